From an optimization exercise on the open Yosys and OpenROAD flow, aimed at small area; shortcuts taken in it are not production practice. Function was checked by simulation only, so behaviour that the tests miss may differ from the original. The runs stand in the order in which they began. Some may have run side by side, so a run need not build on the results above it, and the first need not be the original design. Not every run is shown, and edits may drop behaviour that the tests do not exercise. No activity file was given, so power comes from the tool's default toggle rates.

**flow/design.v**
```verilog
module count99(input clk, input rst, input en, input clr, output reg [6:0] Count, output loop);
always @ (posedge clk or negedge rst)
begin
  if (~rst)
	Count <= 0;    
  else if (clr)
	Count <= 0;
  else if (en) begin
	if ( Count == 99 )
	  Count <= 0;
	else
	  Count <= Count + 1;   
  end
end
assign loop = (Count == 99);
endmodule
module count59(input clk, input rst, input en, input clr, input ud, output reg [6:0] Count, output loop);
always @ (posedge clk or negedge rst)
begin
  if (~rst)
	Count <= 0;    
  else if (clr)
	Count <= 0;
  else if (en) begin
	if ( Count == 59 & ud )
	  Count <= 0;
	else if ( Count == 00 & ~ud)
	  Count <= 59;
	else if (ud)
	  Count <= Count + 1;   
	else Count <= Count - 1;
  end
end
assign loop = (Count == 59)&ud | (Count == 00)&~ud;
endmodule
module countc59(input clk, input rst, input en, input clr, input ud, output reg [6:0] Count);
always @ (posedge clk or negedge rst)
begin
  if (~rst)
	Count <= 0;    
  else if (clr)
	Count <= 0;
  else if (en) begin
	if (ud)
	  Count <= 0;
	else
	  Count <= Count + 1;   
  end
end
endmodule
module count23(input clk, input rst, input en, input ud, output reg [6:0] Count);
always @ (posedge clk or negedge rst)
begin
  if (~rst)
	Count <= 0;    
  else if (en) begin
	if ( Count == 23 & ud )
	  Count <= 0;
	else if ( Count == 00 & ~ud)
	  Count <= 23;
	else if (ud)
	  Count <= Count + 1;   
	else Count <= Count - 1;
  end
end
endmodule
module edgedet(input clk, input rst, input sig, output pulse);
reg q;
always @ (posedge clk or negedge rst)
begin
  if (~rst)
	q <= 1'b1;
  else
	q <= sig;
end
assign pulse = sig & ~q;
endmodule
module statemModo(input clk, reset, h, output r, ah, am, c, aj_h, aj_m);
reg [3:0] state;
parameter r0=4'd0, r1=4'd1, ah0=4'd2, ah1=4'd3, am0=4'd4, am1=4'd5, c0=4'd6, c1=4'd7, aj_h0=4'd8, aj_h1=4'd9, aj_m0=4'd10, aj_m1=4'd11;
assign r = (state == r0 | state == r1);
assign c = (state == c0 | state == c1);
assign ah = (state == ah0 | state == ah1);
assign am = (state == am0 | state == am1);
assign aj_h = (state == aj_h0 | state == aj_h1);
assign aj_m = (state == aj_m0 | state == aj_m1);
always @(posedge clk or negedge reset)
 	begin
      	if (reset==0)
           	state <= r0;
      	else
           	case (state)
                	r0:
                     	if ( h == 1'b1 ) state <= r1;
                	r1:
                     	if ( h == 1'b0 ) state <= ah0;
                	ah0:
                     	if ( h == 1'b1 ) state <= ah1;
                	ah1:
                     	if ( h == 1'b0 ) state <= am0;
                	am0:
                     	if ( h == 1'b1 ) state <= am1;
                	am1:
                     	if ( h == 1'b0 ) state <= c0;
                	c0:
                     	if ( h == 1'b1 ) state <= c1;
                	c1:
                     	if ( h == 1'b0 ) state <= aj_h0;
                	aj_h0:
                     	if ( h == 1'b1 ) state <= aj_h1;
                	aj_h1:
                     	if ( h == 1'b0 ) state <= aj_m0;
                	aj_m0:
                     	if ( h == 1'b1 ) state <= aj_m1;
                	aj_m1:
                     	if ( h == 1'b0 ) state <= r0;
                	default: ;
           	endcase
 	end
endmodule
module statemMais(input clk, reset, h, r, c, t, output al, at,  c_start);
reg [3:0] state;
parameter al0=4'd0, al1=4'd1, ad0=4'd2, ad1=4'd3, at0=4'd4, at1=4'd5, c_start0=4'd6, c_start1=4'd7, c_stop0=4'd8, c_stop1=4'd9;
  assign al = (state == al0 | state == al1) ^(state == at0 | state == at1);
  assign at = (state == at0 | state == at1);
assign c_start = (state == c_start0 | state == c_start1);
  always @(posedge clk or negedge reset)
 	begin
   	if (reset==0)
        	state <= ad0;
      	else
           	case (state)
                	ad0:
                  	if ( h == 1'b1 & r == 1'b1 & t == 1'b0 & c == 1'b0) state <= ad1;
                 	else if (c == 1'b1) state <= c_stop0;
                	ad1:
                     	if ( h == 1'b0 & r == 1'b1 & t == 1'b0 & c == 1'b0) state <= al0;
                     	else if (c == 1'b1) state <= c_stop0;
                	al0:
                  	if ( h == 1'b1 & r == 1'b1 & t == 1'b0 &c == 1'b0) state <= al1;
                     	else if(t == 1'b1) state <= at0;
                     	else if (c == 1'b1) state <= c_stop0;
                	al1:
                   	if ( h == 1'b0 & r == 1'b1 & t == 1'b0 & c == 1'b0) state <= ad0;
                     	else if(t == 1'b1) state <= at0;
                     	else if (c == 1'b1) state <= c_stop0;
                	at0:
                     	if ( h == 1'b1 & r == 1'b1 & t == 1'b1 & c == 1'b0) state <= at1;
             	else if(t==1'b0) state <= ad0;
                   	else if (c == 1'b1) state <= c_stop0;
                	at1:
                  	if ( h == 1'b0 & r == 1'b1 & t == 1'b1 & c == 1'b0) state <= ad0;
             	else if(t==1'b0) state <= ad0;
                    	else if(c == 1'b1) state <= c_stop0;
                	c_start0:
                     	if ( h == 1'b1 & c == 1'b1 ) state <= c_start1;
                     	else if(c == 1'b0) state <= ad0;
                	c_start1:
                     	if ( h == 1'b0 & c == 1'b1 ) state <= c_stop0;
                     	else if(c == 1'b0) state <= ad0;
                	c_stop0:
                     	if ( h == 1'b1 & c == 1'b1 ) state <= c_stop1;
                     	else if(c == 1'b0) state <= ad0;
                	c_stop1:
                     	if ( h == 1'b0 & c == 1'b1 ) state <= c_start0;
             	else if(c == 1'b0) state <= ad0;
                	default: ;
           	endcase
 	end
endmodule
module relogio(input clk, res, modo, mais, menos, output [6:0] h,m,s, output alarmeon, som);
wire outs, outs1, routs, routs1, aouts, aouts1;
wire start;
wire [6:0] sc, sr, sa, mc, mr, ma;
wire [6:0] hr, ha, cs;
wire r, c, ajusteHa, ajusteMa, ajusteHr, ajusteMr;
wire nc_relogioM , nc_relogioH, nc_alarmeM, nc_alarmeH;
wire en_seg, en_min, en_rmin, en_rhor, en_amin, en_ahor;
assign nc_relogioM = (ajusteMr & mais)?mais:
(ajusteMr & menos)?menos:(~routs);
assign nc_relogioH = (ajusteHr & mais)?mais:
(ajusteHr & menos)?menos:(~routs1);
assign nc_alarmeM = (ajusteMa & mais)?mais:
(ajusteMa & menos)?menos:(~aouts);
assign nc_alarmeH = (ajusteHa & mais)?mais:
(ajusteHa & menos)?menos:(~aouts1);
wire ud = ~menos | mais;
wire zera = menos;    
edgedet e_seg (clk, res, ~outs, en_seg);
edgedet e_min (clk, res, ~outs1, en_min);
edgedet e_rmin(clk, res, nc_relogioM, en_rmin);
edgedet e_rhor(clk, res, nc_relogioH, en_rhor);
edgedet e_amin(clk, res, nc_alarmeM, en_amin);
edgedet e_ahor(clk, res, nc_alarmeH, en_ahor);
count99 cent(clk, res, start, zera, cs, outs);
count59 seg(clk, res, en_seg, zera, ud, sc, outs1);
countc59 min(clk, res, en_min, zera, ud, mc);
count59 rseg(clk, res, 1'b1, 1'b0, ud, sr, routs);
count59 rmin(clk, res, en_rmin, 1'b0, ud, mr, routs1);
count23 rhor(clk, res, en_rhor, ud, hr);
assign sa = 7'd0;
assign aouts = (sa == 59)&ud | (sa == 00)&~ud;
count59 amin(clk, res, en_amin, 1'b0, ud, ma, aouts1);
count23 ahor(clk, res, en_ahor, ud, ha);
assign h = (c)?mc:
   	(ajusteHa | ajusteMa)?ha:hr;
assign m = (c)?sc:
   	(ajusteHa | ajusteMa)?ma:mr;
assign s = (c)?cs:
   	(ajusteHa | ajusteMa)?sa:sr;
wire at;
  wire igual = (hr==ha & mr==ma);
assign som = igual  & at &alarmeon;
 statemModo maq(clk,res,modo,r,ajusteHa,ajusteMa,c,ajusteHr,ajusteMr);
  statemMais maq2(clk,res,mais, r, c, igual, alarmeon, at, start);
endmodule
module top(input clk,res,modo,mais,menos,output[6:0] h,m,s, output alarmeon, som);
  relogio C(clk,res,modo,mais,menos,h,m,s,alarmeon,som);
endmodule
```
**flow/run.sh**
```bash
#!/bin/bash
# synth_recipe.tcl (not shown) runs the flow's synth.tcl, then flattens the netlist and writes it again
# the make line also repeats each setting of config.mk as NAME=value (left out here)
make -C /OpenROAD-flow-scripts/flow DESIGN_CONFIG=/design/flow/config.mk WORK_HOME=/design/flow/orfs CLKGATE_MAP_FILE= SYNTH_SCRIPT=/design/flow/synth_recipe.tcl finish
```
**flow/config.mk**
```make
export PLATFORM = sky130hd
export DESIGN_NAME = top
export DESIGN_NICKNAME = top
export VERILOG_FILES = /design/flow/design.v
export SDC_FILE = /design/flow/constraint.sdc
export NUM_CORES = 4
export LEC_CHECK = 0
export CAP_MARGIN = 20
export CORE_MARGIN = 2
export CORE_UTILIZATION = 40
export SLEW_MARGIN = 20
```
**flow/constraint.sdc**
```tcl
create_clock -name core_clock -period 5.0 [get_ports {clk}]
set_input_delay 1.0000 -clock core_clock [delete_from_list [all_inputs] [get_ports {clk}]]
set_output_delay 1.0000 -clock core_clock [all_outputs]
set_load 0.01 [all_outputs]
```
==> flow_metrics.tcl, run 1 <==
set metrics [dict create \
    status "timing/DRC/antenna clean" \
    slowest_stage "nor4b_2" \
    cts_made_buffers 9 \
    cts_setup_buffers 0 \
    synth_ff_type "dfrtp_1" \
    synth-simple-area-share 0.209 \
    synth_edf_count 0 \
    rows 42 \
    cp_max_fo 6 \
    layout-drive-gt1-share 0.0683 \
    antenna_found_initial 0 \
    clock.fmax_ghz 0.259 \
    clk_latency_ns 0.34 \
    async_flop_share 1.00 \
    place_inst 804 \
    cp_cell_sequence "xor2_1, nor4_1, nor4b_2, and3_1, clkdlybuf4s50_1" \
    clkSinkCount 70 \
    finalHoldViolations 0 \
    rsz0062_at_grt "false" \
    cts_hold_buf 0 \
    setup_tns_ns 0 \
    worst_ir_drop_vdd_mv 0.266 \
    whs_path_depth 1 \
    grt_pass1_wl_um 22600 \
    synth_xor_area_frac 0.0603 \
    initial_core_util 0.408 \
    final_common_cell "dfrtp_1" \
    synth_top_area_frac 0.293 \
    drc_errors 0 \
    r2r_cells 6 \
    ys_warn_count 7 \
    max-cap-violations 0 \
    diodes 0 \
    arrival_ns 2.87 \
    io_pins 28 \
    die_w_um 120 \
    fin_crit_ns 3.87 \
    r2r-start "C.amin.Count[2]" \
    ctsResizeCount 0 \
    vias_per_cell 5.68 \
    finalSetupViolations 0 \
    start_kind "flip-flop" \
    hold_class "flip-flop to flip-flop" \
    yosys.cell_types.count 70 \
    path_class "flip-flop to output port" \
    holdCritStartpoint "C.min.Count[2]" \
    synth.top_cells.by_area "dfrtp_1 29%, ha_1 8.4%, a21oi_1 4.2%" \
    hpwl_um 9700 \
    grt_use_total 0.195 \
    synth_top_family_by_area "simple AND/OR/NAND/NOR gates" \
    critPathTopFamily "simple AND/OR/NAND/NOR gates" \
    final_cell_mix "63 x dfrtp_1, 52 x nand2_1, 47 x nor2_1" \
    r2r_end "C.maq2.state[3]" \
    syn_area_um2 5380 \
    numPortBuffers 27 \
    finalClockSkew_ns 0.00858 \
    ys_seq_area_frac 0.327 \
    globalplace.congestion 0.860 \
    cts_root_buffer "clkbuf_16" \
    drv_slew 0 \
    first_pass_iters 4 \
    clkTransAtPathRegs_ns 0.06 \
    grt.overflow.total 0 \
    cts.htree.levels 3 \
    grt_max_degree 62 \
    nets 686 \
    cellPowerDensity_nw_per_um2 549 \
    die-area_um2 14400 \
    fin_cells 820 \
    synth.largest_area_cell "dfrtp_1" \
    crit_path_end_kind "output port" \
    drt-total-wl_um 13300 \
    syn_to_final_growth_pct 12.9 \
    synth_fa_ha_area_frac 0.106 \
    ant_nets 0 \
    slowest_delay_ns 0.65 \
    slew_headroom 0.395 \
    grt_pass1_vias 4605 \
    leakage_uw 0.00264 \
    wl_per_cell_um 16.2 \
    worstHoldEndpoint "C.min.Count[2]" \
    reg2reg_slack_ns 2.52 \
    drtIter0Drc 266 \
    ctsLongestPathBuffers 2 \
    crit_buf_inv 1 \
    cts_tree "done" \
    synthCells 619 \
    synth_compound_area_frac 0.205 \
    finalCritPeriodShare 0.773 \
    muxShareOfSynthArea 0.0449 \
    avgSynthCellArea_um2 8.69 \
    vias 4657 \
    crit_required_ns 4.00 \
    synth-seq-cells 70 \
    worst_pin_slew_ns 0.908 \
    coreArea_um2 13200 \
    die_height_um 120 \
]
[worst reg2reg max path, stage by stage, from the launching register on]
cell and delay (ns):
dfrtp_1 0.45, xor2_1 0.19, nor4_1 0.43, nor4b_2 0.65, mux2_1 0.39, o221ai_1 0.16
o21ai_1 0.09
[power breakdown]
group	switching, µW	internal (µW)	total (µW)
clock network	245	362	607
registers	274	717	991
logic	876	860	1740
[registers in the layout, summed over array words and instances, names as in the netlist, 4 cells and up]
| signal | count |
|---|---|
| C.ahor.Count | 7 |
| C.amin.Count | 7 |
| C.cent.Count | 7 |
| C.min.Count | 7 |
| C.rhor.Count | 7 |
| C.rmin.Count | 7 |
| C.rseg.Count | 7 |
| C.seg.Count | 7 |
| C.maq.state | 4 |
| C.maq2.state | 4 |
[cells by family after synthesis]
logic type,Yosys count
AND/OR/NAND/NOR,213
AO/OA/AOI/OAI,176
flip-flops,70
buffers and inverters,58
adder cells (fa/ha/maj),42
XOR/XNOR,37
multiplexers,23
[how the worst max path moves through the flow]
stage,startpoint,endpoint,cells after the start
3_3_place_gp,mais,C.rmin.Count[6],11
2_1_floorplan,mais,C.ahor.Count[6],11
3_5_place_dp,mais,C.rmin.Count[6],11
5_1_grt,mais,C.rmin.Count[6],11
4_1_cts,C.ahor.Count[5],som,5
6_report,C.amin.Count[2],som,5
[final cells by class]
cell class	count	area, µm²
Clock buffer	13	260
Clock inverter	3	18.8
Fill cell	1260	7120
Inverter	32	120
Multi-Input combinational cell	491	3370
Sequential cell	70	1760
Tap cell	176	220
Timing Repair Buffer	35	325
[stage by stage]
step	worst slack (ns)	hold WS (ns)	area [µm²]	power (µW)	util
global placement	0.945	0.468	5790	2690	0.439
finish	1.13	0.484	6070	3330	0.460
CTS	1.17	0.489	6070	3350	0.460
detailed placement	0.907	0.474	5790	2720	0.439
global route	1.00	0.514	6070	3600	0.460
floorplan	1.37	0.453	5380	2110	-
[synthesized netlist by cell type, drive strengths merged, types with 8 or more instances]
| cell type | number |
|---|---|
| a211oi | 10 |
| a21o | 11 |
| a21oi | 46 |
| and2 | 9 |
| and3 | 8 |
| buf | 13 |
| clkbuf | 13 |
| dfrtp | 63 |
| ha | 36 |
| inv | 32 |
| mux2 | 9 |
| mux2i | 14 |
| nand2 | 52 |
| nand2b | 10 |
| nand3 | 13 |
| nand4 | 9 |
| nor2 | 48 |
| nor2b | 12 |
| nor3 | 16 |
| o21ai | 55 |
| o31ai | 8 |
| or3 | 8 |
| xnor2 | 25 |
| xor2 | 12 |
[per-layer routing]
metal  part of all wire  global-route usage  up-vias
met3              0.044              0.0485       12
met1               0.47               0.253     2281
met5                  0                   0        -
li1                   -                   -     2269
met2               0.48               0.325       95
met4              0.012              0.0507        0
==> run 2, diff against run 1 <==
==> flow/design.v (replaced) <==
module top(input clk, res, modo, mais, menos,
           output [6:0] h, m, s, output alarmeon, som);
wire ud = ~menos | mais;    
wire pm = mais | menos;
reg       p;
reg [2:0] k;
always @(posedge clk or negedge res)
  if (~res) begin p <= 1'b0; k <= 3'b000; end
  else begin
    p <= modo;
    if (p & ~modo) k <= {k[1:0], ~k[2]};
  end
wire md_r   = ~k[2] & ~k[0];
wire md_ah  =  k[0] & ~k[1];
wire md_am  =  k[1] & ~k[2];
wire md_c   =  k[2] &  k[0];
wire md_ajh =  k[1] & ~k[0];
wire md_ajm =  k[2] & ~k[1];
wire md_adj =  k[0] & ~k[2];    
localparam AD0=4'd0, AD1=4'd1, AL0=4'd2, AL1=4'd3, AT0=4'd4, AT1=4'd5,
           CS0=4'd6, CS1=4'd7, CP0=4'd8, CP1=4'd9;
reg [3:0] st;
wire t;
always @(posedge clk or negedge res)
  if (~res) st <= AD0;
  else case (st)
    AD0: if (mais & md_r & ~t) st <= AD1; else if (md_c) st <= CP0;
    AD1: if (~mais & md_r & ~t) st <= AL0; else if (md_c) st <= CP0;
    AL0: if (mais & md_r & ~t) st <= AL1; else if (t) st <= AT0; else if (md_c) st <= CP0;
    AL1: if (~mais & md_r & ~t) st <= AD0; else if (t) st <= AT0; else if (md_c) st <= CP0;
    AT0: if (mais & md_r & t) st <= AT1; else if (~t) st <= AD0; else if (md_c) st <= CP0;
    AT1: if (~t | (~mais & md_r)) st <= AD0; else if (md_c) st <= CP0;
    CS0: if (mais & md_c) st <= CS1; else if (~md_c) st <= AD0;
    CS1: if (~mais & md_c) st <= CP0; else if (~md_c) st <= AD0;
    CP0: if (mais & md_c) st <= CP1; else if (~md_c) st <= AD0;
    CP1: if (~mais & md_c) st <= CS0; else if (~md_c) st <= AD0;
    default: ;
  endcase
wire st_al = (st == AL0) | (st == AL1);
wire st_at = (st == AT0) | (st == AT1);
wire start = (st == CS0) | (st == CS1);
reg [6:0] cs;             
reg [5:0] sc;             
reg [5:0] sr, mr, ma;     
reg [4:0] hr, ha;         
function w59(input [5:0] v, input u);
  reg [5:0] e;
  begin
    e = ~(v ^ {6{u}});
    w59 = e[0] & e[1] & e[3] & e[4] & e[5] & (u | e[2]);
  end
endfunction
function [5:0] n59(input [5:0] v, input u, input en);
  reg [5:0] e; reg [6:0] c; reg w;
  begin
    e = ~(v ^ {6{u}});
    c[0] = en;
    c[1] = c[0] & e[0]; c[2] = c[1] & e[1]; c[3] = c[2] & e[2];
    c[4] = c[3] & e[3]; c[5] = c[4] & e[4];
    w = en & e[0] & e[1] & e[3] & e[4] & e[5] & (u | e[2]);
    n59 = v ^ {c[5] | w, c[4] | w, c[3] | w, c[2] & ~w, c[1], c[0]};
  end
endfunction
function w23(input [4:0] v, input u);
  reg [4:0] e;
  begin
    e = ~(v ^ {5{u}});
    w23 = e[0] & e[1] & e[2] & e[4] & (u | e[3]);
  end
endfunction
function [4:0] n23(input [4:0] v, input u, input en);
  reg [4:0] e; reg [5:0] c; reg w;
  begin
    e = ~(v ^ {5{u}});
    c[0] = en;
    c[1] = c[0] & e[0]; c[2] = c[1] & e[1]; c[3] = c[2] & e[2];
    c[4] = c[3] & e[3];
    w = en & e[0] & e[1] & e[2] & e[4] & (u | e[3]);
    n23 = v ^ {c[4] | w, c[3] & ~w, c[2], c[1], c[0]};
  end
endfunction
wire cs99 = cs[6] & cs[5] & cs[1] & cs[0];
wire [6:0] cs_c;
assign cs_c[0] = start;
genvar gi;
generate for (gi = 1; gi < 7; gi = gi + 1) begin : csc
  assign cs_c[gi] = cs_c[gi-1] & cs[gi-1];
end endgenerate
wire sig_sc = ~cs99;
wire sig_mr = (md_ajm & pm) | ~w59(sr, ud);
wire sig_hr = (md_ajh & pm) | ~w59(mr, ud);
wire sig_ma = (md_am & pm) | ud;
wire sig_ha = (md_ah & pm) | ~w59(ma, ud);
reg nq_sc, nq_mr, nq_hr, nq_ma, nq_ha;
always @(posedge clk or negedge res)
  if (~res) {nq_sc, nq_mr, nq_hr, nq_ma, nq_ha} <= 5'b0;
  else {nq_sc, nq_mr, nq_hr, nq_ma, nq_ha} <= ~{sig_sc, sig_mr, sig_hr, sig_ma, sig_ha};
wire en_sc = sig_sc & nq_sc;
wire en_mr = sig_mr & nq_mr;
wire en_hr = sig_hr & nq_hr;
wire en_ma = sig_ma & nq_ma;
wire en_ha = sig_ha & nq_ha;
always @(posedge clk or negedge res)
  if (~res) begin
    cs <= 0; sc <= 0; sr <= 0; mr <= 0; hr <= 0; ma <= 0; ha <= 0;
  end else begin
    cs <= (menos | (start & cs99)) ? 7'd0 : cs ^ cs_c;
    sc <= menos ? 6'd0 : n59(sc, ud, en_sc);
    sr <= n59(sr, ud, 1'b1);
    mr <= n59(mr, ud, en_mr);
    hr <= n23(hr, ud, en_hr);
    ma <= n59(ma, ud, en_ma);
    ha <= n23(ha, ud, en_ha);
  end
assign t = (hr == ha) & (mr == ma);
assign h = md_c ? 7'd0 : md_adj ? {2'b0, ha} : {2'b0, hr};
assign m = md_c ? {1'b0, sc} : md_adj ? {1'b0, ma} : {1'b0, mr};
assign s = md_c ? cs : md_adj ? 7'd0 : {1'b0, sr};
assign alarmeon = st_al | st_at;
assign som = t & st_at;
endmodule
==> run 2 against run 1 <==
Effect of this change:
- still clean on timing, DRC and antenna
- critical path depth is 3 higher
- first-iteration DRC count down 56%
- flip-flop and latch count shrank 16
- non-clock buffer count fell by 5
- clock power shrank 51%
- design area fell by 33%
- die area shrank 31%
- fmax grew 4.4%
- cell count is 35% lower
- area after synthesis fell by 32%
- wire length fell by 37%
- largest cell class unchanged
- largest power group is now sequential cells
==> flow_metrics.tcl, run 2 <==
set metrics [dict create \
    status "timing/DRC/antenna clean" \
    crit_required_ns 5.19 \
    fin_crit_ns 3.70 \
    numPortBuffers 24 \
    clkSinkCount 54 \
    die-area_um2 9980 \
    slew_headroom 0.472 \
    antenna_found_initial 0 \
    crit_start "mais" \
    grt_pass1_vias 2911 \
    finalHoldViolations 0 \
    cp_cell_sequence "clkdlybuf4s50_1, nand2b_1, inv_1, buf_4, mux2i_1, a2111oi_4, nor3_1, or4_1" \
    clkTransAtPathRegs_ns 0.10 \
    vias 2934 \
    cts.htree.levels 2 \
    nets 438 \
    synth_commonest_cells "54 x dfrtp_1, 42 x xnor2_1, 32 x o21ai_0" \
    cts_hold_buf 0 \
    die_height_um 99.9 \
    synth.top_cells.by_area "dfrtp_1 37%, xnor2_1 10%, o21ai_0 4.4%" \
    initial_core_util 0.418 \
    async_flop_share 1.00 \
    die_w_um 99.9 \
    cellPowerDensity_nw_per_um2 473 \
    ctsResizeCount 0 \
    cts_setup_buffers 0 \
    ys_seq_area_frac 0.367 \
    reg2reg_slack_ns 2.43 \
    syn_to_final_growth_pct 10.5 \
    leakage_uw 0.00169 \
    ctsLongestPathBuffers 2 \
    seq_area_um2 1350 \
    first_pass_iters 4 \
    worst_pin_slew_ns 0.786 \
    ys_warn_count 1 \
    synth_edf_count 0 \
    max-cap-violations 0 \
    globalplace.congestion 0.813 \
    drt-total-wl_um 8350 \
    cts_made_buffers 5 \
    final_common_cell "dfrtp_1" \
    fillers 872 \
    finalCritPeriodShare 0.741 \
    synthCells 419 \
    cts_root_buffer "clkbuf_8" \
    synth-seq-cells 54 \
    grt_use_total 0.178 \
    holdWs_ns 0.520 \
    path_class "input port to flip-flop" \
    start_kind "input port" \
    coreArea_um2 8810 \
    final_cell_mix "54 x dfrtp_1, 42 x xnor2_1, 32 x o21ai_0" \
    worst_ir_drop_vdd_mv 0.188 \
    total_power_uw 1920 \
    diodes 0 \
    finalClockSkew_ns 0.0121 \
    synth_ff_type "dfrtp_1" \
    drtIter0Drc 117 \
    r2r_cells 6 \
    synth_fa_ha_area_frac 0.0306 \
    avgSynthCellArea_um2 8.78 \
    vias_per_cell 5.50 \
    yosysMostFrequentCell "dfrtp_1" \
    arrival_ns 3.90 \
    clk_latency_ns 0.31 \
    drv_slew 0 \
    top_register "cs" \
    synth_top_area_frac 0.367 \
    synth_top_family_by_area "simple AND/OR/NAND/NOR gates" \
    ant_nets 0 \
    clock.fmax_ghz 0.270 \
    setup_tns_ns 0 \
    r2r-start "k[0]" \
    finalSetupViolations 0 \
    slowest_delay_ns 0.73 \
    grt_pass1_wl_um 14300 \
    syn_area_um2 3680 \
    hpwl_um 5940 \
    synth_compound_area_frac 0.157 \
    synth_xor_area_frac 0.114 \
    cp_max_fo 15 \
    synth-simple-area-share 0.233 \
    hold_class "flip-flop to flip-flop" \
    crit_path_end_kind "flip-flop" \
    io_pins 28 \
    layout-drive-gt1-share 0.0659 \
    cts_tree "done" \
    rows 34 \
    synth.largest_area_cell "dfrtp_1" \
    wl_per_cell_um 15.7 \
    grt_max_degree 55 \
    crit_path_end "ha[4]" \
    r2r_end "st[3]" \
    grt.overflow.total 0 \
    muxShareOfSynthArea 0.0398 \
    largest_reg_flops 7 \
    rsz0062_at_grt "false" \
    drc_errors 0 \
    yosys.cell_types.count 58 \
    slowest_stage "clkdlybuf4s50_1" \
    multiInputGateArea_um2 2120 \
]
-- run 2: changes by cell type after synthesis, sizes merged, moves of 12 or more --
cell / delta
inv: -14
o21ai: -23
nor2: -20
a21oi: -29
nand2: -22
ha: -27
clkbuf: +12
xnor2: +17
-- run 2: final cells by class --
cell class / count / share of cell area
Clock inverter: 1 / 0.00739
Tap cell: 108 / 0.0332
Inverter: 18 / 0.0166
Multi-Input combinational cell: 315 / 0.523
Timing Repair Buffer: 30 / 0.0689
Sequential cell: 54 / 0.332
Clock buffer: 7 / 0.0188
-- run 2: layer usage --
metal	share of wire	vias to the layer above	wire length [µm]	global-route usage
met5	0	-	0	0
li1	-	1470	-	-
met4	0.014	0	114	0.0464
met2	0.47	44	3940	0.298
met1	0.48	1412	4050	0.243
met3	0.029	8	242	0.0258
-- run 2: metrics by stage --
step	area (µm²)	setup slack, ns	std cells	util
after floorplan	3690	1.86	421	-
after global placement	3960	1.07	525	0.450
after detailed placement	3960	0.976	525	0.450
after CTS	4070	1.31	533	0.462
after global routing	4070	1.08	533	0.462
final	4070	1.30	533	0.462
-- run 2: worst min-delay path by stage --
stage	from	endpoint	slack (ns)	depth (start not counted)
after floorplan	sr[2]	sr[2]	0.47	1
after global placement	sr[2]	sr[2]	0.50	1
after detailed placement	sr[2]	sr[2]	0.51	1
after CTS	sr[2]	sr[2]	0.53	1
after global routing	sr[2]	sr[2]	0.56	1
final	sr[2]	sr[2]	0.52	1
-- run 2: critical path: cells and delay by family --
family | cells | cell delay [ns]
AO/OA/AOI/OAI | 1 | 0.50
multiplexers | 1 | 0.20
AND/OR/NAND/NOR | 3 | 1.12
buffers and inverters | 3 | 1.06
-- run 2: cells by family after synthesis --
logic type / Yosys count
muxes: 14
xor gates and xnor gates: 48
AOI/OAI and AO/OA: 85
DFF: 54
buffers and inverters: 52
other: 1
adders and majority gates: 9
and+or+nand+nor: 156
-- run 2: report_power, final --
group	total, µW	leakage (µW)	switching [µW]	internal [µW]
registers	814	0.000689	265	549
clock network	299	0.0000524	148	150
logic	810	0.000946	380	430
total	1920	0.00169	794	1130
==> run 3, diff against run 2 <==
==> flow/flow/run.sh (new file) <==
#!/bin/bash
# Standard flow, with the standard synthesis's combinational logic re-mapped
# for area (registers untouched) and ports buffered with the smallest buffer.
set -euo pipefail
R=orfs/results/$FLOW_PLATFORM/top/base
LIB=$FLOW_HOME/platforms/$FLOW_PLATFORM/lib/sky130_fd_sc_hd__tt_025C_1v80.lib

# 1. standard synthesis, unchanged
bash standard.sh synth > synth.log 2>&1

# 2. re-map the combinational logic
cp $R/1_2_yosys.v $R/1_2_yosys.std.v
python3 flow/splitlib.py $LIB comb.lib seq.lib > splitlib.log 2>&1
DU=""
for c in $(grep -oE "cell \(\"?sky130_fd_sc_hd__(probe|lpflow)\w*" $LIB | sed 's/.*__/sky130_fd_sc_hd__/' | sort -u); do DU="$DU -dont_use $c"; done
REMAP_IN=$R/1_2_yosys.std.v REMAP_OUT=$R/1_2_yosys.v REMAP_LIB=$LIB REMAP_DONT_USE="$DU" \
  yosys -c flow/remap.tcl > remap.log 2>&1
rm -f $R/1_synth.odb $R/1_synth.sdc

# 3. the rest of the standard flow
bash standard.sh BUFFER_PORTS_ARGS="-buffer_cell sky130_fd_sc_hd__buf_1" finish > finish.log 2>&1
rm -f comb.lib seq.lib
==> flow/flow/abc_area.script (new file) <==
strash; &get -n; &deepsyn -T 30; &put; dch; amap; topo; mfs3 -a
==> flow/flow/remap.tcl (new file) <==
# Re-map the combinational logic of the standard synthesis netlist for area.
# Flip-flops stay as they are (same instances, names and cell types): the
# sequential cells are read as black boxes, the combinational cells by function.
yosys read_liberty -lib seq.lib
yosys read_liberty -ignore_miss_func comb.lib
yosys read_verilog $::env(REMAP_IN)
yosys hierarchy -top $::env(FLOW_TOP)
yosys flatten
yosys opt -purge
yosys abc -script flow/abc_area.script -liberty $::env(REMAP_LIB) {*}$::env(REMAP_DONT_USE)
yosys read_liberty -lib -overwrite $::env(REMAP_LIB)
yosys setundef -zero
yosys opt_clean -purge
yosys hilomap -singleton -hicell sky130_fd_sc_hd__conb_1 HI -locell sky130_fd_sc_hd__conb_1 LO
yosys splitnets
yosys opt_clean -purge
yosys check -assert
yosys write_verilog -noattr -nohex -nodec $::env(REMAP_OUT)
yosys tee -o remap_stat.txt stat -liberty $::env(REMAP_LIB)
==> flow/flow/splitlib.py (new file) <==
#!/usr/bin/env python3
# Split a liberty file into combinational-only and sequential-only libraries.
# usage: splitlib.py in.lib comb.lib seq.lib
import sys, re
src = open(sys.argv[1]).read()
# locate top-level cell groups by brace matching
cells = []
for m in re.finditer(r'\n(\s*)cell\s*\(\s*"?([\w]+)"?\s*\)\s*\{', src):
    start = m.start() + 1
    i = m.end(); depth = 1
    while depth:
        c = src[i]
        if c == '{': depth += 1
        elif c == '}': depth -= 1
        i += 1
    cells.append((start, i, m.group(2)))
head = src[:cells[0][0]]
tail = src[cells[-1][1]:]
comb, seq = [], []
for s, e, n in cells:
    body = src[s:e]
    if re.search(r'\b(ff|latch|statetable)\s*\(', body):
        seq.append(body)
    else:
        comb.append(body)
open(sys.argv[2], 'w').write(head + '\n'.join(comb) + tail)
open(sys.argv[3], 'w').write(head + '\n'.join(seq) + tail)
print(len(comb), 'comb', len(seq), 'seq', file=sys.stderr)
==> flow/standard.sh (new file) <==
#!/bin/bash
# synth_recipe.tcl (not shown) runs the flow's synth.tcl, then flattens the netlist and writes it again
# the make line also repeats each setting of config.mk as NAME=value (left out here)
make -C /OpenROAD-flow-scripts/flow DESIGN_CONFIG=/design/flow/config.mk WORK_HOME=/design/flow/orfs CLKGATE_MAP_FILE= SYNTH_SCRIPT=/design/flow/synth_recipe.tcl "${@:-finish}"
removed: flow/run.sh
==> run 3 against run 2 <==
Effect of this change:
- still clean on timing, DRC and antenna
- clock power decreased by 14%
- die area decreased by 23%
- fmax decreased by 5.0%
- total power decreased by 20%
- clock skew increased by 0.00091 ns
- synthesized cell count decreased by 16%
- register-to-register slack got worse by 0.69 ns
- first-iteration DRC count increased by 7.7%
- sequential power decreased by 15%
- core utilization decreased by 0.23 points
- worst setup slack got worse by 0.20 ns
- flip-flop and latch count unchanged
- largest cell class is now sequential cells
==> flow_metrics.tcl, run 3 <==
set metrics [dict create \
    finalClockSkew_ns 0.0130 \
    coreArea_um2 6790 \
    clkTransAtPathRegs_ns 0.09 \
    ctsResizeCount 0 \
    drc_errors 0 \
    grt_max_degree 55 \
    fin_crit_ns 3.90 \
    layout-drive-gt1-share 0.0259 \
    fillers 670 \
    diodes 0 \
    comb_power_share 0.386 \
    slew_headroom 0.490 \
    cts_tree "done" \
    cts_setup_buffers 0 \
    grt.overflow.total 0 \
    p_int_uw 867 \
    cts_made_buffers 5 \
    total_power_uw 1540 \
    syn_area_um2 2800 \
    drv_slew 0 \
    initial_core_util 0.411 \
    crit_required_ns 4.00 \
    vias 2609 \
    rsz0062_at_grt "false" \
    die_height_um 87.6 \
    netSwitchingPower_uw 674 \
    finalCritPeriodShare 0.780 \
    synthCells 350 \
    largest_reg_flops 7 \
    drt-total-wl_um 7050 \
    syn_to_final_growth_pct 11.6 \
    avgSynthCellArea_um2 7.99 \
    final_cell_mix "60 x clkinv_1, 55 x nor2_1, 54 x dfrtp_1" \
    rows 30 \
    ant_nets 0 \
    grt_pass1_vias 2555 \
    clock.fmax_ghz 0.256 \
    antenna_found_initial 0 \
    clkSinkCount 54 \
    cts.htree.levels 2 \
    setup_tns_ns 0 \
    path_class "flip-flop to output port" \
    top_register "cs" \
    status "timing/DRC/antenna clean" \
    seq_area_um2 1350 \
    drtIter0Drc 126 \
    grt_use_total 0.198 \
    first_pass_iters 5 \
    finalSetupViolations 0 \
    die-area_um2 7670 \
    vias_per_cell 5.41 \
    seq_power_share 0.447 \
    io_pins 28 \
    final_common_cell "clkinv_1" \
    finalHoldViolations 0 \
    multiInputGateArea_um2 1230 \
    max-cap-violations 0 \
    globalplace.congestion 0.894 \
    worst_pin_slew_ns 0.758 \
    worst_ir_drop_vdd_mv 0.189 \
    leakage_uw 0.00119 \
    cellPowerDensity_nw_per_um2 494 \
    wl_per_cell_um 14.6 \
    p_sw_frac 0.437 \
    numPortBuffers 24 \
    arrival_ns 2.90 \
    cts_hold_buf 0 \
    start_kind "flip-flop" \
    cts_root_buffer "clkbuf_8" \
    grt_pass1_wl_um 12000 \
    hold_class "flip-flop to flip-flop" \
    ctsLongestPathBuffers 2 \
    cp_max_fo 14 \
    ys_warn_count 1 \
    crit_path_end_kind "output port" \
    hpwl_um 5200 \
    die_w_um 87.6 \
    p_clk_frac 0.166 \
    nets 390 \
    clk_latency_ns 0.31 \
]
-- run 3: critical path: stages, from the launching register on --
cell and delay (ns):
dfrtp_1 0.59, clkinv_1 0.47, nor2_1 0.59, clkinv_1 0.47, o22ai_1 0.28, a21oi_1 0.07, buf_1 0.14
-- run 3: final cells by class --
cell class,instances,area share
clock buffer,7,0.0277
clock inverter,1,0.00160
inverter,60,0.0722
multi-input combinational,238,0.393
sequential,54,0.433
tap,96,0.0385
timing repair buffer,26,0.0341
-- run 3: worst paths after layout --
| check | start | to | slack [ns] | cells after the start |
|---|---|---|---|---|
| min | sc[0] | sc[0] | 0.50 | 1 |
| max reg2reg | mr[0] | st[2] | 1.74 | 13 |
| max | k[0] | m[3] | 1.10 | 6 |
| min reg2reg | sc[0] | sc[0] | 0.50 | 1 |
| min in group asynchronous | res | sc[4] | 0.82 | 2 |
| max in group asynchronous | res | st[2] | 3.71 | 2 |
-- run 3: per-stage QoR --
stage	setup slack (ns)	instances	hold WS, ns	utilization	area [µm²]
after floorplan	1.53	352	0.456	-	2800
after global placement	1.28	474	0.470	0.446	3030
after detailed placement	1.15	474	0.481	0.446	3030
after CTS	1.14	482	0.496	0.459	3120
after global routing	0.885	482	0.534	0.459	3120
final	1.10	482	0.503	0.459	3120
-- run 3: metal layers --
metal	vias to the layer above	GRT usage	routed length (µm)
li1	1295	-	-
met1	1236	0.271	3320
met2	70	0.306	3240
met3	8	0.0405	378
met4	0	0.0797	109
met5	-	0	0
-- run 3: power groups by stage --
stage	sequential, µW	combinational (µW)	clock (µW)
final	689	596	257
after global routing	709	678	279
after CTS	685	593	264
after detailed placement	694	590	0
after global placement	693	583	0
after floorplan	654	431	0
==> run 4, diff against run 3 <==
==> flow/design.v (replaced) <==
module top(input clk, res, modo, mais, menos,
           output [6:0] h, m, s, output alarmeon, som);
wire ud = ~menos | mais;    
wire pm = mais | menos;
reg       p;
reg [2:0] k;
always @(posedge clk or negedge res)
  if (~res) begin p <= 1'b0; k <= 3'b000; end
  else begin
    p <= modo;
    if (p & ~modo) k <= {k[1:0], ~k[2]};
  end
wire md_r   = ~k[2] & ~k[0];
wire md_ah  =  k[0] & ~k[1];
wire md_am  =  k[1] & ~k[2];
wire md_c   =  k[2] &  k[0];
wire md_ajh =  k[1] & ~k[0];
wire md_ajm =  k[2] & ~k[1];
wire md_adj =  k[0] & ~k[2];    
localparam GA = 2'd0, GT = 2'd1, GC = 2'd2;
reg [1:0] g, q;
wire t;
wire ph   = q[0] ^ q[1];
wire edg  = mais ^ ph;
wire [1:0] qn = ph ? {~q[1], q[0]} : {q[1], ~q[0]};
always @(posedge clk or negedge res)
  if (~res) begin g <= GA; q <= 2'b00; end
  else case (g)
    GA: if (edg & md_r & ~t) q <= qn;
        else if (t & q[1]) begin g <= GT; q <= 2'b00; end
        else if (md_c) begin g <= GC; q <= 2'b11; end
    GT: if (~q[0]) begin
          if (edg & md_r & t) q <= 2'b01;
          else if (~t) begin g <= GA; q <= 2'b00; end
          else if (md_c) begin g <= GC; q <= 2'b11; end
        end else begin
          if (~t | (edg & md_r)) begin g <= GA; q <= 2'b00; end
          else if (md_c) begin g <= GC; q <= 2'b11; end
        end
    GC: if (edg & md_c) q <= qn;
        else if (~md_c) begin g <= GA; q <= 2'b00; end
    default: ;
  endcase
wire st_at = (g == GT);
wire st_al = (g == GA) & q[1];
wire start = (g == GC) & ~q[1];
reg [6:0] cs;             
reg [5:0] sc;             
reg [5:0] sr, mr, ma;     
reg [4:0] hr, ha;         
wire cs99 = cs[6] & cs[5] & cs[1] & cs[0];
function w59(input [5:0] v, input u);
  w59 = u ? (v[5] & v[4] & v[3] & v[1] & v[0]) : (v == 6'd0);
endfunction
function [5:0] n59(input [5:0] v, input u);
  n59 = u ? ((v[5] & v[4] & v[3] & v[1] & v[0]) ? 6'd0 : v + 6'd1)
          : ((v == 6'd0) ? 6'd59 : v - 6'd1);
endfunction
function [4:0] n23(input [4:0] v, input u);
  n23 = u ? ((v[4] & v[2] & v[1] & v[0]) ? 5'd0 : v + 5'd1)
          : ((v == 5'd0) ? 5'd23 : v - 5'd1);
endfunction
wire sig_sc = ~cs99;
wire sig_mr = (md_ajm & pm) | ~w59(sr, ud);
wire sig_hr = (md_ajh & pm) | ~w59(mr, ud);
wire sig_ma = (md_am & pm) | ud;
wire sig_ha = (md_ah & pm) | ~w59(ma, ud);
reg nq_sc, nq_mr, nq_hr, nq_ma, nq_ha;
always @(posedge clk or negedge res)
  if (~res) {nq_sc, nq_mr, nq_hr, nq_ma, nq_ha} <= 5'b0;
  else {nq_sc, nq_mr, nq_hr, nq_ma, nq_ha} <= ~{sig_sc, sig_mr, sig_hr, sig_ma, sig_ha};
wire en_sc = sig_sc & nq_sc;
wire en_mr = sig_mr & nq_mr;
wire en_hr = sig_hr & nq_hr;
wire en_ma = sig_ma & nq_ma;
wire en_ha = sig_ha & nq_ha;
always @(posedge clk or negedge res)
  if (~res) begin
    cs <= 0; sc <= 0; sr <= 0; mr <= 0; hr <= 0; ma <= 0; ha <= 0;
  end else begin
    if (menos) cs <= 0;
    else if (start) cs <= cs99 ? 7'd0 : cs + 7'd1;
    if (menos) sc <= 0;
    else if (en_sc) sc <= n59(sc, ud);
    sr <= n59(sr, ud);
    if (en_mr) mr <= n59(mr, ud);
    if (en_hr) hr <= n23(hr, ud);
    if (en_ma) ma <= n59(ma, ud);
    if (en_ha) ha <= n23(ha, ud);
  end
assign t = (hr == ha) & (mr == ma);
assign h = md_c ? 7'd0 : md_adj ? {2'b0, ha} : {2'b0, hr};
assign m = md_c ? {1'b0, sc} : md_adj ? {1'b0, ma} : {1'b0, mr};
assign s = md_c ? cs : md_adj ? 7'd0 : {1'b0, sr};
assign alarmeon = st_al | st_at;
assign som = t & st_at;
endmodule
==> flow/flow/run.sh (replaced) <==
#!/bin/bash
# Standard flow, with the standard synthesis's combinational logic re-mapped
# for area (registers untouched: same instances, names and cell types), ports
# buffered with the smallest buffer, and a clock tree without dummy loads.
set -uo pipefail
R=orfs/results/$FLOW_PLATFORM/top/base
LIB=$FLOW_HOME/platforms/$FLOW_PLATFORM/lib/sky130_fd_sc_hd__tt_025C_1v80.lib

# 1. standard synthesis, unchanged
bash standard.sh synth > synth.log 2>&1 || exit 1

# 2. re-map the combinational logic: several ABC runs, keep the smallest
cp $R/1_2_yosys.v $R/1_2_yosys.std.v
python3 flow/splitlib.py $LIB comb.lib seq.lib > splitlib.log 2>&1
DU=""
for c in $(grep -oE "cell \(\"?sky130_fd_sc_hd__(probe|lpflow)\w*" $LIB | sed 's/.*__/sky130_fd_sc_hd__/' | sort -u); do DU="$DU -dont_use $c"; done
mkdir -p remap
remap_one() {  # $1 = tag, $2 = abc script text
  echo "$2" > remap/$1.script
  REMAP_IN=$R/1_2_yosys.std.v REMAP_OUT=remap/$1.v REMAP_STAT=remap/$1.stat \
  REMAP_SCRIPT=remap/$1.script REMAP_LIB=$LIB REMAP_DONT_USE="$DU" \
    timeout 300 yosys -c flow/remap.tcl > remap/$1.log 2>&1 || rm -f remap/$1.v remap/$1.stat
}
for S in 0 1 2 3 4 5 6 7; do
  remap_one s$S "strash; &get -n; &deepsyn -J 20 -S $S -T 120; &put; dch -f; amap; topo" &
  if (( S % 4 == 3 )); then wait; fi
done
remap_one plain "strash; dch; amap; topo"
wait
best=""; bestarea=""
for f in remap/*.stat; do
  [[ -f ${f%.stat}.v ]] || continue
  a=$(grep "Chip area" $f | awk '{print $NF}')
  if [[ -z "$best" ]] || python3 -c "import sys; sys.exit(0 if $a < $bestarea else 1)"; then best=${f%.stat}.v; bestarea=$a; fi
done
echo "best remap: $best $bestarea" > remap/choice.txt
if [[ -n "$best" ]]; then cp $best $R/1_2_yosys.v; fi
rm -f $R/1_synth.odb $R/1_synth.sdc comb.lib seq.lib

# 3. the rest of the standard flow
bash standard.sh BUFFER_PORTS_ARGS="-buffer_cell sky130_fd_sc_hd__buf_1" \
  CTS_ARGS="-sink_clustering_enable -repair_clock_nets -dont_use_dummy_load" \
  finish > finish.log 2>&1
--- a/flow/flow/remap.tcl
+++ b/flow/flow/remap.tcl
@@ -7,7 +7,7 @@
 yosys hierarchy -top $::env(FLOW_TOP)
 yosys flatten
 yosys opt -purge
-yosys abc -script flow/abc_area.script -liberty $::env(REMAP_LIB) {*}$::env(REMAP_DONT_USE)
+yosys abc -script $::env(REMAP_SCRIPT) -liberty $::env(REMAP_LIB) {*}$::env(REMAP_DONT_USE)
 yosys read_liberty -lib -overwrite $::env(REMAP_LIB)
 yosys setundef -zero
 yosys opt_clean -purge
@@ -16,4 +16,4 @@
 yosys opt_clean -purge
 yosys check -assert
 yosys write_verilog -noattr -nohex -nodec $::env(REMAP_OUT)
-yosys tee -o remap_stat.txt stat -liberty $::env(REMAP_LIB)
+yosys tee -o $::env(REMAP_STAT) stat -liberty $::env(REMAP_LIB)
removed: flow/flow/abc_area.script
==> run 4 against run 3 <==
Effect of this change:
- global-route usage decreased by 0.90 points
- synthesized cell count fell by 0.86%
- flip-flop and latch count did not move
- via count down 2.3%
- count of clock-buffer cells in the layout down 2
- design area fell by 0.20%
- cell count fell by 1.0%
- clock skew down 0.0031 ns
==> flow_metrics.tcl, run 4 <==
set metrics [dict create \
    status "timing/DRC/antenna clean" \
    largest_reg_flops 7 \
    grt_pass1_vias 2373 \
    hpwl_um 5060 \
    final_common_cell "clkinv_1" \
    seq_power_share 0.476 \
    crit_buf_inv 3 \
    first_pass_iters 4 \
    crit_cells 5 \
    worstHoldEndpoint "cs[1]" \
    avgSynthCellArea_um2 8.08 \
    p_int_uw 809 \
    cp_common_cell "clkinv_1" \
    multiInputGateArea_um2 1230 \
    clkTransAtPathRegs_ns 0.09 \
    r2r-start "sr[0]" \
    nets 388 \
    vias_per_cell 5.34 \
    ys_warn_count 1 \
    fin_crit_ns 3.81 \
    max-cap-violations 0 \
    slowest_stage "dfrtp_1" \
    reg2reg_slack_ns 2.48 \
    grt.overflow.total 0 \
    place_ws_ns 0.933 \
    leakage_uw 0.00120 \
    clk_latency_ns 0.31 \
    seq_area_um2 1350 \
    drv_slew 0 \
    cp_cell_sequence "clkinv_1, nor2_1, clkinv_1, o22ai_1, buf_1" \
    r2r_cells 12 \
    die_height_um 87.7 \
    top_register "cs" \
    final_cell_mix "60 x clkinv_1, 54 x dfrtp_1, 48 x nor2_1" \
    synthCells 347 \
    ctsLongestPathBuffers 2 \
    comb_power_share 0.363 \
    coreArea_um2 6790 \
    numPortBuffers 24 \
    slew_headroom 0.526 \
    globalplace.congestion 0.876 \
    ctsResizeCount 0 \
    netSwitchingPower_uw 591 \
    grt_max_degree 55 \
    hold_class "flip-flop to flip-flop" \
    cts_hold_buf 0 \
    p_sw_frac 0.422 \
    initial_core_util 0.413 \
    diodes 0 \
    io_pins 28 \
    ant_nets 0 \
    rows 30 \
    worst_pin_slew_ns 0.705 \
    syn_to_final_growth_pct 11.1 \
    cts_tree "done" \
    p_clk_frac 0.161 \
    cp_max_fo 18 \
    critPathTopFamily "buffers and inverters" \
    setup_tns_ns 0 \
    layout-drive-gt1-share 0.0236 \
    drt-total-wl_um 6780 \
    grt_pass1_wl_um 11300 \
    path_class "flip-flop to output port" \
    total_power_uw 1400 \
    die_w_um 87.7 \
    cellPowerDensity_nw_per_um2 450 \
    fillers 673 \
    crit_path_end_kind "output port" \
    wl_per_cell_um 14.2 \
    syn_area_um2 2800 \
    vias 2549 \
    cts_made_buffers 5 \
    whs_path_depth 1 \
    start_kind "flip-flop" \
    finalCritPeriodShare 0.761 \
    postLayoutSetupSlackWorst_ns 1.19 \
    die-area_um2 7700 \
    arrival_ns 2.81 \
    drc_errors 0 \
    slowest_delay_ns 0.77 \
    finalHoldViolations 0 \
    worst_ir_drop_vdd_mv 0.189 \
    r2r_end "mr[5]" \
    clock.fmax_ghz 0.263 \
    crit_required_ns 4.00 \
    clkSinkCount 54 \
    cts_setup_buffers 0 \
    finalClockSkew_ns 0.00994 \
    cts.htree.levels 2 \
    grt_use_total 0.189 \
    drtIter0Drc 131 \
    cts_root_buffer "clkbuf_8" \
    antenna_found_initial 0 \
    finalSetupViolations 0 \
    holdCritStartpoint "cs[1]" \
    rsz0062_at_grt "false" \
]
-- run 4: layout make-up --
type                            count  area share
Sequential cell                    54       0.434
Clock buffer                        5      0.0221
Inverter                           60      0.0723
Multi-Input combinational cell    235       0.397
Tap cell                           96      0.0386
Timing Repair Buffer               27      0.0366
-- run 4: metrics by stage --
step                      cell area [µm²]  utilization  hold WS (ns)  std cells
after floorplan                      2810            -         0.462        349
after global placement               3050        0.448         0.495        472
after detailed placement             3050        0.448         0.501        472
after CTS                            3110        0.458         0.514        477
after global routing                 3110        0.458         0.536        477
final                                3110        0.458         0.513        477
-- run 4: worst max-delay path by stage --
stage	startpoint	to
after floorplan	menos	mr[5]
after global placement	menos	mr[5]
after detailed placement	menos	mr[5]
after CTS	k[0]	h[1]
after global routing	menos	mr[5]
final	k[0]	h[1]
-- run 4: layer usage --
metal	vias to the layer above	share of wire	global-route usage
met5	-	0	0
met4	0	0.016	0.0573
met3	11	0.055	0.0386
met2	75	0.45	0.302
met1	1159	0.48	0.259
li1	1304	-	-
-- run 4: power groups by stage --
| stage | Clock [µW] | Sequential [µW] | Combinational [µW] |
|---|---|---|---|
| 6_report | 226 | 666 | 508 |
| 5_1_grt | 252 | 684 | 581 |
| 4_1_cts | 234 | 663 | 511 |
| 3_5_place_dp | 0 | 671 | 508 |
| 3_3_place_gp | 0 | 670 | 505 |
| 2_1_floorplan | 0 | 635 | 372 |
==> run 5, diff against run 4 <==
--- a/flow/flow/run.sh
+++ b/flow/flow/run.sh
@@ -39,5 +39,5 @@
 
 # 3. the rest of the standard flow
 bash standard.sh BUFFER_PORTS_ARGS="-buffer_cell sky130_fd_sc_hd__buf_1" \
-  CTS_ARGS="-sink_clustering_enable -repair_clock_nets -dont_use_dummy_load" \
+  CTS_ARGS="-sink_clustering_enable -repair_clock_nets -dont_use_dummy_load -sink_clustering_size 30 -sink_clustering_max_diameter 300" \
   finish > finish.log 2>&1
==> run 5 against run 4 <==
Effect of this change:
- critical endpoint unchanged
- highest routed layer unchanged
- sequential power about the same
- critical path type unchanged
- worst hold slack stayed put
- synthesized cell count did not move
- area after synthesis is the same
- worst setup slack unchanged
- via count unchanged
- register-to-register slack about the same
- first-iteration DRC count is the same
- fmax stayed put
- clock skew unchanged
==> flow_metrics.tcl, run 5 <==
set metrics [dict create \
    ctsLongestPathBuffers 2 \
    grt_use_total 0.189 \
    grt_pass1_wl_um 11300 \
    comb_power_share 0.363 \
    initial_core_util 0.413 \
    cts.htree.levels 2 \
    die_w_um 87.7 \
    avgSynthCellArea_um2 8.08 \
    finalHoldViolations 0 \
    hold_class "flip-flop to flip-flop" \
    clk_latency_ns 0.31 \
    first_pass_iters 4 \
    drv_slew 0 \
    r2r_end "mr[5]" \
    final_common_cell "clkinv_1" \
    coreArea_um2 6790 \
    cts_made_buffers 5 \
    p_int_uw 809 \
    rsz0062_at_grt "false" \
    grt_pass1_vias 2373 \
    p_clk_frac 0.161 \
    clkSinkCount 54 \
    cts_tree "done" \
    clock.fmax_ghz 0.263 \
    vias 2549 \
    synthCells 347 \
    cts_setup_buffers 0 \
    setup_tns_ns 0 \
    antenna_found_initial 0 \
    reg2reg_slack_ns 2.48 \
    diodes 0 \
    cp_max_fo 18 \
    holdWs_ns 0.513 \
    grt.overflow.total 0 \
    p_sw_frac 0.422 \
    fin_crit_ns 3.81 \
    path_class "flip-flop to output port" \
    worst_ir_drop_vdd_mv 0.189 \
    seq_area_um2 1350 \
    nets 388 \
    finalClockSkew_ns 0.00994 \
    r2r_cells 12 \
    ctsResizeCount 0 \
    multiInputGateArea_um2 1230 \
    ys_warn_count 1 \
    worst_pin_slew_ns 0.705 \
    finalSetupViolations 0 \
    arrival_ns 2.81 \
    top_register "cs" \
    drc_errors 0 \
    cts_hold_buf 0 \
    vias_per_cell 5.34 \
    wl_per_cell_um 14.2 \
    seq_power_share 0.476 \
    io_pins 28 \
    cellPowerDensity_nw_per_um2 450 \
    max-cap-violations 0 \
    start_kind "flip-flop" \
    finalCritPeriodShare 0.761 \
    final_cell_mix "60 x clkinv_1, 54 x dfrtp_1, 48 x nor2_1" \
    syn_to_final_growth_pct 11.1 \
    grt_max_degree 55 \
    syn_area_um2 2800 \
    leakage_uw 0.00120 \
    globalplace.congestion 0.876 \
    cts_root_buffer "clkbuf_8" \
    clkTransAtPathRegs_ns 0.09 \
    crit_required_ns 4.00 \
    numPortBuffers 24 \
    rows 30 \
    slew_headroom 0.526 \
    die_height_um 87.7 \
    crit_start "k[0]" \
    hpwl_um 5060 \
    netSwitchingPower_uw 591 \
    r2r-start "sr[0]" \
    crit_path_end_kind "output port" \
    layout-drive-gt1-share 0.0236 \
    ant_nets 0 \
    die-area_um2 7700 \
    status "timing/DRC/antenna clean" \
    fillers 673 \
    drtIter0Drc 131 \
    largest_reg_flops 7 \
    drt-total-wl_um 6780 \
    crit_path_end "h[1]" \
]
==> run 5: how the worst min path moves through the flow <==
| stage | end | depth (start not counted) | from | slack, ns |
|---|---|---|---|---|
| floorplan | cs[1] | 1 | cs[1] | 0.46 |
| global placement | cs[6] | 2 | cs[6] | 0.49 |
| detailed placement | cs[1] | 1 | cs[1] | 0.50 |
| CTS | cs[1] | 1 | cs[1] | 0.51 |
| global route | nq_ma | 1 | k[1] | 0.54 |
| finish | cs[1] | 1 | cs[1] | 0.51 |
==> run 5: power groups by stage <==
stage	Combinational (µW)	Sequential [µW]	Clock [µW]
final	508	666	226
after global routing	581	684	252
after CTS	511	663	234
after detailed placement	508	671	0
after global placement	505	670	0
after floorplan	372	635	0
==> run 5: worst max-delay path, cell delays in order (launching register included) <==
cell and delay, ns:
dfrtp_1 0.77, clkinv_1 0.43, nor2_1 0.56, clkinv_1 0.30, o22ai_1 0.26, buf_1 0.18
==> run 5: stage by stage <==
stage | utilization | instance area, µm² | power [µW] | instances | setup WS, ns
CTS | 0.458 | 3110 | 1410 | 477 | 1.17
floorplan | - | 2810 | 1010 | 349 | 1.47
global placement | 0.448 | 3050 | 1180 | 472 | 1.10
finish | 0.458 | 3110 | 1400 | 477 | 1.19
global route | 0.458 | 3110 | 1520 | 477 | 0.849
detailed placement | 0.448 | 3050 | 1180 | 472 | 0.933
==> run 5: layer usage <==
layer  vias to the layer above  GRT usage  part of all wire
met4                         0     0.0573             0.016
met2                        75      0.302              0.45
li1                       1304          -                 -
met3                        11     0.0386             0.055
met5                         -          0                 0
met1                      1159      0.259              0.48
==> run 5: layout make-up <==
class	count	area share
flip-flops and latches	54	0.434
multi-input cells	235	0.397
inverters	60	0.0723
well taps	96	0.0386
repair buffers	27	0.0366
clock buffers	5	0.0221
==> run 6, diff against run 5 <==
--- a/flow/flow/run.sh
+++ b/flow/flow/run.sh
@@ -39,5 +39,5 @@
 
 # 3. the rest of the standard flow
 bash standard.sh BUFFER_PORTS_ARGS="-buffer_cell sky130_fd_sc_hd__buf_1" \
-  CTS_ARGS="-sink_clustering_enable -repair_clock_nets -dont_use_dummy_load -sink_clustering_size 30 -sink_clustering_max_diameter 300" \
+  CTS_ARGS="-sink_clustering_enable -repair_clock_nets -dont_use_dummy_load -buf_list sky130_fd_sc_hd__clkbuf_16 -sink_clustering_size 30 -sink_clustering_max_diameter 300" \
   finish > finish.log 2>&1
==> run 6 against run 5 <==
Effect of this change:
- fmax is 1.1% lower
- largest cell class unchanged
- critical path depth unchanged
- sequential share of layout area down 0.77 points
- combinational power about the same
- critical path type unchanged
- largest power group unchanged
==> flow_metrics.tcl, run 6 <==
set metrics [dict create \
    status "timing/DRC/antenna clean" \
    multiInputGateArea_um2 1230 \
    coreArea_um2 6790 \
    slowest_delay_ns 0.78 \
    crit_cells 5 \
    die-area_um2 7700 \
    rows 30 \
    syn_to_final_growth_pct 13.1 \
    vias_per_cell 5.26 \
    hpwl_um 5060 \
    crit_start "k[0]" \
    grt_pass1_wl_um 11300 \
    crit_required_ns 4.00 \
    crit_path_end_kind "output port" \
    wl_per_cell_um 14.2 \
    leakage_uw 0.00122 \
    synthCells 347 \
    top_register "cs" \
    clkTransAtPathRegs_ns 0.07 \
    ctsResizeCount 0 \
    drtIter0Drc 115 \
    hold_class "flip-flop to flip-flop" \
    fin_crit_ns 3.85 \
    layout-drive-gt1-share 0.0236 \
    r2r_end "ha[4]" \
    clk_latency_ns 0.29 \
    worst_pin_slew_ns 0.719 \
    cts_root_buffer "clkbuf_16" \
    globalplace.congestion 0.876 \
    finalHoldViolations 0 \
    finalClockSkew_ns 0.00495 \
    rsz0062_at_grt "false" \
    grt.overflow.total 0 \
    start_kind "flip-flop" \
    cts_made_buffers 5 \
    numPortBuffers 24 \
    reg2reg_slack_ns 2.48 \
    first_pass_iters 4 \
    seq_area_um2 1350 \
    cp_max_fo 18 \
    largest_reg_flops 7 \
    grt_pass1_vias 2378 \
    grt_use_total 0.187 \
    setup_tns_ns 0 \
    drt-total-wl_um 6770 \
    drv_slew 0 \
    r2r-start "k[0]" \
    finalCritPeriodShare 0.770 \
    clkSinkCount 54 \
    crit_path_end "h[1]" \
    io_pins 28 \
    avgSynthCellArea_um2 8.08 \
    r2r_cells 7 \
    grt_max_degree 55 \
    final_cell_mix "60 x clkinv_1, 54 x dfrtp_1, 48 x nor2_1" \
    slowest_stage "dfrtp_1" \
    cellPowerDensity_nw_per_um2 473 \
    fillers 660 \
    crit_buf_inv 3 \
    nets 388 \
    finalSetupViolations 0 \
    slew_headroom 0.516 \
    die_height_um 87.7 \
    cts_hold_buf 0 \
    initial_core_util 0.413 \
    vias 2511 \
    max-cap-violations 0 \
    syn_area_um2 2800 \
    antenna_found_initial 0 \
    holdWs_ns 0.508 \
    clock.fmax_ghz 0.260 \
    arrival_ns 2.85 \
    path_class "flip-flop to output port" \
    ys_warn_count 1 \
    drc_errors 0 \
    cts.htree.levels 2 \
    cp_cell_sequence "clkinv_1, nor2_1, clkinv_1, o22ai_1, buf_1" \
    cts_tree "done" \
    diodes 0 \
    worst_ir_drop_vdd_mv 0.258 \
    final_common_cell "clkinv_1" \
    cts_setup_buffers 0 \
    cp_common_cell "clkinv_1" \
    die_w_um 87.7 \
    ctsLongestPathBuffers 2 \
    ant_nets 0 \
    critPathTopFamily "buffers and inverters" \
]
## run 6: per-stage QoR
stage               utilization  area, µm²  total power (µW)  instances  setup slack [ns]
finish                    0.467       3170              1500        477              1.15
floorplan                     -       2810              1010        349              1.47
detailed placement        0.448       3050              1180        472             0.933
global route              0.467       3170              1610        477             0.817
CTS                       0.467       3170              1500        477              1.21
global placement          0.448       3050              1180        472              1.10
## run 6: where the power goes
group | switching, µW | internal (µW) | total, µW
Clock | 146 | 178 | 324
Sequential | 130 | 538 | 668
Combinational | 326 | 182 | 508
Total | 602 | 897 | 1500
## run 6: worst min path at each step
| stage | startpoint | to | slack (ns) | cells past startpoint |
|---|---|---|---|---|
| 2_1_floorplan | cs[1] | cs[1] | 0.46 | 1 |
| 3_3_place_gp | cs[6] | cs[6] | 0.49 | 2 |
| 3_5_place_dp | cs[1] | cs[1] | 0.50 | 1 |
| 4_1_cts | cs[1] | cs[1] | 0.51 | 1 |
| 5_1_grt | k[1] | nq_ma | 0.53 | 1 |
| 6_report | cs[1] | cs[1] | 0.51 | 1 |
## run 6: final cells by class
cell class / instances / area share
clock buffers: 5 / 0.0395
inverters: 60 / 0.0710
multi-input cells: 235 / 0.390
flip-flops and latches: 54 / 0.426
well taps: 96 / 0.0379
repair buffers: 27 / 0.0359
## run 6: per-layer routing
layer  GRT usage  vias up  wire length (µm)
li1            -     1302                 -
met1       0.257     1134              3170
met2       0.300       62              3060
met3      0.0405       13               420
met4      0.0531        0               121
met5           0        -                 0
==> run 7, diff against run 6 <==
==> flow/flow/run.sh (replaced) <==
#!/bin/bash
# Standard flow, with the standard synthesis's combinational logic re-mapped
# for area (registers untouched: same instances, names and cell types), ports
# buffered with the smallest buffer, and a clock tree without dummy loads.
set -uo pipefail
R=orfs/results/$FLOW_PLATFORM/top/base
LIB=$FLOW_HOME/platforms/$FLOW_PLATFORM/lib/sky130_fd_sc_hd__tt_025C_1v80.lib

# 1. standard synthesis, unchanged
bash standard.sh synth > synth.log 2>&1 || exit 1

# 2. re-map the combinational logic: several ABC runs, keep the smallest
cp $R/1_2_yosys.v $R/1_2_yosys.std.v
python3 flow/splitlib.py $LIB comb.lib seq.lib > splitlib.log 2>&1
DU=""
for c in $(grep -oE "cell \(\"?sky130_fd_sc_hd__(probe|lpflow)\w*" $LIB | sed 's/.*__/sky130_fd_sc_hd__/' | sort -u); do DU="$DU -dont_use $c"; done
mkdir -p remap
remap_one() {  # $1 = tag, $2 = input netlist, $3 = abc script text
  echo "$3" > remap/$1.script
  REMAP_IN=$2 REMAP_OUT=remap/$1.v REMAP_STAT=remap/$1.stat \
  REMAP_SCRIPT=remap/$1.script REMAP_LIB=$LIB REMAP_DONT_USE="$DU" \
    timeout 300 yosys -c flow/remap.tcl > remap/$1.log 2>&1 || rm -f remap/$1.v remap/$1.stat
}
area_of() { grep "Chip area" $1 | awk '{print $NF}'; }
best=$R/1_2_yosys.std.v; bestarea=1e9
pick_best() {  # keep the smallest netlist among remap/$1*.v
  for f in remap/$1*.stat; do
    [[ -f ${f%.stat}.v ]] || continue
    a=$(area_of $f)
    if python3 -c "import sys; sys.exit(0 if $a < $bestarea else 1)"; then best=${f%.stat}.v; bestarea=$a; fi
  done
  echo "after $1: $best $bestarea" >> remap/choice.txt
}
for round in 1 2 3; do
  src=$best
  for S in 0 1 2 3 4 5 6 7; do
    remap_one r${round}s$S $src "strash; &get -n; &deepsyn -J 20 -S $S -T 120; &put; dch -f; amap; topo" &
    if (( S % 4 == 3 )); then wait; fi
  done
  wait
  pick_best r${round}
done
if [[ "$best" != "$R/1_2_yosys.std.v" ]]; then cp $best $R/1_2_yosys.v; fi
rm -f $R/1_synth.odb $R/1_synth.sdc comb.lib seq.lib

# 3. the rest of the standard flow
bash standard.sh BUFFER_PORTS_ARGS="-buffer_cell sky130_fd_sc_hd__buf_1" \
  CTS_ARGS="-sink_clustering_enable -repair_clock_nets -dont_use_dummy_load" \
  finish > finish.log 2>&1
==> run 7 against run 6 <==
Effect of this change:
- still clean on timing, DRC and antenna
- core utilization decreased by 1.5 points
- die area decreased by 1.4%
- clock skew increased by 0.012 ns
- cell count decreased by 5.5%
- critical path type unchanged
==> flow_metrics.tcl, run 7 <==
set metrics [dict create \
    postLayoutSetupSlackWorst_ns 1.27 \
    start_kind "flip-flop" \
    ctsLongestPathBuffers 2 \
    coreArea_um2 6760 \
    vias_per_cell 5.62 \
    finalClockSkew_ns 0.0167 \
    cellPowerDensity_nw_per_um2 511 \
    finalSetupViolations 0 \
    initial_core_util 0.409 \
    grt_pass1_vias 2394 \
    arrival_ns 2.73 \
    r2r-start "hr[0]" \
    worst_pin_slew_ns 0.814 \
    final_cell_mix "58 x clkinv_1, 54 x nor2_1, 54 x dfrtp_1" \
    antenna_found_initial 0 \
    r2r_cells 9 \
    clock.fmax_ghz 0.268 \
    layout-drive-gt1-share 0.0243 \
    grt.overflow.total 0 \
    cts_made_buffers 5 \
    die_w_um 87.1 \
    hold_class "flip-flop to flip-flop" \
    clkTransAtPathRegs_ns 0.10 \
    place_ws_ns 1.36 \
    io_pins 28 \
    rsz0062_at_grt "false" \
    cts.htree.levels 2 \
    wl_per_cell_um 15.4 \
    synthCells 337 \
    utilization 0.452 \
    die_height_um 87.1 \
    ys_warn_count 1 \
    fillers 676 \
    die-area_um2 7590 \
    first_pass_iters 5 \
    fin_crit_ns 3.73 \
    drtIter0Drc 189 \
    cts_root_buffer "clkbuf_8" \
    multiInputGateArea_um2 1200 \
    whs_path_depth 1 \
    clk_latency_ns 0.31 \
    top_register "cs" \
    ctsResizeCount 0 \
    globalplace.congestion 0.862 \
    final_common_cell "clkinv_1" \
    total_power_uw 1560 \
    seq_area_um2 1350 \
    r2r_end "q[1]" \
    grt_max_degree 55 \
    slew_headroom 0.450 \
    worst_ir_drop_vdd_mv 0.178 \
    clkSinkCount 54 \
    grt_use_total 0.197 \
    cts_setup_buffers 0 \
    numPortBuffers 24 \
    cp_cell_sequence "clkinv_1, nor2_1, clkinv_1, o22ai_1, a21oi_1, buf_1" \
    finalHoldViolations 0 \
    holdCritStartpoint "cs[1]" \
    worstHoldEndpoint "cs[1]" \
    status "timing/DRC/antenna clean" \
    cp_max_fo 13 \
    syn_area_um2 2760 \
    crit_required_ns 4.00 \
    avgSynthCellArea_um2 8.20 \
    setup_tns_ns 0 \
    rows 30 \
    drv_slew 0 \
    drc_errors 0 \
    ant_nets 0 \
    diodes 0 \
    drt-total-wl_um 6950 \
    cts_hold_buf 0 \
    path_class "flip-flop to output port" \
    slowest_delay_ns 0.62 \
    largest_reg_flops 7 \
    nets 378 \
    grt_pass1_wl_um 11800 \
    slowest_stage "dfrtp_1" \
    finalCritPeriodShare 0.746 \
    syn_to_final_growth_pct 10.5 \
    cts_tree "done" \
    max-cap-violations 0 \
    reg2reg_slack_ns 2.58 \
    vias 2536 \
    hpwl_um 5270 \
    crit_path_end_kind "output port" \
    cp_common_cell "clkinv_1" \
    leakage_uw 0.00115 \
]
-- run 7: worst max path at each step --
| stage | startpoint | endpoint | cells after the start |
|---|---|---|---|
| final | k[0] | m[1] | 6 |
| after global routing | k[0] | m[1] | 6 |
| after CTS | k[0] | m[1] | 6 |
| after detailed placement | menos | mr[5] | 15 |
| after global placement | menos | mr[5] | 15 |
| after floorplan | menos | mr[5] | 13 |
-- run 7: layout make-up --
cell class / count / share of cell area
Clock buffer: 5 / 0.0225
Inverter: 58 / 0.0713
Multi-Input combinational cell: 227 / 0.393
Sequential cell: 54 / 0.443
Tap cell: 80 / 0.0328
Timing Repair Buffer: 27 / 0.0373
-- run 7: critical path: cells and delay by family (launching register included) --
family	cells	cell delay, ns
AOI/OAI and AO/OA	2	0.34
DFF	1	0.62
and+or+nand+nor	1	0.53
buffers and inverters	3	0.94
-- run 7: report_power, final --
| group | leakage [µW] | internal, µW | switching [µW] |
|---|---|---|---|
| logic | 0.000446 | 226 | 407 |
| clock network | 0.0000359 | 91.0 | 139 |
| registers | 0.000673 | 558 | 139 |
-- run 7: metrics by stage --
stage               instance area (µm²)  cells  hold slack, ns
floorplan                          2770    339           0.456
global placement                   2980    446           0.478
detailed placement                 2980    446           0.490
finish                             3050    451           0.500
global route                       3050    451           0.539
CTS                                3050    451           0.505
-- run 7: routing by layer --
metal  vias up  global-route usage  share of wire
met1      1189               0.276           0.48
met3        13              0.0313          0.037
met5         -                   0              0
met4         0              0.0727          0.021
met2        56               0.310           0.46
li1       1278                   -              -
==> run 8, diff against run 7 <==
--- a/flow/config.mk
+++ b/flow/config.mk
@@ -5,7 +5,8 @@
 export SDC_FILE = /design/flow/constraint.sdc
 export NUM_CORES = 4
 export LEC_CHECK = 0
-export CAP_MARGIN = 20
+export CAP_MARGIN = 0
 export CORE_MARGIN = 2
 export CORE_UTILIZATION = 40
-export SLEW_MARGIN = 20
+export GPL_TIMING_DRIVEN = 0
+export SLEW_MARGIN = 0
==> run 8 against run 7 <==
Effect of this change:
- clock power shrank 2%
- die area unchanged
- clock skew grew 0.016 ns
- flip-flop and latch count unchanged
- largest power group unchanged
- area after synthesis unchanged
- sequential share of layout area about the same
==> flow_metrics.tcl, run 8 <==
set metrics [dict create \
    finalSetupViolations 0 \
    clock.fmax_ghz 0.246 \
    cp_max_fo 13 \
    die-area_um2 7590 \
    layout-drive-gt1-share 0.0190 \
    drv_slew 0 \
    top_register "cs" \
    vias_per_cell 5.54 \
    seq_power_share 0.450 \
    cts_hold_buf 0 \
    crit_required_ns 4.00 \
    synthCells 337 \
    worst_pin_slew_ns 0.769 \
    ys_warn_count 1 \
    grt_max_degree 32 \
    grt_pass1_vias 2367 \
    nets 376 \
    place_ws_ns 0.606 \
    finalHoldViolations 0 \
    ctsResizeCount 0 \
    worst_ir_drop_vdd_mv 0.176 \
    utilization 0.451 \
    setup_tns_ns 0 \
    p_sw_frac 0.432 \
    die_height_um 87.1 \
    total_power_uw 1540 \
    cts_setup_buffers 0 \
    critPathTopFamily "buffers and inverters" \
    comb_power_share 0.404 \
    wl_met1_um 3120 \
    cts_root_buffer "clkbuf_8" \
    grt_use_total 0.187 \
    hold_class "flip-flop to flip-flop" \
    met2WireLength_um 3160 \
    slew_headroom 0.486 \
    crit_buf_inv 3 \
    drt-total-wl_um 6620 \
    largest_reg_flops 7 \
    drc_errors 0 \
    numPortBuffers 24 \
    globalplace.congestion 0.864 \
    leakage_uw 0.00115 \
    fillers 688 \
    clkSinkCount 54 \
    die_w_um 87.1 \
    final_common_cell "clkinv_1" \
    diodes 0 \
    drtIter0Drc 173 \
    final_cell_mix "58 x clkinv_1, 54 x nor2_1, 54 x dfrtp_1" \
    start_kind "flip-flop" \
    slowest_delay_ns 0.72 \
    rows 30 \
    ctsLongestPathBuffers 2 \
    vias 2486 \
    finalClockSkew_ns 0.0328 \
    clkTransAtPathRegs_ns 0.11 \
    syn_to_final_growth_pct 10.4 \
    slowest_stage "nor2_1" \
    status "timing/DRC/antenna clean" \
    max-cap-violations 0 \
    crit_path_end_kind "output port" \
    cts_made_buffers 5 \
    grt.overflow.total 0 \
    path_class "flip-flop to output port" \
    rsz0062_at_grt "false" \
    avgSynthCellArea_um2 8.20 \
    fin_crit_ns 4.07 \
    cts_tree "done" \
    io_pins 28 \
    maxUsedRoutingLayer "met4" \
    grt_pass1_wl_um 11200 \
    syn_area_um2 2760 \
    ant_nets 0 \
    coreArea_um2 6760 \
    p_int_uw 875 \
    hpwl_um 5090 \
    wl_per_cell_um 14.7 \
    cts.htree.levels 2 \
    finalCritPeriodShare 0.813 \
    postLayoutSetupSlackWorst_ns 0.934 \
    arrival_ns 3.07 \
    wl_met3_um 269 \
    cp_common_cell "clkinv_1" \
    cellPowerDensity_nw_per_um2 504 \
    antenna_found_initial 0 \
    clk_latency_ns 0.32 \
    p_clk_frac 0.147 \
    cp_cell_sequence "clkinv_1, nor2_1, clkinv_1, o22ai_1, buf_1" \
    netSwitchingPower_uw 664 \
    first_pass_iters 4 \
    initial_core_util 0.409 \
]
[run 8: path summary, 6_finish.rpt]
kind | from | to | slack, ns | depth (start not counted)
hold reg to reg | sc[1] | sc[1] | 0.49 | 1
hold / removal | sc[1] | sc[1] | 0.49 | 1
setup reg to reg | k[0] | q[1] | 1.89 | 6
max in group asynchronous | res | ma[2] | 3.73 | 2
min in group asynchronous | res | g[0] | 0.68 | 1
setup / recovery | k[0] | s[0] | 0.93 | 5
[run 8: final cells by class]
type,instances,area [µm²],share of cell area
inverter,58,218,0.0714
clock buffer,5,68.8,0.0226
sequential,54,1350,0.443
multi-input combinational,227,1200,0.394
tap,80,100,0.0328
timing repair buffer,25,111,0.0365
[run 8: layer usage]
metal | track usage | vias up
li1 | - | 1270
met1 | 0.250 | 1166
met2 | 0.314 | 44
met3 | 0.0351 | 6
met4 | 0.0503 | 0
met5 | 0 | -
[run 8: power groups by stage]
| stage | registers [µW] | clock network [µW] | logic [µW] |
|---|---|---|---|
| 2_1_floorplan | 663 | 0 | 464 |
| 6_report | 692 | 225 | 621 |
| 5_1_grt | 713 | 250 | 704 |
| 3_3_place_gp | 697 | 0 | 609 |
| 4_1_cts | 691 | 233 | 622 |
| 3_5_place_dp | 699 | 0 | 622 |
[run 8: stage by stage]
stage	instance area (µm²)	instances	hold slack [ns]
after floorplan	2770	339	0.456
after global placement	2960	443	0.474
after detailed placement	2980	444	0.481
after CTS	3050	449	0.496
after global routing	3050	449	0.522
final	3050	449	0.492
[run 8: worst register-to-register path: stages, from the launching register on]
cell and delay (ns):
dfrtp_1 0.63, clkinv_1 0.46, nor2_1 0.72, clkinv_1 0.49, o22ai_1 0.31, o21ai_0 0.16, o221a_1 0.22
==> run 9, diff against run 8 <==
--- a/flow/flow/run.sh
+++ b/flow/flow/run.sh
@@ -45,5 +45,5 @@
 
 # 3. the rest of the standard flow
 bash standard.sh BUFFER_PORTS_ARGS="-buffer_cell sky130_fd_sc_hd__buf_1" \
-  CTS_ARGS="-sink_clustering_enable -repair_clock_nets -dont_use_dummy_load" \
+  CTS_ARGS="-sink_clustering_enable -repair_clock_nets -dont_use_dummy_load -sink_clustering_levels 1 -sink_clustering_size 20" \
   finish > finish.log 2>&1
==> flow/config.mk (replaced) <==
export PLATFORM = sky130hd
export DESIGN_NAME = top
export DESIGN_NICKNAME = top
export VERILOG_FILES = /design/flow/design.v
export SDC_FILE = /design/flow/constraint.sdc
export NUM_CORES = 4
export LEC_CHECK = 0
export CAP_MARGIN = 20
export CORE_MARGIN = 2
export CORE_UTILIZATION = 40
export SLEW_MARGIN = 20
==> run 9 against run 8 <==
Effect of this change:
- die area unchanged
- non-clock buffer count rose by 2
- core utilization about the same
- cell count grew 0.45%
- flip-flop and latch count did not move
- synthesized cell count stayed put
- combinational power up 2%
- clock power increased by 2%
- area after synthesis is the same
- total power up 1.4%
- sequential share of layout area about the same
- critical endpoint is now m[1]
- largest power group unchanged
- highest routed layer unchanged
==> flow_metrics.tcl, run 9 <==
set metrics [dict create \
    status "timing/DRC/antenna clean" \
    worst_ir_drop_vdd_mv 0.178 \
    max-cap-violations 0 \
    grt.overflow.total 0 \
    fin_crit_ns 3.73 \
    cts_root_buffer "clkbuf_8" \
    leakage_uw 0.00115 \
    drt-total-wl_um 6950 \
    drtIter0Drc 189 \
    diodes 0 \
    cts_setup_buffers 0 \
    clk_latency_ns 0.31 \
    cp_max_fo 13 \
    globalplace.congestion 0.862 \
    syn_area_um2 2760 \
    hold_class "flip-flop to flip-flop" \
    final_common_cell "clkinv_1" \
    wl_per_cell_um 15.4 \
    grt_use_total 0.197 \
    ys_warn_count 1 \
    crit_required_ns 4.00 \
    layout-drive-gt1-share 0.0243 \
    rsz0062_at_grt "false" \
    cts_hold_buf 0 \
    slew_headroom 0.450 \
    ant_nets 0 \
    crit_path_end_kind "output port" \
    total_power_uw 1560 \
    grt_pass1_wl_um 11800 \
    ctsResizeCount 0 \
    finalHoldViolations 0 \
    rows 30 \
    top_register "cs" \
    initial_core_util 0.409 \
    path_class "flip-flop to output port" \
    arrival_ns 2.73 \
    clkSinkCount 54 \
    grt_pass1_vias 2394 \
    vias_per_cell 5.62 \
    cellPowerDensity_nw_per_um2 511 \
    vias 2536 \
    clock.fmax_ghz 0.268 \
    finalClockSkew_ns 0.0167 \
    cts_tree "done" \
    hpwl_um 5270 \
    syn_to_final_growth_pct 10.5 \
    cts.htree.levels 2 \
    first_pass_iters 5 \
    finalCritPeriodShare 0.746 \
    coreArea_um2 6760 \
    largest_reg_flops 7 \
    ctsLongestPathBuffers 2 \
    grt_max_degree 55 \
    io_pins 28 \
    clkTransAtPathRegs_ns 0.10 \
    finalSetupViolations 0 \
    drc_errors 0 \
    final_cell_mix "58 x clkinv_1, 54 x nor2_1, 54 x dfrtp_1" \
    nets 378 \
    cts_made_buffers 5 \
    die-area_um2 7590 \
    fillers 676 \
    drv_slew 0 \
    die_height_um 87.1 \
    die_w_um 87.1 \
    antenna_found_initial 0 \
    synthCells 337 \
    setup_tns_ns 0 \
    worst_pin_slew_ns 0.814 \
    avgSynthCellArea_um2 8.20 \
    numPortBuffers 24 \
    start_kind "flip-flop" \
]
[run 9: area by class of cell]
| type | instances | area, µm² | share of cell area |
|---|---|---|---|
| Sequential cell | 54 | 1350 | 0.443 |
| Multi-Input combinational cell | 227 | 1200 | 0.393 |
| Clock buffer | 5 | 68.8 | 0.0225 |
| Inverter | 58 | 218 | 0.0713 |
| Timing Repair Buffer | 27 | 114 | 0.0373 |
| Tap cell | 80 | 100 | 0.0328 |
[run 9: critical path: stages (launching register included)]
cell and delay, ns:
dfrtp_1 0.62, clkinv_1 0.46, nor2_1 0.53, clkinv_1 0.33, o22ai_1 0.25, a21oi_1 0.09
buf_1 0.15
[run 9: path summary, 6_finish.rpt]
path | slack [ns] | cells past startpoint | end | from
worst max register to register | 2.58 | 9 | q[1] | hr[0]
worst min-delay path | 0.50 | 1 | cs[1] | cs[1]
min in group asynchronous | 0.82 | 2 | k[2] | res
worst max-delay path | 1.27 | 6 | m[1] | k[0]
worst min register to register | 0.50 | 1 | cs[1] | cs[1]
max in group asynchronous | 3.71 | 2 | k[1] | res
[run 9: power by group]
group / internal (µW) / switching, µW / total [µW] / leakage, µW
logic: 226 / 407 / 633 / 0.000446
registers: 558 / 139 / 698 / 0.000673
clock network: 91.0 / 139 / 230 / 0.0000359
[run 9: metal layers]
metal | vias up | routed length (µm) | GRT usage
li1 | 1278 | - | -
met1 | 1189 | 3350 | 0.276
met2 | 56 | 3190 | 0.310
met3 | 13 | 259 | 0.0313
met4 | 0 | 148 | 0.0727
met5 | - | 0 | 0
[run 9: per-stage QoR]
stage	utilization	hold WS (ns)	setup slack, ns	cell area, µm²	instances
finish	0.452	0.500	1.27	3050	451
global route	0.452	0.539	1.07	3050	451
CTS	0.452	0.505	1.32	3050	451
detailed placement	0.442	0.490	1.36	2980	446
global placement	0.442	0.478	1.53	2980	446
floorplan	-	0.456	1.77	2770	339
==> run 10, diff against run 9 <==
--- a/flow/design.v
+++ b/flow/design.v
@@ -3,47 +3,55 @@
 wire ud = ~menos | mais;    
 wire pm = mais | menos;
 reg       p;
-reg [2:0] k;
+reg [2:0] k, u;
+wire cg = (k[2] ^ k[1]) & (k[1] ^ k[0]);                
+wire [2:0] kc = k | {cg & ~k[2], cg & k[2], 1'b0};     
+wire md_r   = ~kc[2] & ~kc[0];
+wire md_ah  =  kc[0] & ~kc[1];
+wire md_am  =  kc[1] & ~kc[2];
+wire md_c   =  kc[2] &  kc[0];
+wire md_ajh =  kc[1] & ~kc[0];
+wire md_ajm =  kc[2] & ~kc[1];
+wire md_adj =  kc[0] & ~kc[2];    
+wire t;
+wire [1:0] q = u[1:0];
+wire gt  = ~cg & u[2];
+wire ga  = ~cg & ~u[2];
+wire ph  = q[0] ^ q[1];
+wire edg = mais ^ ph;
+wire [1:0] qs = ph ? {~q[1], q[0]} : {q[1], ~q[0]};
+reg cg_n, gt_n; reg [1:0] q_n;
+always @* begin
+  cg_n = cg; gt_n = gt; q_n = q;
+  if (ga) begin
+    if (edg & md_r & ~t) q_n = qs;
+    else if (t & q[1]) begin gt_n = 1'b1; q_n = 2'b00; end
+    else if (md_c) begin cg_n = 1'b1; q_n = 2'b11; end
+  end else if (gt) begin
+    if (~q[0]) begin
+      if (edg & md_r & t) q_n = 2'b01;
+      else if (~t) begin gt_n = 1'b0; q_n = 2'b00; end
+      else if (md_c) begin gt_n = 1'b0; cg_n = 1'b1; q_n = 2'b11; end
+    end else begin
+      if (~t | (edg & md_r)) begin gt_n = 1'b0; q_n = 2'b00; end
+      else if (md_c) begin gt_n = 1'b0; cg_n = 1'b1; q_n = 2'b11; end
+    end
+  end else begin
+    if (edg & md_c) q_n = qs;
+    else if (~md_c) begin cg_n = 1'b0; q_n = 2'b00; end
+  end
+end
+wire [2:0] kb = (p & ~modo) ? {kc[1:0], ~kc[2]} : kc;
 always @(posedge clk or negedge res)
-  if (~res) begin p <= 1'b0; k <= 3'b000; end
+  if (~res) begin p <= 1'b0; k <= 3'b000; u <= 3'b000; end
   else begin
     p <= modo;
-    if (p & ~modo) k <= {k[1:0], ~k[2]};
+    k <= kb & ~{cg_n & ~kb[0], cg_n & kb[0], 1'b0};
+    u <= {gt_n, q_n};
   end
-wire md_r   = ~k[2] & ~k[0];
-wire md_ah  =  k[0] & ~k[1];
-wire md_am  =  k[1] & ~k[2];
-wire md_c   =  k[2] &  k[0];
-wire md_ajh =  k[1] & ~k[0];
-wire md_ajm =  k[2] & ~k[1];
-wire md_adj =  k[0] & ~k[2];    
-localparam GA = 2'd0, GT = 2'd1, GC = 2'd2;
-reg [1:0] g, q;
-wire t;
-wire ph   = q[0] ^ q[1];
-wire edg  = mais ^ ph;
-wire [1:0] qn = ph ? {~q[1], q[0]} : {q[1], ~q[0]};
-always @(posedge clk or negedge res)
-  if (~res) begin g <= GA; q <= 2'b00; end
-  else case (g)
-    GA: if (edg & md_r & ~t) q <= qn;
-        else if (t & q[1]) begin g <= GT; q <= 2'b00; end
-        else if (md_c) begin g <= GC; q <= 2'b11; end
-    GT: if (~q[0]) begin
-          if (edg & md_r & t) q <= 2'b01;
-          else if (~t) begin g <= GA; q <= 2'b00; end
-          else if (md_c) begin g <= GC; q <= 2'b11; end
-        end else begin
-          if (~t | (edg & md_r)) begin g <= GA; q <= 2'b00; end
-          else if (md_c) begin g <= GC; q <= 2'b11; end
-        end
-    GC: if (edg & md_c) q <= qn;
-        else if (~md_c) begin g <= GA; q <= 2'b00; end
-    default: ;
-  endcase
-wire st_at = (g == GT);
-wire st_al = (g == GA) & q[1];
-wire start = (g == GC) & ~q[1];
+wire st_at = gt;
+wire st_al = ga & q[1];
+wire start = cg & ~q[1];
 reg [6:0] cs;             
 reg [5:0] sc;             
 reg [5:0] sr, mr, ma;     
--- a/flow/flow/run.sh
+++ b/flow/flow/run.sh
@@ -45,5 +45,5 @@
 
 # 3. the rest of the standard flow
 bash standard.sh BUFFER_PORTS_ARGS="-buffer_cell sky130_fd_sc_hd__buf_1" \
-  CTS_ARGS="-sink_clustering_enable -repair_clock_nets -dont_use_dummy_load -sink_clustering_levels 1 -sink_clustering_size 20" \
+  CTS_ARGS="-sink_clustering_enable -repair_clock_nets -dont_use_dummy_load" \
   finish > finish.log 2>&1
==> run 10 against run 9 <==
Effect of this change:
- still clean on timing, DRC and antenna
- wire length fell by 2.9%
- global-route usage down 0.52 points
- worst hold slack improved by 0.0077 ns
- worst setup slack got worse by 0.051 ns
- synthesized cell count rose by 1.5%
- die area shrank 0.17%
- clock power decreased by 5%
- area after synthesis fell by 0.18%
- critical path type unchanged
- largest cell class unchanged
- largest power group is now combinational cells
==> flow_metrics.tcl, run 10 <==
set metrics [dict create \
    drc_errors 0 \
    setup_tns_ns 0 \
    leakage_uw 0.00116 \
    drv_slew 0 \
    crit_required_ns 4.00 \
    drt-total-wl_um 6750 \
    cts_root_buffer "clkbuf_8" \
    antenna_found_initial 0 \
    rows 30 \
    ctsLongestPathBuffers 2 \
    crit_buf_inv 3 \
    cts_made_buffers 5 \
    final_cell_mix "60 x clkinv_1, 57 x nor2_1, 53 x dfrtp_1" \
    r2r-start "k[0]" \
    cp_max_fo 14 \
    avgSynthCellArea_um2 8.06 \
    path_class "flip-flop to output port" \
    r2r_cells 11 \
    largest_reg_flops 7 \
    layout-drive-gt1-share 0.0239 \
    multiInputGateArea_um2 1210 \
    ctsResizeCount 0 \
    drtIter0Drc 177 \
    arrival_ns 2.78 \
    critPathTopFamily "buffers and inverters" \
    final_common_cell "clkinv_1" \
    cp_cell_sequence "clkinv_1, nor2_1, clkinv_1, o22ai_1, a21oi_1, buf_1" \
    status "timing/DRC/antenna clean" \
    coreArea_um2 6720 \
    crit_path_end_kind "output port" \
    globalplace.congestion 0.897 \
    finalCritPeriodShare 0.756 \
    diodes 0 \
    rsz0062_at_grt "false" \
    cts_setup_buffers 0 \
    die_height_um 87.0 \
    slowest_delay_ns 0.66 \
    r2r_end "cs[5]" \
    synthCells 342 \
    numPortBuffers 24 \
    clk_latency_ns 0.31 \
    cp_common_cell "clkinv_1" \
    holdCritStartpoint "cs[1]" \
    grt_max_degree 54 \
    worst_pin_slew_ns 0.684 \
    slew_headroom 0.538 \
    top_register "cs" \
    vias 2549 \
    stdcell_area_um2 3050 \
    cellPowerDensity_nw_per_um2 518 \
    worstHoldEndpoint "cs[1]" \
    grt.overflow.total 0 \
    whs_path_depth 1 \
    total_power_uw 1580 \
    finalClockSkew_ns 0.0266 \
    finalHoldViolations 0 \
    grt_pass1_vias 2364 \
    seq_area_um2 1330 \
    reg2reg_slack_ns 2.07 \
    hpwl_um 5110 \
    clkTransAtPathRegs_ns 0.10 \
    max-cap-violations 0 \
    io_pins 28 \
    syn_area_um2 2760 \
    syn_to_final_growth_pct 10.5 \
    first_pass_iters 6 \
    cts_hold_buf 0 \
    ys_warn_count 1 \
    ant_nets 0 \
    crit_cells 6 \
    grt_use_total 0.192 \
    cts_tree "done" \
    grt_pass1_wl_um 11400 \
    die_w_um 87.0 \
    clkSinkCount 53 \
    fin_crit_ns 3.78 \
    fillers 665 \
    place_area_um2 2980 \
    cts.htree.levels 2 \
    initial_core_util 0.410 \
    start_kind "flip-flop" \
    finalSetupViolations 0 \
    worst_ir_drop_vdd_mv 0.229 \
    slowest_stage "dfrtp_1" \
    hold_class "flip-flop to flip-flop" \
    wl_per_cell_um 14.8 \
    die-area_um2 7570 \
    nets 383 \
    clock.fmax_ghz 0.264 \
    vias_per_cell 5.59 \
]
## run 10: worst max path at each step
stage                      from  slack (ns)  endpoint
final                      k[0]        1.22      m[1]
after detailed placement  menos        1.23     mr[5]
after floorplan           menos        1.71     mr[5]
after CTS                  k[0]        1.24      m[1]
after global routing       k[0]        0.93      s[2]
after global placement    menos        1.33     mr[5]
## run 10: power by group
| part | internal (µW) | leakage, µW | switching (µW) |
|---|---|---|---|
| Clock | 90.7 | 0.0000359 | 128 |
| Sequential | 537 | 0.000654 | 137 |
| Combinational | 240 | 0.000474 | 448 |
| Total | 868 | 0.00116 | 713 |
## run 10: worst reg2reg max path: stages (launching register included)
cell	delay, ns
dfrtp_1	0.66
clkinv_1	0.43
nor2_1	0.18
o21ai_0	0.14
or2_0	0.31
nor2_1	0.24
nand2_1	0.11
nor2_1	0.18
and2_0	0.21
nand2_1	0.11
nor2_1	0.14
a211oi_1	0.07
## run 10: layout make-up
type | count | share of cell area
Clock buffer | 5 | 0.0226
Inverter | 60 | 0.0739
Multi-Input combinational cell | 231 | 0.398
Sequential cell | 53 | 0.435
Tap cell | 80 | 0.0328
Timing Repair Buffer | 27 | 0.0374
## run 10: metal layers
metal,vias to the layer above,routed length [µm],global-route usage
met3,13,361,0.0303
met1,1179,3100,0.263
met5,-,0,0
met2,72,3150,0.314
li1,1285,-,-
met4,0,126,0.0582
## run 10: metrics by stage
stage / hold WS, ns / utilization / setup slack (ns) / cells
detailed placement: 0.489 / 0.443 / 1.23 / 451
floorplan: 0.462 / - / 1.71 / 344
global route: 0.534 / 0.454 / 0.929 / 456
global placement: 0.486 / 0.443 / 1.33 / 451
CTS: 0.507 / 0.454 / 1.24 / 456
finish: 0.507 / 0.454 / 1.22 / 456
==> run 11, diff against run 10 <==
--- a/flow/config.mk
+++ b/flow/config.mk
@@ -7,5 +7,7 @@
 export LEC_CHECK = 0
 export CAP_MARGIN = 20
 export CORE_MARGIN = 2
-export CORE_UTILIZATION = 40
+export CORE_UTILIZATION = 60
+export GPL_TIMING_DRIVEN = 0
+export PLACE_DENSITY = 0.8
 export SLEW_MARGIN = 20
==> run 11 against run 10 <==
Effect of this change:
- cell count down 6.6%
- critical path depth is the same
- worst setup slack worse by 0.26 ns
- fmax down 6.3%
- largest power group unchanged
- still clean
- sequential share of layout area increased by 0.43 points
- register-to-register slack got worse by 0.37 ns
- critical endpoint unchanged
- design area is 0.99% lower
==> flow_metrics.tcl, run 11 <==
set metrics [dict create \
    holdCritStartpoint "cs[1]" \
    worst_ir_drop_vdd_mv 0.323 \
    p_clk_frac 0.140 \
    drtIter0Drc 243 \
    fin_crit_ns 4.04 \
    start_kind "flip-flop" \
    finalClockSkew_ns 0.0185 \
    clkTransAtPathRegs_ns 0.09 \
    final_cell_mix "60 x clkinv_1, 57 x nor2_1, 53 x dfrtp_1" \
    vias 2592 \
    layout-drive-gt1-share 0.0187 \
    hpwl_um 4820 \
    cts_hold_buf 0 \
    initial_core_util 0.629 \
    cts_tree "done" \
    slew_headroom 0.495 \
    cts_root_buffer "clkbuf_8" \
    finalHoldViolations 0 \
    wl_met1_um 3100 \
    grt_pass1_wl_um 10800 \
    holdWs_ns 0.498 \
    diodes 0 \
    grt_use_total 0.268 \
    grt_max_degree 32 \
    r2r_end "ha[4]" \
    clkSinkCount 53 \
    place_ws_ns 0.746 \
    drv_slew 0 \
    r2r_cells 8 \
    grt_pass1_vias 2257 \
    worstHoldEndpoint "cs[1]" \
    r2r-start "k[0]" \
    drc_errors 0 \
    rows 24 \
    largest_reg_flops 7 \
    fillers 366 \
    path_class "flip-flop to output port" \
    leakage_uw 0.00116 \
    met2WireLength_um 2790 \
    finalSetupViolations 0 \
    cts_setup_buffers 0 \
    die_w_um 71.8 \
    p_sw_frac 0.453 \
    max-cap-violations 0 \
    first_pass_iters 5 \
    ant_nets 0 \
    stdcell_area_um2 3020 \
    rsz0062_at_grt "false" \
    finalCritPeriodShare 0.808 \
    cts.htree.levels 2 \
    grt.overflow.total 0 \
    netSwitchingPower_uw 715 \
    cp_max_fo 14 \
    drt-total-wl_um 6490 \
    ctsResizeCount 0 \
    antenna_found_initial 0 \
    cts_made_buffers 5 \
    clock.fmax_ghz 0.248 \
    final_common_cell "clkinv_1" \
    ctsLongestPathBuffers 2 \
    synthCells 342 \
    clk_latency_ns 0.31 \
    syn_to_final_growth_pct 9.44 \
    utilization 0.688 \
    coreArea_um2 4380 \
    avgSynthCellArea_um2 8.06 \
    globalplace.congestion 0.914 \
    die_height_um 71.8 \
    arrival_ns 3.04 \
    ys_warn_count 1 \
    reg2reg_slack_ns 1.70 \
    vias_per_cell 6.08 \
    comb_power_share 0.432 \
    hold_class "flip-flop to flip-flop" \
    io_pins 28 \
    wl_per_cell_um 15.2 \
    die-area_um2 5150 \
    postLayoutSetupSlackWorst_ns 0.961 \
    status "timing/DRC/antenna clean" \
    top_register "cs" \
    wl_met3_um 518 \
    maxUsedRoutingLayer "met4" \
    whs_path_depth 1 \
    worst_pin_slew_ns 0.754 \
    nets 381 \
    crit_path_end_kind "output port" \
    cellPowerDensity_nw_per_um2 523 \
    setup_tns_ns 0 \
    syn_area_um2 2760 \
    place_area_um2 2950 \
    seq_power_share 0.429 \
    numPortBuffers 24 \
    crit_required_ns 4.00 \
    p_int_uw 864 \
]
[run 11: cell count changes in the layout (fill, tap and decap cells not counted)]
| cell | before | now |
|---|---|---|
| buf_2 | 0 | 1 |
| clkbuf_2 | 1 | 0 |
| buf_4 | 3 | 0 |
| buf_16 | 0 | 1 |
[run 11: through the flow]
stage | power (µW) | std cells
floorplan | 1130 | 344
CTS | 1570 | 426
finish | 1580 | 426
global route | 1690 | 426
detailed placement | 1350 | 421
global placement | 1330 | 420
[run 11: critical path, stage by stage (launching register included)]
cell and delay [ns]:
dfrtp_1 0.67, clkinv_1 0.50, nor2_1 0.67, clkinv_1 0.43, o22ai_1 0.25, a21oi_1 0.08
buf_1 0.15
[run 11: worst max path at each step]
| stage | startpoint | to | slack (ns) | cells past startpoint |
|---|---|---|---|---|
| global placement | menos | mr[5] | 0.80 | 16 |
| finish | k[0] | m[1] | 0.96 | 6 |
| detailed placement | menos | mr[5] | 0.75 | 16 |
| floorplan | menos | mr[5] | 1.71 | 15 |
| global route | menos | mr[5] | 0.63 | 16 |
| CTS | k[0] | m[1] | 0.98 | 6 |
[run 11: area by class of cell]
class | instances | area (µm²) | share of cell area
timing repair buffer | 25 | 119 | 0.0394
tap | 52 | 65.1 | 0.0216
multi-input combinational | 231 | 1210 | 0.402
inverter | 60 | 225 | 0.0746
sequential | 53 | 1330 | 0.439
clock buffer | 5 | 68.8 | 0.0228
[run 11: metal layers]
metal  track usage  vias to the layer above
li1              -                     1290
met1         0.425                     1195
met2         0.385                       99
met3        0.0352                        8
met4        0.0797                        0
met5             0                        -
[run 11: power by group through the flow]
| stage | Sequential, µW | Clock, µW | Combinational (µW) |
|---|---|---|---|
| floorplan | 644 | 0 | 488 |
| global placement | 677 | 0 | 649 |
| detailed placement | 680 | 0 | 669 |
| CTS | 672 | 223 | 671 |
| global route | 694 | 238 | 757 |
| finish | 677 | 221 | 681 |
==> run 12, diff against run 11 <==
--- a/flow/config.mk
+++ b/flow/config.mk
@@ -7,7 +7,5 @@
 export LEC_CHECK = 0
 export CAP_MARGIN = 20
 export CORE_MARGIN = 2
-export CORE_UTILIZATION = 60
-export GPL_TIMING_DRIVEN = 0
-export PLACE_DENSITY = 0.8
+export CORE_UTILIZATION = 75
 export SLEW_MARGIN = 20
==> run 12 against run 11 <==
Effect of this change:
- sequential share of layout area increased by 0.26 points
- register-to-register slack better by 0.29 ns
- cell count decreased by 0.70%
- global-route usage rose by 7.8 points
- critical path depth did not move
- area after synthesis did not move
- wire length increased by 1.2%
- sequential power grew 1%
- total power is 1.1% higher
- die area down 19%
- non-clock buffer count rose by 1
- highest routed layer unchanged
==> flow_metrics.tcl, run 12 <==
set metrics [dict create \
    die_height_um 64.6 \
    grt_use_total 0.346 \
    final_common_cell "clkinv_1" \
    ant_nets 0 \
    initial_core_util 0.765 \
    finalCritPeriodShare 0.794 \
    slew_headroom 0.549 \
    fin_crit_ns 3.97 \
    io_pins 28 \
    clock.fmax_ghz 0.252 \
    drt-total-wl_um 6570 \
    finalSetupViolations 0 \
    r2r_cells 10 \
    grt_pass1_vias 2401 \
    cts_root_buffer "clkbuf_8" \
    numPortBuffers 24 \
    drv_slew 0 \
    final_cell_mix "60 x clkinv_1, 57 x nor2_1, 53 x dfrtp_1" \
    start_kind "flip-flop" \
    crit_path_end_kind "output port" \
    layout-drive-gt1-share 0.0213 \
    rsz0062_at_grt "false" \
    top_register "cs" \
    fillers 235 \
    grt_max_degree 54 \
    syn_to_final_growth_pct 8.80 \
    ctsLongestPathBuffers 2 \
    cellPowerDensity_nw_per_um2 532 \
    cp_max_fo 14 \
    finalClockSkew_ns 0.0169 \
    path_class "flip-flop to output port" \
    setup_tns_ns 0 \
    finalHoldViolations 0 \
    vias_per_cell 6.21 \
    holdCritStartpoint "sr[5]" \
    worst_ir_drop_vdd_mv 0.383 \
    first_pass_iters 6 \
    vias 2625 \
    cts_setup_buffers 0 \
    nets 382 \
    diodes 0 \
    largest_reg_flops 7 \
    die-area_um2 4180 \
    syn_area_um2 2760 \
    cts_made_buffers 5 \
    holdWs_ns 0.505 \
    cts_hold_buf 0 \
    worstHoldEndpoint "sr[5]" \
    r2r_end "cs[5]" \
    max-cap-violations 0 \
    clkSinkCount 53 \
    leakage_uw 0.00116 \
    clk_latency_ns 0.31 \
    arrival_ns 2.97 \
    rows 22 \
    status "timing/DRC/antenna clean" \
    clkTransAtPathRegs_ns 0.09 \
    whs_path_depth 1 \
    hold_class "flip-flop to flip-flop" \
    drtIter0Drc 407 \
    ys_warn_count 1 \
    avgSynthCellArea_um2 8.06 \
    grt_pass1_wl_um 11100 \
    coreArea_um2 3610 \
    r2r-start "k[0]" \
    grt.overflow.total 0 \
    ctsResizeCount 0 \
    synthCells 342 \
    die_w_um 64.6 \
    hpwl_um 4900 \
    cts_tree "done" \
    wl_per_cell_um 15.5 \
    crit_required_ns 4.00 \
    globalplace.congestion 0.969 \
    worst_pin_slew_ns 0.667 \
    antenna_found_initial 0 \
    cts.htree.levels 2 \
    reg2reg_slack_ns 1.99 \
    drc_errors 0 \
]
-- run 12: power breakdown --
part / total, µW / internal, µW / switching (µW)
logic: 691 / 239 / 452
clock network: 221 / 90.7 / 130
registers: 685 / 537 / 148
-- run 12: per-stage QoR --
stage	utilization	setup slack [ns]	cells	cell area, µm²	power [µW]
4_1_cts	0.832	1.17	423	3000	1570
2_1_floorplan	-	1.71	344	2770	1130
6_report	0.832	1.03	423	3000	1600
5_1_grt	0.832	0.724	423	3000	1700
3_5_place_dp	0.813	0.920	418	2930	1360
3_3_place_gp	0.813	1.19	418	2930	1340
-- run 12: critical path: stages (launching register included) --
cell	delay, ns
dfrtp_1	0.68
clkinv_1	0.47
nor2_1	0.63
clkinv_1	0.43
o22ai_1	0.26
a21oi_1	0.06
buf_1	0.15
-- run 12: area by class of cell --
class                           count  area [µm²]  share of cell area
Sequential cell                    53        1330               0.442
Multi-Input combinational cell    231        1210               0.405
Inverter                           60         225              0.0751
Timing Repair Buffer               26         106              0.0354
Clock buffer                        5        68.8              0.0229
Tap cell                           48        60.1              0.0200
-- run 12: how the worst max path moves through the flow --
stage               start  cells after the start  slack (ns)  endpoint
floorplan           menos                     15        1.71     mr[5]
global placement    menos                     16        1.19     mr[5]
detailed placement  menos                     16        0.92     mr[5]
CTS                  k[0]                      6        1.17      m[1]
global route        menos                     17        0.72     mr[5]
finish               k[0]                      6        1.03      m[1]
-- run 12: metal layers --
layer	GRT usage	vias up	wire length (µm)
li1	-	1278	-
met1	0.470	1192	2790
met2	0.570	137	3150
met3	0.0573	18	499
met4	0.122	0	131
met5	0	-	0
==> run 13, diff against run 12 <==
--- a/flow/config.mk
+++ b/flow/config.mk
@@ -7,5 +7,5 @@
 export LEC_CHECK = 0
 export CAP_MARGIN = 20
 export CORE_MARGIN = 2
-export CORE_UTILIZATION = 75
+export CORE_UTILIZATION = 85
 export SLEW_MARGIN = 20
==> run 13 against run 12 <==
Effect of this change:
- the run now fails in global placement without I/O
- synthesized cell count stayed put
- area after synthesis stayed put
==> flow_metrics.tcl, run 13 <==
set metrics [dict create \
    status "aborted with a tool error" \
    stop_stage "global placement without I/O" \
    tool.error "[ERROR GPL-0301] Utilization 103.787 % exceeds 100%." \
    syn_area_um2 2760 \
    ys_warn_count 1 \
    rows 20 \
    die_height_um 61.0 \
    avgSynthCellArea_um2 8.06 \
    synthCells 342 \
    die_w_um 61.0 \
    initial_core_util 0.896 \
]
==> run 14, diff against run 13 <==
--- a/flow/config.mk
+++ b/flow/config.mk
@@ -7,5 +7,5 @@
 export LEC_CHECK = 0
 export CAP_MARGIN = 20
 export CORE_MARGIN = 2
-export CORE_UTILIZATION = 85
+export CORE_UTILIZATION = 60
 export SLEW_MARGIN = 20
==> run 14 against run 13 <==
Effect of this change:
- synthesized cell count did not move
- area after synthesis did not move
- the run now finishes clean
==> flow_metrics.tcl, run 14 <==
set metrics [dict create \
    status "timing/DRC/antenna clean" \
    grt.overflow.total 0 \
    io_pins 28 \
    clk_latency_ns 0.31 \
    crit_path_end_kind "output port" \
    use_met3 0.0352 \
    clkSinkCount 53 \
    cts_hold_buf 0 \
    seq_power_share 0.432 \
    ys_warn_count 1 \
    worst_pin_slew_ns 0.684 \
    die_w_um 71.8 \
    drt-total-wl_um 6530 \
    slew_headroom 0.538 \
    synthCells 342 \
    first_pass_iters 5 \
    leakage_uw 0.00116 \
    die-area_um2 5150 \
    grt_max_degree 54 \
    place_ws_ns 0.849 \
    cp_max_fo 14 \
    diodes 0 \
    grt_pass1_vias 2267 \
    syn_to_final_growth_pct 8.98 \
    fin_cells 427 \
    ctsResizeCount 0 \
    grt_pass1_wl_um 10600 \
    place_inst 422 \
    ant_nets 0 \
    rows 24 \
    p_int_uw 867 \
    globalplace.congestion 0.940 \
    max-cap-violations 0 \
    setup_tns_ns 0 \
    slowest_stage "dfrtp_1" \
    clock.fmax_ghz 0.247 \
    layout-drive-gt1-share 0.0213 \
    grt_use_total 0.265 \
    start_kind "flip-flop" \
    met2_usage 0.388 \
    rsz0062_at_grt "false" \
    cts_tree "done" \
    avgSynthCellArea_um2 8.06 \
    slowest_delay_ns 0.69 \
    ctsLongestPathBuffers 2 \
    hold_class "flip-flop to flip-flop" \
    drc_errors 0 \
    cellPowerDensity_nw_per_um2 524 \
    cts_setup_buffers 0 \
    worst_ir_drop_vdd_mv 0.285 \
    arrival_ns 3.05 \
    final_common_cell "clkinv_1" \
    p_sw_frac 0.450 \
    drtIter0Drc 278 \
    drv_slew 0 \
    vias_per_cell 6.06 \
    comb_power_share 0.427 \
    largest_reg_flops 7 \
    antenna_found_initial 0 \
    cts.htree.levels 2 \
    final_cell_mix "60 x clkinv_1, 57 x nor2_1, 53 x dfrtp_1" \
    numPortBuffers 24 \
    cts_root_buffer "clkbuf_8" \
    cp_common_cell "clkinv_1" \
    path_class "flip-flop to output port" \
    crit_required_ns 4.00 \
    clkTransAtPathRegs_ns 0.10 \
    wl_per_cell_um 15.3 \
    top_register "cs" \
    nets 382 \
    vias 2587 \
    use_met1 0.415 \
    syn_area_um2 2760 \
    netSwitchingPower_uw 709 \
    coreArea_um2 4380 \
    initial_core_util 0.629 \
    postLayoutSetupSlackWorst_ns 0.946 \
    finalHoldViolations 0 \
    cp_cell_sequence "clkinv_1, nor2_1, clkinv_1, o22ai_1, a21oi_1, buf_1" \
    p_clk_frac 0.141 \
    fin_crit_ns 4.05 \
    hpwl_um 4870 \
    cts_made_buffers 5 \
    utilization 0.686 \
    finalSetupViolations 0 \
    top_usage_layer "met1" \
    finalCritPeriodShare 0.811 \
    finalClockSkew_ns 0.0145 \
    die_height_um 71.8 \
]
==> run 14: final cells by class <==
class / count / area, µm²
Timing Repair Buffer: 26 / 106
Sequential cell: 53 / 1330
Fill cell: 386 / 1380
Inverter: 60 / 225
Tap cell: 52 / 65.1
Multi-Input combinational cell: 231 / 1210
Clock buffer: 5 / 68.8
==> run 14: metrics by stage <==
step | hold slack [ns] | total power, µW | area, µm²
floorplan | 0.462 | 1130 | 2770
global placement | 0.485 | 1350 | 2940
detailed placement | 0.496 | 1350 | 2940
CTS | 0.511 | 1570 | 3010
global route | 0.530 | 1690 | 3010
finish | 0.511 | 1580 | 3010
==> run 14: path summary, 6_finish.rpt <==
check | from | endpoint | cells after the start | slack [ns]
setup / recovery | k[0] | m[1] | 6 | 0.95
hold / removal | sc[5] | sc[5] | 2 | 0.51
setup reg to reg | k[0] | cs[5] | 11 | 1.98
hold reg to reg | sc[5] | sc[5] | 2 | 0.51
max in group asynchronous | res | ha[4] | 2 | 3.73
min in group asynchronous | res | cs[0] | 2 | 0.80
==> run 14: power by group through the flow <==
stage | logic (µW) | clock network, µW | registers [µW]
5_1_grt | 758 | 236 | 699
6_report | 674 | 222 | 680
2_1_floorplan | 488 | 0 | 644
3_3_place_gp | 666 | 0 | 683
4_1_cts | 670 | 225 | 675
3_5_place_dp | 669 | 0 | 683
==> run 14: layer usage <==
metal	vias up	wire length [µm]	part of all wire
met1	1212	3220	0.49
met3	9	365	0.056
met5	-	0	0
met2	75	2860	0.44
li1	1291	-	-
met4	0	83	0.013
==> run 14: worst max-delay path: cells and delay by family, from the launching register on <==
kind | cells | cell delay [ns]
DFF | 1 | 0.69
buffers and inverters | 3 | 1.05
and+or+nand+nor | 1 | 0.63
AOI/OAI and AO/OA | 2 | 0.38

[re-timing with driven ports]
No port has a modelled driver above. Below, the same layouts with a new extraction and two added sets of constraints. Step 1 (the two cells are an assumption about what drives the block):
set clk [get_ports {clk}]
set_driving_cell -lib_cell sky130_fd_sc_hd__clkbuf_16 $clk
set_driving_cell -lib_cell sky130_fd_sc_hd__buf_2 [delete_from_list [all_inputs] $clk]
Step 2 moves the port delays by t, midway between the first and last clock arrival at a register: inputs arrive t later, outputs are due t later. That takes back most of the time a late clock gives input paths. a / b / c = ideal / step 1 / step 2; a / b = the first two.
run	t, ns	setup slack, ns	latest minus earliest clock arrival (ns)
run 1	0.372	1.133 / 1.097 / 0.835	0.008 / 0.009
run 2	0.336	1.295 / 1.304 / 0.969	0.013 / 0.013
run 3	0.332	1.098 / 1.067 / 1.127	0.013 / 0.013
run 4	0.328	1.193 / 1.166 / 0.879	0.010 / 0.010
run 5	0.328	1.193 / 1.166 / 0.879	0.010 / 0.010
run 6	0.317	1.151 / 1.121 / 0.882	0.005 / 0.005
run 7	0.338	1.269 / 1.238 / 1.315	0.018 / 0.017
run 8	0.335	0.934 / 0.904 / 0.621	0.034 / 0.034
run 9	0.338	1.269 / 1.238 / 1.315	0.018 / 0.017
run 10	0.329	1.218 / 1.189 / 1.185	0.026 / 0.027
run 11	0.325	0.961 / 0.934 / 0.655	0.019 / 0.019
run 12	0.327	1.031 / 1.003 / 0.851	0.017 / 0.017
run 14	0.325	0.946 / 0.919 / 0.744	0.016 / 0.016
After both steps setup and hold are still met in every run listed. For run 2, which loses most, drivers alone change the setup slack by +0.009 ns; drivers and shift together by -0.326 ns.
